This design comes from an exercise in tuning for small area and a short achievable clock period on the open sky130 flow, not from production work. In this exercise RTL edits were held to simulation tests only and were not proved equivalent to the original. The runs stand in the order in which they began. Some may have run side by side, so a run need not build on the results above it, and the first need not be the original design. Some runs may be left out. An edit can pass the tests and still lose a function that they never use. Power figures rest on the tool's default switching activity, not on a simulated workload.

## design/flow/run.sh

```bash
#!/bin/bash
# synth_recipe.tcl (not shown) runs the flow's synth.tcl, then flattens the netlist and writes it again
# the make line also repeats each setting of config.mk as NAME=value (left out here)
make -C /OpenROAD-flow-scripts/flow DESIGN_CONFIG=/design/flow/config.mk WORK_HOME=/design/flow/orfs CLKGATE_MAP_FILE= SYNTH_SCRIPT=/design/flow/synth_recipe.tcl finish
```

## design/flow/config.mk

```make
export PLATFORM = sky130hd
export DESIGN_NAME = datapath
export DESIGN_NICKNAME = datapath
export VERILOG_FILES = /design/flow/design.v
export SDC_FILE = /design/flow/constraint.sdc
export NUM_CORES = 4
export LEC_CHECK = 0
export CAP_MARGIN = 20
export CORE_MARGIN = 2
export CORE_UTILIZATION = 40
export SLEW_MARGIN = 20
```

## design/flow/constraint.sdc

```tcl
create_clock -name core_clock -period 5.5 [get_ports {clk}]
set_input_delay 1.1000 -clock core_clock [delete_from_list [all_inputs] [get_ports {clk}]]
set_output_delay 1.1000 -clock core_clock [all_outputs]
set_load 0.01 [all_outputs]
```

## design/flow/design.v

```verilog
module vDFFE(clk,en,D,Q);
  parameter n=1;
  input clk, en;
  input [n-1:0] D;
  output [n-1:0] Q;
  reg [n-1:0] Q;
  always @(posedge clk)
    if (en) Q <= D;
endmodule
module regfile(data_in,writenum,write,readnum,clk,data_out);
localparam IV0 = 8'b00000001;
localparam IV1 = 8'b00000010;
localparam IV2 = 8'b00000100;
localparam IV3 = 8'b00001000;
localparam IV4 = 8'b00010000;
localparam IV5 = 8'b00100000;
localparam IV6 = 8'b01000000;
localparam IV7 = 8'b10000000;
reg[15:0] OUT0, OUT1, OUT2, OUT3, OUT4, OUT5, OUT6, OUT7;
input [15:0] data_in;
input [2:0] writenum, readnum;
input write, clk;
output [15:0] data_out;
reg registerOut;
reg regSel[2:0];
always_ff @(posedge clk) begin
if (write) begin
case(writenum)
	0:begin
	   OUT0 <= data_in;
	   OUT1 <= OUT1;
	   OUT2 <= OUT2;
	   OUT3 <= OUT3;
	   OUT4 <= OUT4;
	   OUT5 <= OUT5;
	   OUT6 <= OUT6;
	   OUT7 <= OUT7;
	   end
	1: begin
	   OUT0 <= OUT0;
	   OUT1 <= data_in;
	   OUT2 <= OUT2;
	   OUT3 <= OUT3;
	   OUT4 <= OUT4;
	   OUT5 <= OUT5;
	   OUT6 <= OUT6;
	   OUT7 <= OUT7;
	   end
	2: begin
 	   OUT0 <= OUT0;
	   OUT1 <= OUT1;
	   OUT2 <= data_in;
	   OUT3 <= OUT3;
	   OUT4 <= OUT4;
	   OUT5 <= OUT5;
	   OUT6 <= OUT6;
	   OUT7 <= OUT7;
	   end
	3: begin 
	   OUT0 <= OUT0;
	   OUT1 <= OUT1;
	   OUT2 <= OUT2;
	   OUT3 <= data_in;
	   OUT4 <= OUT4;
	   OUT5 <= OUT5;
	   OUT6 <= OUT6;
	   OUT7 <= OUT7;
	   end
	4: begin
	   OUT0 <= OUT0;
	   OUT1 <= OUT1;
	   OUT2 <= OUT2;
	   OUT3 <= OUT3;
	   OUT4 <= data_in;
	   OUT5 <= OUT5;
	   OUT6 <= OUT6;
	   OUT7 <= OUT7;
	   end
	5: begin
	   OUT0 <= OUT0;
	   OUT1 <= OUT1;
	   OUT2 <= OUT2;
	   OUT3 <= OUT3;
	   OUT4 <= OUT4;
	   OUT5 <= data_in;
	   OUT6 <= OUT6;
	   OUT7 <= OUT7;
	   end
	6: begin 
	   OUT0 <= OUT0;
	   OUT1 <= OUT1;
	   OUT2 <= OUT2;
	   OUT3 <= OUT3;
	   OUT4 <= OUT4;
	   OUT5 <= OUT5;
	   OUT6 <= data_in;
	   OUT7 <= OUT7;
	   end
	7: begin
	   OUT0 <= OUT0;
	   OUT1 <= OUT1;
	   OUT2 <= OUT2;
	   OUT3 <= OUT3;
	   OUT4 <= OUT4;
	   OUT5 <= OUT5;
	   OUT6 <= OUT6;
	   OUT7 <= data_in;
	   end
	default: begin
	   OUT0 <= OUT0;
	   OUT1 <= OUT1;
	   OUT2 <= OUT2;
	   OUT3 <= OUT3;
	   OUT4 <= OUT4;
	   OUT5 <= OUT5;
	   OUT6 <= OUT6;
	   OUT7 <= OUT7;
	   end
endcase
end 
end  
assign data_out = (readnum == 3'b000) ? OUT0 :
              (readnum == 3'b001) ? OUT1 :
              (readnum == 3'b010) ? OUT2 :
              (readnum == 3'b011) ? OUT3 :
              (readnum == 3'b100) ? OUT4 :
              (readnum == 3'b101) ? OUT5 :
              (readnum == 3'b110) ? OUT6 :
              (readnum == 3'b111) ? OUT7 :
              1'b0;  
endmodule
module shifter(in,shift,sout);
input [15:0] in;
input [1:0] shift;
output reg [15:0] sout;
always @(shift or in) begin 
    case(shift)
        2'b00: sout = in;
        2'b01: sout = in << 1;
        2'b10: sout = in >> 1;
        2'b11: sout = $signed(in) >>> 1;
        default: sout = 16'bx;
    endcase
end
endmodule
module ALU(Ain,Bin,ALUop,out,Z);
input [15:0] Ain, Bin;
input [1:0] ALUop;
output reg [15:0] out;
output reg Z;
always @(Ain or Bin or ALUop) begin
	case(ALUop) 
		2'b00: out = Ain + Bin;
		2'b01: out = Ain - Bin;
		2'b10: out = Ain & Bin;
		2'b11: out = ~Bin;
		default: out = 16'bx;
	endcase
	if (out == 16'b0) Z = 1;
	else Z = 0;
end 
endmodule
module datapath(write, vsel, loada, loadb, asel, bsel, loadc, loads, datapath_in,
		 clk, readnum, writenum, shift, ALUop, Z_out, datapath_out);
  input [15:0] datapath_in;
  input clk, write, vsel, loada, loadb, asel, bsel, loadc, loads;
  input [2:0] writenum, readnum;
  input [1:0] shift, ALUop;
  output [15:0] datapath_out;
  output reg Z_out;
  reg [15:0] Ain, Bin,data_out, A_out, B_out, ALU_out, B_shift, data_in, sout;
  reg Z;
  assign data_in = vsel ? datapath_in: datapath_out;
  regfile REGFILE (.data_in(data_in), .writenum(writenum),
			 .write(write), .readnum(readnum), .clk(clk), .data_out(data_out));
  vDFFE #(16) A (.clk(clk), .en(loada), .D(data_out), .Q(A_out));
  vDFFE #(16) B (.clk(clk), .en(loadb), .D(data_out), .Q(B_out));
  vDFFE #(16) C (.clk(clk), .en(loadc), .D(ALU_out), .Q(datapath_out));
  vDFFE status (.clk(clk), .en(loads), .D(Z), .Q(Z_out));
 shifter shifter (.in(B_out), .shift(shift), .sout(sout));
  assign Ain = (asel == 1) ? 16'b0 : A_out;
  assign Bin = (bsel == 1) ? {11'b0, datapath_in[4:0]} : sout;
  ALU calculator (.Ain(Ain), .Bin(Bin), .ALUop(ALUop), .out(ALU_out) , .Z(Z));
endmodule
```

==> flow_summary.ini, run 1 <==
[critical_path]
crit_path_cell_trace = clkdlybuf4s50_1, nor2b_1, a221o_1, ha_1, nand3_1, nor3_1, nor2_1, nor2_1, xor2_1, ha_1, and3_1, a221oi_1, a2bb2oi_1, o211ai_1, xnor2_1, mux2_2, nand4b_1, nor2_1
path_buf_inv = 1
worstSetupEndpointType = register
crit_end = status.Q$_DFFE_PP_
path_depth = 18
crit_top_cell = nor2_1
crit_required_ps = 5680
r2r-end = status.Q$_DFFE_PP_
critPathMaxFanout = 6
startpoint = shift[1]
reg2reg_depth = 18
timing.rr.start = B.Q[1]$_DFFE_PP_
cpMaxStageDelayCell = clkdlybuf4s50_1
cp_slowest_stage_delay_ps = 590
critical_path_class = input pin to register
cp.arrival_ps = 5210
start_kind = input pin
regToRegSetupSlack_ps = 1460
path_delay_family = simple AND/OR/NAND/NOR gates

[logic_synthesis]
netlist_instances = 688
yosysWarningCount = 8
synthDistinctLibCells = 61
synth-edff-count = 177
synthMostInstantiatedCell = edfxtp_1
seq_area_frac_synth_pct = 59.35
yosys-top-cells-count = edfxtp_1 (177), nor2_1 (48), nor2b_1 (47)
synth_top_area_share_pct = 59.35
synth_seq_cells = 177
syn-num-nets = 741
ys.flop_type = edfxtp_1
synth_area_leaders = edfxtp_1 (59%), mux2_2 (5.4%), mux2i_1 (4.1%)
syn_area_per_cell_um2 = 13.02
yosysTopAreaCell = edfxtp_1
syn_area_um2 = 8955
async_flop_share_pct = 0

[sta]
hold_viol = 0
fin_crit_ps = 5031
fin_crit_sh_pct = 91.47
tns_ps = 0
finalSetupViolCount = 0
worstMarginPinSlew_ps = 934.6
fmax_mhz = 198.8
relSlewSlack_pct = 37.50
fin_worst_skew_ps = 8.286
slew_violations = 0
rsz0062_at_grt = false

[power]
irDropWorstVdd_mv = 0.2084
power_mw = 3.496
p_leak_nw = 3.823
p_per_area_nw_per_um2 = 329.7

[global_route]
antenna_found_initial = 0
grt_pass1_vias = 5978
grt_pass1_wl_mm = 33.27
grt_overflow = 0
grt_use_total_pct = 18.38
grt_max_degree = 41

[min_path]
min_path_type = register to register

[detailed_routing]
wl_per_cell_um = 20.05
first_pass_iters = 5
initialDrtViolationCount = 397
drc = 0
vias = 5773
routed_via_density = 5.467
wirelength_mm = 21.17
ant_nets = 0

[cts]
cts_buffers = 17
cts_tree = done
clk_pin_slew_worst_paths_ps = 60
clock_tree.buffer_depth = 2
cts_max_level = 4
cts-resized-gates = 0
hold_buffers = 0
cts.sinks = 177
cts_setup_buffers = 0
clk_latency_ps = 430
cts_root_buffer = clkbuf_16

[floorplanning]
num_rows = 54
start_util_pct = 40.91
io_pins = 52
coreArea_um2 = 21890
die_h_um = 153.6
die-width_um = 153.6
die_area_um2 = 23600

[layout]
area_growth_pct = 18.43
final_area_um2 = 10610
diodes = 0
drive_above_1_share_pct = 16.62
final_nets = 816

[placement]
gp_congestion = 0.8247
place.port_buffers = 51
placed_area_um2 = 9966
dp_hpwl_mm = 14.97

[outcome]
status = timing/DRC/antenna clean

[run]
max_cap_viol_count = 0
-- flip-flops by register name, summed over array words and instances (netlist names) --
| name | flops |
|---|---|
| A.Q | 16 |
| B.Q | 16 |
| C.Q | 16 |
| REGFILE.OUT0 | 16 |
| REGFILE.OUT1 | 16 |
| REGFILE.OUT2 | 16 |
| REGFILE.OUT3 | 16 |
| REGFILE.OUT4 | 16 |
| REGFILE.OUT5 | 16 |
| REGFILE.OUT6 | 16 |
| REGFILE.OUT7 | 16 |
| status.Q | 1 |
-- power breakdown --
part	switching, mW	leakage, nW	internal (mW)
logic	0.331	1.86	0.260
registers	0.0274	1.65	1.58
clock network	0.492	0.310	0.806
total	0.850	3.82	2.65
-- final cells by class --
class                      count  area, um2
sequential                   177       5315
tap                          280      350.3
multi-input combinational    453       3403
clock buffer                  18      429.2
clock inverter                14      210.2
timing repair buffer          89      803.3
fill                        1947      11290
inverter                      25      93.84
-- logic make-up (layout without fill, tap and decap cells) --
| family | after synthesis | in the layout | share of synthesized area (%) |
|---|---|---|---|
| and+or+nand+nor | 186 | 186 | 10.77 |
| DFF | 177 | 177 | 59.35 |
| AOI/OAI and AO/OA | 139 | 139 | 10.97 |
| muxes | 87 | 87 | 11.30 |
| buffers and inverters | 58 | 146 | 2.753 |
| xor gates and xnor gates | 23 | 23 | 2.250 |
| adders and majority gates | 18 | 18 | 2.599 |
-- layout by cell type, fill, tap and decap left out, types with 4 or more instances in the layout --
master	instances
a211oi_1	9
a21o_1	9
a21oi_1	34
a222oi_1	6
a22o_1	8
a22oi_1	7
a31oi_1	4
and3_1	4
buf_4	37
bufinv_16	5
clkbuf_16	17
clkdlybuf4s50_1	50
edfxtp_1	177
ha_1	17
inv_1	24
mux2_2	43
mux2i_1	37
mux4_2	7
nand2_1	32
nand2b_1	11
nand3_1	6
nor2_1	48
nor2b_1	47
nor3_1	8
nor3b_1	6
o211ai_1	5
o21a_1	7
o21ai_0	21
o221ai_1	8
xnor2_1	17
xor2_1	6
-- per-stage QoR --
step	setup slack, ps	instances	utilization, %	hold slack (ps)
2_1_floorplan	819.5	688	-	508.0
3_5_place_dp	82.43	1024	45.52	571.9
5_1_grt	130.8	1056	48.45	634.8
4_1_cts	508.2	1056	48.45	592.5
3_3_place_gp	157.7	1024	45.52	573.5
6_report	469.3	1056	48.45	599.6
-- how the worst min path moves through the flow --
stage | startpoint | cells past startpoint | end | slack, ps
floorplan | REGFILE.OUT0[11]$_DFFE_PP_ | 2 | A.Q[11]$_DFFE_PP_ | 510
global placement | REGFILE.OUT0[8]$_DFFE_PP_ | 2 | A.Q[8]$_DFFE_PP_ | 570
global route | REGFILE.OUT0[11]$_DFFE_PP_ | 2 | B.Q[11]$_DFFE_PP_ | 630
CTS | REGFILE.OUT0[8]$_DFFE_PP_ | 2 | A.Q[8]$_DFFE_PP_ | 590
detailed placement | REGFILE.OUT0[8]$_DFFE_PP_ | 2 | A.Q[8]$_DFFE_PP_ | 570
finish | REGFILE.OUT0[8]$_DFFE_PP_ | 2 | A.Q[8]$_DFFE_PP_ | 600
-- worst reg2reg max path, cell delays in order (launching register included) --
cell and delay [ps]:
edfxtp_1 410, a21o_1 190, o21a_1 220, inv_1 90, ha_1 220, nand3_1 160, nor3_1 180, nor2_1 110
nor2_1 160, xor2_1 170, ha_1 310, and3_1 240, a221oi_1 270, a2bb2oi_1 210, o211ai_1 130, xnor2_1 190
mux2_2 370, nand4b_1 130, nor2_1 70
-- metal layers --
layer	track usage (%)	vias up	wire (um)
met3	3.269	31	618
met1	24.05	2856	9653
met2	31.37	116	10520
met5	0	-	0
met4	5.505	0	374
li1	-	2770	-
==> run 2: changes to the inputs <==
==> design/flow/design.v (replaced) <==
module vDFFE(clk,en,D,Q);
  parameter n=1;
  input clk, en;
  input [n-1:0] D;
  output [n-1:0] Q;
  reg [n-1:0] Q;
  always @(posedge clk)
    if (en) Q <= D;
endmodule
module regfile(data_in,writenum,write,readnum,clk,data_out);
  input [15:0] data_in;
  input [2:0] writenum, readnum;
  input write, clk;
  output [15:0] data_out;
  reg [15:0] R [0:7];
  always_ff @(posedge clk)
    if (write) R[writenum] <= data_in;
  assign data_out = R[readnum];
endmodule
module shifter(in,shift,sout);
  input [15:0] in;
  input [1:0] shift;
  output reg [15:0] sout;
  always @* begin
    case (shift)
      2'b00: sout = in;
      2'b01: sout = {in[14:0], 1'b0};
      2'b10: sout = {1'b0, in[15:1]};
      default: sout = {in[15], in[15:1]};
    endcase
  end
endmodule
module ALU(Ain,Bin,ALUop,out,Z);
  input [15:0] Ain, Bin;
  input [1:0] ALUop;
  output reg [15:0] out;
  output reg Z;
  wire [15:0] x = Ain ^ Bin;
  wire zadd = ~|(x ^ {Ain[14:0] | Bin[14:0], 1'b0});
  wire zsub = ~|x;
  wire zand = ~|(Ain & Bin);
  wire znot = &Bin;
  always @* begin
    case (ALUop)
      2'b00: out = Ain + Bin;
      2'b01: out = Ain - Bin;
      2'b10: out = Ain & Bin;
      default: out = ~Bin;
    endcase
    case (ALUop)
      2'b00: Z = zadd;
      2'b01: Z = zsub;
      2'b10: Z = zand;
      default: Z = znot;
    endcase
  end
endmodule
module datapath(write, vsel, loada, loadb, asel, bsel, loadc, loads, datapath_in,
		 clk, readnum, writenum, shift, ALUop, Z_out, datapath_out);
  input [15:0] datapath_in;
  input clk, write, vsel, loada, loadb, asel, bsel, loadc, loads;
  input [2:0] writenum, readnum;
  input [1:0] shift, ALUop;
  output [15:0] datapath_out;
  output Z_out;
  wire [15:0] data_in, data_out, A_out, B_out, sout, Ain, Bin, ALU_out;
  wire Z;
  assign data_in = vsel ? datapath_in : datapath_out;
  regfile REGFILE (.data_in(data_in), .writenum(writenum), .write(write),
                   .readnum(readnum), .clk(clk), .data_out(data_out));
  vDFFE #(16) A (.clk(clk), .en(loada), .D(data_out), .Q(A_out));
  vDFFE #(16) B (.clk(clk), .en(loadb), .D(data_out), .Q(B_out));
  vDFFE #(16) C (.clk(clk), .en(loadc), .D(ALU_out), .Q(datapath_out));
  vDFFE status (.clk(clk), .en(loads), .D(Z), .Q(Z_out));
  shifter shifter (.in(B_out), .shift(shift), .sout(sout));
  assign Ain = asel ? 16'b0 : A_out;
  assign Bin = bsel ? {11'b0, datapath_in[4:0]} : sout;
  ALU calculator (.Ain(Ain), .Bin(Bin), .ALUop(ALUop), .out(ALU_out), .Z(Z));
endmodule
==> flow_summary.ini, run 2 <==
[global_route]
grt_pass1_vias = 5779
grt_overflow = 0
antenna_found_initial = 1
grt_use_total_pct = 19.14
grt_max_degree = 33
grt_pass1_wl_mm = 34.64

[layout]
fillerInstances = 2058
utilization_pct = 46.86
largest_reg_flops = 128
diodes = 0
layout_commonest_cell = edfxtp_1
ff_latch_area_um2 = 5315
mostFrequentLayoutCells = edfxtp_1 (177), clkdlybuf4s50_1 (50), ha_1 (48)
max_flop_register = REGFILE.R
drive_above_1_share_pct = 20.49
final_nets = 804
area_growth_pct = 15.70
multiInputGateArea_um2 = 3796

[placement]
dp_hpwl_mm = 16.48
place.port_buffers = 51
gp_congestion = 0.9848
pre_cts_slack_ps = 351.7

[logic_synthesis]
synthDistinctLibCells = 76
syn-num-nets = 742
seq_area_frac_synth_pct = 56.41
async_flop_share_pct = 0
netlist_instances = 658
synth_top_area_share_pct = 56.41
synthMostInstantiatedCell = edfxtp_1
yosys-top-cells-count = edfxtp_1 (177), ha_1 (48), inv_1 (37)
synth-edff-count = 177
yosysTopAreaCell = edfxtp_1
syn_area_per_cell_um2 = 14.32
synth_seq_cells = 177
syn_area_um2 = 9422
yosysWarningCount = 5
synth_area_leaders = edfxtp_1 (56%), mux4_2 (7.6%), ha_1 (6.4%)
ys.flop_type = edfxtp_1

[floorplanning]
coreArea_um2 = 23260
die-width_um = 157.5
start_util_pct = 40.50
die_h_um = 157.5
num_rows = 56
io_pins = 52
die_area_um2 = 24800

[critical_path]
crit_required_ps = 5680
cp.arrival_ps = 4890
critical_path_class = input pin to register
crit_top_cell = o21ai_0
worstSetupEndpointType = register
critPathMaxFanout = 24
cpMaxStageDelayCell = clkdlybuf4s50_1
crit_path_cell_trace = clkdlybuf4s50_1, buf_4, nor3b_1, o31ai_4, ha_1, nor2_1, xor2_1, ha_1, nor2b_1, o21ai_0, a21boi_0, o21ai_0, a21oi_1, a311oi_1, xor2_1, o21ai_0
start_kind = input pin
cp_slowest_stage_delay_ps = 510

[cts]
cts-resized-gates = 0
cts.sinks = 177
clk_pin_slew_worst_paths_ps = 80
cts_tree = done
cts_max_level = 4
cts_setup_buffers = 0
hold_buffers = 0
clk_latency_ps = 430
cts_buffers = 17
cts_root_buffer = clkbuf_16
clock_tree.buffer_depth = 2

[power]
p_int_mw = 2.442
p_comb_share_pct = 17.4
seqPwrFrac_pct = 48.0
sw_frac_of_total_pct = 27.68
p_per_area_nw_per_um2 = 309.7
switching_power_mw = 0.9346
p_leak_nw = 3.913
clock_power_share_pct = 34.6
irDropWorstVdd_mv = 0.2483
power_mw = 3.376

[sta]
worstMarginPinSlew_ps = 1057
rsz0062_at_grt = false
fin_crit_sh_pct = 85.58
slew_violations = 0
fin_worst_skew_ps = 22.35
hold_viol = 0
tns_ps = 0
finalSetupViolCount = 0
fin_crit_ps = 4707
fmax_mhz = 212.5
relSlewSlack_pct = 29.29
fin_ws_ps = 793.2
whs_ps = 751.7

[detailed_routing]
vias = 5687
wl_per_cell_um = 21.63
first_pass_iters = 5
ant_nets = 0
routed_via_density = 5.411
wirelength_mm = 22.73
drc = 0
initialDrtViolationCount = 325

[min_path]
min_path_type = register to register

[run]
max_cap_viol_count = 0

[outcome]
status = timing/DRC/antenna clean
[run 2: cell types whose count changed after synthesis, moves of 7 or more]
cell	change
nor2_1	-32
nor2b_1	-32
ha_1	+31
mux2i_1	-29
mux4_2	+25
a21oi_1	-15
nand2b_1	+15
inv_1	+13
xor2_1	+13
mux2_2	-8
o211ai_1	+8
o221ai_1	-8
a22oi_1	-7
[run 2: logic make-up after synthesis]
logic type	count (synthesis)	synth area share, %
compound gates	108	8.579
xor+xnor	39	3.705
fa+ha+maj	49	6.587
buf+inv	70	3.532
flops	177	56.41
mux	78	13.15
simple gates	137	8.034
[run 2: final timing paths]
kind                         start                         to  slack [ps]  depth (start not counted)
hold / removal    C.Q[0]$_DFFE_PP_  REGFILE.R[4][0]$_DFFE_PP_         750                          1
setup reg to reg  B.Q[1]$_DFFE_PP_          C.Q[12]$_DFFE_PP_        1680                         16
setup / recovery          shift[0]          C.Q[12]$_DFFE_PP_         790                         16
hold reg to reg   C.Q[0]$_DFFE_PP_  REGFILE.R[4][0]$_DFFE_PP_         750                          1
[run 2: layer usage]
| metal | vias up | global-route usage, % | wire length, um |
|---|---|---|---|
| met5 | - | 0 | 0 |
| met4 | 0 | 4.329 | 299 |
| li1 | 2648 | - | - |
| met1 | 2899 | 25.55 | 10120 |
| met2 | 117 | 33.29 | 11660 |
| met3 | 23 | 2.588 | 656 |
[run 2: per-stage QoR]
stage,std cells,area [um2]
6_report,1051,10900
5_1_grt,1051,10900
4_1_cts,1051,10900
3_5_place_dp,1020,10330
3_3_place_gp,1020,10330
2_1_floorplan,658,9422
[run 2: layout make-up]
class	instances	share of cell area, %
clock buffer	17	3.903
clock inverter	14	1.309
inverter	40	1.389
multi-input combinational	411	34.83
sequential	177	48.76
tap	319	3.662
timing repair buffer	73	6.152
[run 2: critical path, delay by kind of cell]
kind                       cells  cell delay, ps
AOI/OAI and AO/OA              7            1590
adders and majority gates      2             660
and+or+nand+nor                3             370
xor gates and xnor gates       2             340
buffers and inverters          2             830
[run 2: power groups by stage]
stage | clock, mW | combinational [mW] | sequential, mW
after floorplan | 0 | 0.382 | 1.64
after global placement | 0 | 0.578 | 1.65
after detailed placement | 0 | 0.586 | 1.65
after CTS | 1.19 | 0.588 | 1.62
after global routing | 1.24 | 0.645 | 1.63
final | 1.17 | 0.587 | 1.62
==> run 3: changes to the inputs <==
--- a/design/flow/design.v
+++ b/design/flow/design.v
@@ -34,6 +34,52 @@
   input [15:0] Ain, Bin;
   input [1:0] ALUop;
-  output reg [15:0] out;
+  output [15:0] out;
   output reg Z;
+  wire arith = ~ALUop[1];
+  wire sub   = ~ALUop[1] & ALUop[0];
+  wire [15:0] bb = Bin ^ {16{sub}};
+  wire [15:0] p  = Ain ^ bb;
+  wire [15:0] g  = Ain & bb & {16{arith}};
+  wire [15:0] t  = arith ? p : (ALUop[0] ? ~Bin : (Ain & Bin));
+  wire [15:0] g0 = {g[15:1], g[0] | (p[0] & sub)};
+  wire [15:0] G1, P1, G2, P2, G3, P3, G4;
+  genvar i;
+  generate
+    for (i = 0; i < 16; i = i + 1) begin : l1
+      if (i >= 1) begin
+        assign G1[i] = g0[i] | (p[i] & g0[i-1]);
+        assign P1[i] = p[i] & p[i-1];
+      end else begin
+        assign G1[i] = g0[i];
+        assign P1[i] = p[i];
+      end
+    end
+    for (i = 0; i < 16; i = i + 1) begin : l2
+      if (i >= 2) begin
+        assign G2[i] = G1[i] | (P1[i] & G1[i-2]);
+        assign P2[i] = P1[i] & P1[i-2];
+      end else begin
+        assign G2[i] = G1[i];
+        assign P2[i] = P1[i];
+      end
+    end
+    for (i = 0; i < 16; i = i + 1) begin : l3
+      if (i >= 4) begin
+        assign G3[i] = G2[i] | (P2[i] & G2[i-4]);
+        assign P3[i] = P2[i] & P2[i-4];
+      end else begin
+        assign G3[i] = G2[i];
+        assign P3[i] = P2[i];
+      end
+    end
+    for (i = 0; i < 16; i = i + 1) begin : l4
+      if (i >= 8)
+        assign G4[i] = G3[i] | (P3[i] & G3[i-8]);
+      else
+        assign G4[i] = G3[i];
+    end
+  endgenerate
+  wire [15:0] c = {G4[14:0], sub};
+  assign out = t ^ (c & {16{arith}});
   wire [15:0] x = Ain ^ Bin;
   wire zadd = ~|(x ^ {Ain[14:0] | Bin[14:0], 1'b0});
@@ -42,10 +88,4 @@
   wire znot = &Bin;
   always @* begin
-    case (ALUop)
-      2'b00: out = Ain + Bin;
-      2'b01: out = Ain - Bin;
-      2'b10: out = Ain & Bin;
-      default: out = ~Bin;
-    endcase
     case (ALUop)
       2'b00: Z = zadd;
==> design/flow/flow/run.sh (new file) <==
#!/bin/bash
set -euo pipefail
W=$(pwd)
cat > "$W/own_config.mk" <<EOF
include $W/config.mk
export BUFFER_PORTS_ARGS = -buffer_cell sky130_fd_sc_hd__buf_2
export CTS_ARGS = -sink_clustering_enable -repair_clock_nets -dont_use_dummy_load
EOF
sed "s#DESIGN_CONFIG=[^ ]*#DESIGN_CONFIG=$W/own_config.mk#" standard.sh > own_standard.sh
bash own_standard.sh > "$W/flow_make.log" 2>&1
==> design/flow/standard.sh (new file) <==
#!/bin/bash
# synth_recipe.tcl (not shown) runs the flow's synth.tcl, then flattens the netlist and writes it again
# the make line also repeats each setting of config.mk as NAME=value (left out here)
make -C /OpenROAD-flow-scripts/flow DESIGN_CONFIG=/design/flow/config.mk WORK_HOME=/design/flow/orfs CLKGATE_MAP_FILE= SYNTH_SCRIPT=/design/flow/synth_recipe.tcl "${@:-finish}"
--- a/design/flow/config.mk
+++ b/design/flow/config.mk
@@ -9,3 +9,4 @@
 export CORE_MARGIN = 2
 export CORE_UTILIZATION = 40
+export SETUP_SLACK_MARGIN = 3.2
 export SLEW_MARGIN = 20
removed: design/flow/run.sh
==> flow_summary.ini, run 3 <==
[global_route]
grt_overflow = 0
grt_use_total_pct = 18.67
grt_max_degree = 37
grt_pass1_vias = 5758
antenna_found_initial = 0
grt_pass1_wl_mm = 33.47

[cts]
cts.sinks = 177
hold_buffers = 0
cts_root_buffer = clkbuf_16
cts_tree = done
clock_tree.buffer_depth = 2
cts_max_level = 4
clk_latency_ps = 420
cts_buffers = 17
clk_pin_slew_worst_paths_ps = 60

[logic_synthesis]
netlist_instances = 643
seq_area_frac_synth_pct = 57.89
synth-edff-count = 177
synth_area_leaders = edfxtp_1 (58%), mux4_2 (7.8%), ha_1 (6.3%)
synthDistinctLibCells = 51
syn-num-nets = 724
syn_area_um2 = 9181
yosysWarningCount = 5
async_flop_share_pct = 0
yosys-top-cells-count = edfxtp_1 (177), ha_1 (46), mux2_2 (43)
syn_area_per_cell_um2 = 14.28
ys.flop_type = edfxtp_1
yosysTopAreaCell = edfxtp_1
synth_seq_cells = 177
synthMostInstantiatedCell = edfxtp_1
synth_top_area_share_pct = 57.89

[layout]
final_nets = 805
drive_above_1_share_pct = 35.87
layout_commonest_cell = edfxtp_1
multiInputGateArea_um2 = 3976
area_growth_pct = 19.04
fillerInstances = 1970
largest_reg_flops = 128
diodes = 0
mostFrequentLayoutCells = edfxtp_1 (177), buf_2 (46), ha_1 (41)
ff_latch_area_um2 = 5315
max_flop_register = REGFILE.R

[floorplanning]
die-width_um = 155.5
die_area_um2 = 24180
start_util_pct = 40.68
coreArea_um2 = 22570
num_rows = 55
die_h_um = 155.5
io_pins = 52

[min_path]
min_from = C.Q[6]$_DFFE_PP_
whs_endpoint = REGFILE.R[2][6]$_DFFE_PP_
min_path_type = register to register
whs_path_depth = 1

[detailed_routing]
routed_via_density = 5.496
ant_nets = 0
vias = 5534
wirelength_mm = 22.11
initialDrtViolationCount = 243
drc = 0
first_pass_iters = 4
wl_per_cell_um = 21.95

[sta]
finalSetupViolCount = 0
fin_ws_ps = 2281
rsz0062_at_grt = true
fin_crit_ps = 3219
slew_violations = 0
tns_ps = 0
worstMarginPinSlew_ps = 674.0
whs_ps = 745.7
hold_viol = 0
fin_crit_sh_pct = 58.53
fmax_mhz = 310.6
fin_worst_skew_ps = 23.43
relSlewSlack_pct = 54.96

[critical_path]
reg2reg_depth = 13
cp_slowest_stage_delay_ps = 380
regToRegSetupSlack_ps = 2690
cp.arrival_ps = 3380
critPathMaxFanout = 5
start_kind = input pin
worstSetupEndpointType = register
cpMaxStageDelayCell = ha_2
r2r-end = C.Q[7]$_DFFE_PP_
crit_required_ps = 5660
path_buf_inv = 3
critical_path_class = input pin to register
crit_path_cell_trace = buf_16, mux2i_1, nor2_1, a21oi_2, o21a_1, xor2_1, ha_2, nand3b_1, o211ai_4, a41oi_2, buf_4, buf_4, o22ai_2, a21oi_2
path_delay_family = compound AO/OA/AOI/OAI gates
timing.rr.start = B.Q[1]$_DFFE_PP_

[power]
p_leak_nw = 3.937
irDropWorstVdd_mv = 0.2005
p_per_area_nw_per_um2 = 295.2
power_mw = 3.226

[placement]
pre_cts_slack_ps = 1313
dp_hpwl_mm = 15.33
gp_congestion = 0.9100
place.port_buffers = 51

[outcome]
status = timing/DRC/antenna clean

[run]
max_cap_viol_count = 0
==> run 3: through the flow <==
stage	util [%]	cell area, um2	cells
final	48.42	10930	1007
after global routing	48.42	10930	1007
after CTS	47.64	10750	997
after detailed placement	43.49	9817	957
after global placement	43.49	9817	957
after floorplan	-	9408	643
==> run 3: logic make-up after synthesis <==
kind of cell / Yosys count / share of synthesized area, %
buffers and inverters: 67 / 3.107
and+or+nand+nor: 125 / 6.732
adders and majority gates: 46 / 6.269
xor gates and xnor gates: 48 / 4.579
DFF: 177 / 57.89
AOI/OAI and AO/OA: 92 / 6.882
muxes: 88 / 14.54
==> run 3: layout make-up <==
class	count	share of cell area [%]
inverters	37	1.339
flip-flops and latches	177	48.63
well taps	285	3.263
repair buffers	92	6.491
multi-input cells	399	36.38
clock buffers	17	3.892
==> run 3: repair_timing <==
action	CTS	global route
setup buffers	21	9
endpoints found under the setup margin	70	26
gates cloned	2	1
gates resized for setup	68	17
pin swaps	26	22
==> run 3: worst max-delay path by stage <==
| stage | startpoint | end | slack (ps) | cells past startpoint |
|---|---|---|---|---|
| 2_1_floorplan | shift[0] | C.Q[13]$_DFFE_PP_ | 1970 | 14 |
| 3_3_place_gp | shift[0] | C.Q[5]$_DFFE_PP_ | 1330 | 13 |
| 3_5_place_dp | shift[0] | C.Q[5]$_DFFE_PP_ | 1310 | 13 |
| 4_1_cts | shift[0] | C.Q[13]$_DFFE_PP_ | 2260 | 13 |
| 5_1_grt | shift[0] | C.Q[10]$_DFFE_PP_ | 2150 | 14 |
| 6_report | shift[0] | C.Q[7]$_DFFE_PP_ | 2280 | 14 |
==> run 3: power breakdown <==
part	total (mW)	internal [mW]	switching, mW
Clock	0.973	0.538	0.435
Combinational	0.634	0.282	0.353
Sequential	1.62	1.58	0.0388
Total	3.23	2.40	0.827
==> run 3: per-layer routing <==
layer  GRT usage (%)  share of wire (%)  vias to the layer above
li1                -                  -                     2572
met1           24.62                 45                     2822
met2           32.34                 51                      111
met3           2.451                2.6                       29
met4           5.636                1.9                        0
met5               0                  0                        -
==> run 4: changes to the inputs <==
--- a/design/flow/design.v
+++ b/design/flow/design.v
@@ -35,64 +35,65 @@
   input [1:0] ALUop;
   output [15:0] out;
-  output reg Z;
+  output Z;
   wire arith = ~ALUop[1];
   wire sub   = ~ALUop[1] & ALUop[0];
-  wire [15:0] bb = Bin ^ {16{sub}};
-  wire [15:0] p  = Ain ^ bb;
-  wire [15:0] g  = Ain & bb & {16{arith}};
-  wire [15:0] t  = arith ? p : (ALUop[0] ? ~Bin : (Ain & Bin));
-  wire [15:0] g0 = {g[15:1], g[0] | (p[0] & sub)};
-  wire [15:0] G1, P1, G2, P2, G3, P3, G4;
-  genvar i;
-  generate
-    for (i = 0; i < 16; i = i + 1) begin : l1
-      if (i >= 1) begin
-        assign G1[i] = g0[i] | (p[i] & g0[i-1]);
-        assign P1[i] = p[i] & p[i-1];
-      end else begin
-        assign G1[i] = g0[i];
-        assign P1[i] = p[i];
-      end
-    end
-    for (i = 0; i < 16; i = i + 1) begin : l2
-      if (i >= 2) begin
-        assign G2[i] = G1[i] | (P1[i] & G1[i-2]);
-        assign P2[i] = P1[i] & P1[i-2];
-      end else begin
-        assign G2[i] = G1[i];
-        assign P2[i] = P1[i];
-      end
-    end
-    for (i = 0; i < 16; i = i + 1) begin : l3
-      if (i >= 4) begin
-        assign G3[i] = G2[i] | (P2[i] & G2[i-4]);
-        assign P3[i] = P2[i] & P2[i-4];
-      end else begin
-        assign G3[i] = G2[i];
-        assign P3[i] = P2[i];
-      end
-    end
-    for (i = 0; i < 16; i = i + 1) begin : l4
-      if (i >= 8)
-        assign G4[i] = G3[i] | (P3[i] & G3[i-8]);
-      else
-        assign G4[i] = G3[i];
-    end
-  endgenerate
-  wire [15:0] c = {G4[14:0], sub};
-  assign out = t ^ (c & {16{arith}});
-  wire [15:0] x = Ain ^ Bin;
-  wire zadd = ~|(x ^ {Ain[14:0] | Bin[14:0], 1'b0});
-  wire zsub = ~|x;
-  wire zand = ~|(Ain & Bin);
-  wire znot = &Bin;
-  always @* begin
-    case (ALUop)
-      2'b00: Z = zadd;
-      2'b01: Z = zsub;
-      2'b10: Z = zand;
-      default: Z = znot;
-    endcase
-  end
+  wire add   = ~ALUop[1] & ~ALUop[0];
+  wire [15:0] a = Ain ^ {16{sub}};
+  wire [15:0] p = a ^ Bin;
+  wire [15:0] g = a & Bin & {16{arith}};
+  wire [15:0] t = arith ? (p ^ {16{sub}}) : (ALUop[0] ? ~Bin : (Ain & Bin));
+  wire g1_1 = g[1] | (p[1] & g[0]);
+  wire g1_3 = g[3] | (p[3] & g[2]);
+  wire p1_3 = p[3] & p[2];
+  wire g1_5 = g[5] | (p[5] & g[4]);
+  wire p1_5 = p[5] & p[4];
+  wire g1_7 = g[7] | (p[7] & g[6]);
+  wire p1_7 = p[7] & p[6];
+  wire g1_9 = g[9] | (p[9] & g[8]);
+  wire p1_9 = p[9] & p[8];
+  wire g1_11 = g[11] | (p[11] & g[10]);
+  wire p1_11 = p[11] & p[10];
+  wire g1_13 = g[13] | (p[13] & g[12]);
+  wire p1_13 = p[13] & p[12];
+  wire g1_15 = g[15] | (p[15] & g[14]);
+  wire p1_15 = p[15] & p[14];
+  wire g2_2 = g[2] | (p[2] & g1_1);
+  wire g2_3 = g1_3 | (p1_3 & g1_1);
+  wire g2_6 = g[6] | (p[6] & g1_5);
+  wire p2_6 = p[6] & p1_5;
+  wire g2_7 = g1_7 | (p1_7 & g1_5);
+  wire p2_7 = p1_7 & p1_5;
+  wire g2_10 = g[10] | (p[10] & g1_9);
+  wire p2_10 = p[10] & p1_9;
+  wire g2_11 = g1_11 | (p1_11 & g1_9);
+  wire p2_11 = p1_11 & p1_9;
+  wire g2_14 = g[14] | (p[14] & g1_13);
+  wire p2_14 = p[14] & p1_13;
+  wire g2_15 = g1_15 | (p1_15 & g1_13);
+  wire p2_15 = p1_15 & p1_13;
+  wire g3_4 = g[4] | (p[4] & g2_3);
+  wire g3_5 = g1_5 | (p1_5 & g2_3);
+  wire g3_6 = g2_6 | (p2_6 & g2_3);
+  wire g3_7 = g2_7 | (p2_7 & g2_3);
+  wire g3_12 = g[12] | (p[12] & g2_11);
+  wire p3_12 = p[12] & p2_11;
+  wire g3_13 = g1_13 | (p1_13 & g2_11);
+  wire p3_13 = p1_13 & p2_11;
+  wire g3_14 = g2_14 | (p2_14 & g2_11);
+  wire p3_14 = p2_14 & p2_11;
+  wire g3_15 = g2_15 | (p2_15 & g2_11);
+  wire p3_15 = p2_15 & p2_11;
+  wire g4_8 = g[8] | (p[8] & g3_7);
+  wire g4_9 = g1_9 | (p1_9 & g3_7);
+  wire g4_10 = g2_10 | (p2_10 & g3_7);
+  wire g4_11 = g2_11 | (p2_11 & g3_7);
+  wire g4_12 = g3_12 | (p3_12 & g3_7);
+  wire g4_13 = g3_13 | (p3_13 & g3_7);
+  wire g4_14 = g3_14 | (p3_14 & g3_7);
+  wire g4_15 = g3_15 | (p3_15 & g3_7);
+  wire [15:0] c = {g4_14, g4_13, g4_12, g4_11, g4_10, g4_9, g4_8, g3_7, g3_6, g3_5, g3_4, g2_3, g2_2, g1_1, g[0], 1'b0};
+  assign out = t ^ c;
+  wire [15:0] k = {(a[14:0] | Bin[14:0]) & {15{add}}, 1'b0};
+  assign Z = ~|(t ^ k);
 endmodule
 module datapath(write, vsel, loada, loadb, asel, bsel, loadc, loads, datapath_in,
--- a/design/flow/config.mk
+++ b/design/flow/config.mk
@@ -6,7 +6,8 @@
 export NUM_CORES = 4
 export LEC_CHECK = 0
+export ABC_AREA = 1
 export CAP_MARGIN = 20
 export CORE_MARGIN = 2
 export CORE_UTILIZATION = 40
-export SETUP_SLACK_MARGIN = 3.2
+export SETUP_SLACK_MARGIN = 2.6
 export SLEW_MARGIN = 20
==> flow_summary.ini, run 4 <==
[logic_synthesis]
yosysTopAreaCell = edfxtp_1
seq_area_frac_synth_pct = 57.35
async_flop_share_pct = 0
syn_area_um2 = 9268
syn-num-nets = 1033
syn_area_per_cell_um2 = 9.554
synth_seq_cells = 177
synth_area_leaders = edfxtp_1 (57%), nand2_1 (7.3%), nor2_1 (6.5%)
synth_top_area_share_pct = 57.35
ys.flop_type = edfxtp_1
yosysWarningCount = 4
synth-edff-count = 177
yosys-top-cells-count = nand2_1 (180), edfxtp_1 (177), nor2_1 (161)
synthMostInstantiatedCell = nand2_1
netlist_instances = 970
synthDistinctLibCells = 36

[cts]
cts_tree = done
clk_pin_slew_worst_paths_ps = 60
cts_buffers = 17
cts.sinks = 177
cts_max_level = 4
hold_buffers = 0
cts_root_buffer = clkbuf_16
clk_latency_ps = 420
clock_tree.buffer_depth = 2

[power]
irDropWorstVdd_mv = 0.2022
p_per_area_nw_per_um2 = 294.0
p_leak_nw = 4.281
power_mw = 3.164

[placement]
dp_hpwl_mm = 15.25
gp_congestion = 0.8205
place.port_buffers = 51

[layout]
drive_above_1_share_pct = 18.32
mostFrequentLayoutCells = edfxtp_1 (177), nand2_1 (168), nor2_1 (159)
layout_commonest_cell = edfxtp_1
max_flop_register = REGFILE.R
largest_reg_flops = 128
diodes = 0
fillerInstances = 2113
final_nets = 1091
area_growth_pct = 16.15

[sta]
whs_ps = 692.3
fin_worst_skew_ps = 18.11
worstMarginPinSlew_ps = 948.5
finalSetupViolCount = 0
hold_viol = 0
slew_violations = 0
tns_ps = 0
fmax_mhz = 358.9
rsz0062_at_grt = false
relSlewSlack_pct = 36.77
fin_crit_ps = 2786
fin_crit_sh_pct = 50.66

[global_route]
antenna_found_initial = 0
grt_max_degree = 37
grt_pass1_wl_mm = 35.25
grt_overflow = 0
grt_use_total_pct = 19.04
grt_pass1_vias = 6554

[floorplanning]
die-width_um = 156.2
io_pins = 52
coreArea_um2 = 22710
die_h_um = 156.2
start_util_pct = 40.81
num_rows = 55
die_area_um2 = 24400

[critical_path]
cpMaxStageDelayCell = nor2_4
crit_required_ps = 5660
worstSetupEndpointType = register
critical_path_class = input pin to register
cp.arrival_ps = 2950
crit_path_cell_trace = buf_8, nor2_4, nand2_1, nand3_2, nand2_2, ha_4, a21oi_2, nor2_2, nand3_1, nand3_2, nand3_2, nand3_4, nand2_2, nand3_2, nand2_1, nand2_1
crit_top_cell = nand3_2
critPathMaxFanout = 21
cp_slowest_stage_delay_ps = 230
start_kind = input pin

[run]
max_cap_viol_count = 0

[detailed_routing]
drc = 0
first_pass_iters = 5
wl_per_cell_um = 17.48
wirelength_mm = 22.92
vias = 6868
initialDrtViolationCount = 439
routed_via_density = 5.239
ant_nets = 0

[min_path]
min_path_type = register to register

[outcome]
status = timing/DRC/antenna clean
==> run 4: cell types whose count changed after synthesis, sizes merged, moves of 13 or more <==
cell    delta
nand2    +149
nor2     +135
nand3     +69
o21ai     +64
inv       +49
mux4      -32
mux2      -29
ha        -18
nand2b    -18
mux2i     -13
xnor2     -13
==> run 4: cells by family after synthesis <==
kind of cell | synth area share [%]
XOR/XNOR | 2.268
AO/OA/AOI/OAI | 8.505
flip-flops | 57.35
buffers and inverters | 5.873
AND/OR/NAND/NOR | 20.52
multiplexers | 1.701
adder cells (fa/ha/maj) | 3.780
==> run 4: per-stage QoR <==
stage / worst slack (ps) / instance area (um2) / instances / utilization (%)
global route: 2592 / 10760 / 1311 / 47.40
floorplan: 2577 / 9417 / 970 / -
finish: 2714 / 10760 / 1311 / 47.40
CTS: 2602 / 10460 / 1301 / 46.07
detailed placement: 1469 / 9899 / 1275 / 43.59
global placement: 1527 / 9872 / 1274 / 43.47
==> run 4: metal layers <==
metal | track usage [%] | share of wire [%] | vias to the layer above
li1 | - | - | 3405
met1 | 25.56 | 45 | 3286
met2 | 32.57 | 49 | 152
met3 | 2.991 | 4.5 | 25
met4 | 4.500 | 1.4 | 0
met5 | 0 | 0 | -
==> run 4: repair_timing <==
action / CTS / global route
cloned: 1 / 3
resized for setup: 22 / 45
setup buffers: 8 / 7
setup endpoints to repair: 16 / 11
pin swaps: 3 / 14
==> run 4: worst paths after layout <==
kind | start | endpoint | slack (ps) | cells after the start
setup / recovery | shift[1] | C.Q[12]$_DFFE_PP_ | 2710 | 16
hold / removal | REGFILE.R[1][2]$_DFFE_PP_ | B.Q[2]$_DFFE_PP_ | 690 | 2
setup reg to reg | B.Q[3]$_DFFE_PP_ | C.Q[12]$_DFFE_PP_ | 3230 | 13
hold reg to reg | REGFILE.R[1][2]$_DFFE_PP_ | B.Q[2]$_DFFE_PP_ | 690 | 2
==> run 4: worst max-delay path: cells and delay by family <==
kind | cells | cell delay, ps
AO/OA/AOI/OAI | 1 | 140
buffers and inverters | 1 | 150
adder cells (fa/ha/maj) | 1 | 230
AND/OR/NAND/NOR | 13 | 1310
==> run 4: where the power goes <==
part / switching (mW) / internal (mW)
clock: 0.440 / 0.538
combinational: 0.370 / 0.204
sequential: 0.0293 / 1.58
total: 0.839 / 2.33
==> run 4: final cells by class <==
cell class / instances / area (um2) / area share [%]
repair buffers: 80 / 585.6 / 5.440
clock buffers: 17 / 425.4 / 3.952
repair inverters: 1 / 5.005 / 0.04650
well taps: 285 / 356.6 / 3.313
inverters: 88 / 371.6 / 3.452
flip-flops and latches: 177 / 5315 / 49.38
multi-input cells: 663 / 3705 / 34.42
==> run 5: changes to the inputs <==
--- a/design/flow/design.v
+++ b/design/flow/design.v
@@ -16,5 +16,10 @@
   always_ff @(posedge clk)
     if (write) R[writenum] <= data_in;
-  assign data_out = R[readnum];
+  wire [7:0] rsel = 8'b1 << readnum;
+  wire [15:0] r01 = (R[0] & {16{rsel[0]}}) | (R[1] & {16{rsel[1]}});
+  wire [15:0] r23 = (R[2] & {16{rsel[2]}}) | (R[3] & {16{rsel[3]}});
+  wire [15:0] r45 = (R[4] & {16{rsel[4]}}) | (R[5] & {16{rsel[5]}});
+  wire [15:0] r67 = (R[6] & {16{rsel[6]}}) | (R[7] & {16{rsel[7]}});
+  assign data_out = (r01 | r23) | (r45 | r67);
 endmodule
 module shifter(in,shift,sout);
==> design/flow/flow/run.sh (replaced) <==
#!/bin/bash
# Own layout flow: the standard ORFS flow (standard.sh, unchanged synthesis)
# with these changes layered on top of the standard flow's config.mk:
#  - port buffers are plain buf_2 cells instead of the delay cells
#    buffer_ports picks by default,
#  - CTS builds the clock tree from clkbuf_8 cells and adds no dummy loads,
set -euo pipefail
W=$(pwd)
cat > "$W/own_config.mk" <<EOF
include $W/config.mk
export BUFFER_PORTS_ARGS = -buffer_cell sky130_fd_sc_hd__buf_2
export CTS_ARGS = -sink_clustering_enable -repair_clock_nets -dont_use_dummy_load -buf_list sky130_fd_sc_hd__clkbuf_8
EOF
sed "s#DESIGN_CONFIG=[^ ]*#DESIGN_CONFIG=$W/own_config.mk#" standard.sh > own_standard.sh
bash own_standard.sh > "$W/flow_make.log" 2>&1
==> flow_summary.ini, run 5 <==
[logic_synthesis]
synth-edff-count = 177
yosysWarningCount = 4
synth_seq_cells = 177
synth_area_leaders = edfxtp_1 (59%), nand2_1 (8.5%), ha_1 (3.9%)
async_flop_share_pct = 0
syn_area_um2 = 9071
netlist_instances = 861
yosysTopAreaCell = edfxtp_1
syn_area_per_cell_um2 = 10.54
seq_area_frac_synth_pct = 58.59
synth_top_area_share_pct = 58.59
synthDistinctLibCells = 33
yosys-top-cells-count = nand2_1 (206), edfxtp_1 (177), inv_1 (91)
synthMostInstantiatedCell = nand2_1
ys.flop_type = edfxtp_1
syn-num-nets = 924

[layout]
instances_no_fill = 1215
diodes = 0
final_nets = 995
largest_reg_flops = 128
area_growth_pct = 13.86
max_flop_register = REGFILE.R
layout_commonest_cell = nand2_1
drive_above_1_share_pct = 21.29
mostFrequentLayoutCells = nand2_1 (196), edfxtp_1 (177), inv_1 (88)

[sta]
hold_viol = 0
fin_worst_skew_ps = 40.83
worstMarginPinSlew_ps = 848.0
slew_violations = 0
tns_ps = 0
relSlewSlack_pct = 43.47
fin_crit_ps = 2762
rsz0062_at_grt = true
fin_crit_sh_pct = 50.21
finalSetupViolCount = 0
fmax_mhz = 362.1

[detailed_routing]
ant_nets = 0
wirelength_mm = 23.15
first_pass_iters = 5
initialDrtViolationCount = 512
wl_per_cell_um = 19.06
routed_via_density = 5.267
vias = 6399
drc = 0

[critical_path]
cp.arrival_ps = 2940
critPathMaxFanout = 11
start_kind = input pin
crit_required_ps = 5680
worstSetupEndpointType = register
critical_path_class = input pin to register

[global_route]
grt_pass1_wl_mm = 35.12
grt_pass1_vias = 6064
grt_overflow = 0
grt_max_degree = 36
grt_use_total_pct = 19.62
antenna_found_initial = 0

[cts]
cts_max_level = 4
cts_root_buffer = clkbuf_8
clk_pin_slew_worst_paths_ps = 90
clk_latency_ps = 460
clock_tree.buffer_depth = 2
cts_tree = done
cts_buffers = 17
cts.sinks = 177
hold_buffers = 0

[floorplanning]
coreArea_um2 = 22430
num_rows = 55
start_util_pct = 40.44
die_area_um2 = 23900
die_h_um = 154.6
die-width_um = 154.6
io_pins = 52

[power]
p_per_area_nw_per_um2 = 278.9
irDropWorstVdd_mv = 0.2072
p_leak_nw = 4.116

[placement]
gp_congestion = 0.8612
dp.cells = 1181
place.port_buffers = 51
dp_hpwl_mm = 15.60

[run]
max_cap_viol_count = 0

[outcome]
status = timing/DRC/antenna clean

[min_path]
min_path_type = register to register
run 5: cell type report:
type / instances / area, um2
clock buffers: 17 / 234.0
fillers: 2091 / 12110
inverters: 96 / 391.6
multi-input cells: 558 / 3448
flip-flops and latches: 177 / 5315
well taps: 285 / 356.6
repair buffers: 81 / 578.1
repair inverters: 1 / 5.005
run 5: what timing repair did:
| action | 4_1_cts | 5_1_grt |
|---|---|---|
| pin swaps | 2 | 7 |
| gates cloned | 1 | 1 |
| endpoints found under the setup margin | 15 | 10 |
| gates resized for setup | 21 | 38 |
| buffers inserted | 8 | 7 |
run 5: stage by stage:
stage | util [%] | area [um2] | setup WS [ps] | power, mW | hold slack, ps
2_1_floorplan | - | 9111 | 2357 | 2.004 | 524.1
3_3_place_gp | 43.11 | 9671 | 1492 | 2.178 | 569.6
3_5_place_dp | 43.11 | 9671 | 1443 | 2.185 | 604.0
4_1_cts | 44.83 | 10060 | 2594 | 2.857 | 619.0
5_1_grt | 46.04 | 10330 | 2594 | 3.011 | 640.0
6_report | 46.04 | 10330 | 2738 | 2.881 | 607.4
run 5: kinds of logic after synthesis:
group           synth area share, %
compound gates                7.228
xor+xnor                      2.304
fa+ha+maj                     3.862
buf+inv                       5.917
flops                         58.59
mux                           1.614
simple gates                  20.48
run 5: power by group:
group | internal (mW) | leakage [nW] | switching, mW
combinational | 0.206 | 2.35 | 0.364
sequential | 1.59 | 1.65 | 0.0404
clock | 0.274 | 0.122 | 0.404
run 5: path summary, 6_finish.rpt:
kind	start	endpoint	slack (ps)	depth (start not counted)
hold / removal	REGFILE.R[4][5]$_DFFE_PP_	B.Q[5]$_DFFE_PP_	610	2
setup reg to reg	B.Q[2]$_DFFE_PP_	C.Q[13]$_DFFE_PP_	3170	17
hold reg to reg	REGFILE.R[4][5]$_DFFE_PP_	B.Q[5]$_DFFE_PP_	610	2
setup / recovery	bsel	C.Q[13]$_DFFE_PP_	2740	18
run 5: worst max-delay path, stage by stage:
cell        delay, ps
buf_8             130
clkinvlp_4        120
or2_2             300
nand2_2            80
inv_1              70
ha_4              250
nand3_1            70
nand2_1            50
inv_1              60
nand2_2            70
nand2_1            90
nand3_2            80
nand2_2            90
nand2_4           100
nand2_1           100
nand3_1            70
nand2_1            60
nand2_1            50
run 5: layer usage:
metal	vias up	GRT usage (%)	wire length, um
li1	3125	-	-
met1	3078	26.68	10190
met2	173	33.01	11330
met3	23	3.783	1315
met4	0	3.924	316
met5	-	0	0
==> run 6: changes to the inputs <==
--- a/design/flow/flow/run.sh
+++ b/design/flow/flow/run.sh
@@ -5,4 +5,6 @@
 #    buffer_ports picks by default,
 #  - CTS builds the clock tree from clkbuf_8 cells and adds no dummy loads,
+#  - synthesis maps no half/full adder cells (ha/fa are added to the
+#    don't-use list, so the adders stay plain gates for abc),
 set -euo pipefail
 W=$(pwd)
@@ -10,4 +12,5 @@
 include $W/config.mk
 export BUFFER_PORTS_ARGS = -buffer_cell sky130_fd_sc_hd__buf_2
+export DONT_USE_CELLS = sky130_fd_sc_hd__ha_1 sky130_fd_sc_hd__ha_2 sky130_fd_sc_hd__ha_4 sky130_fd_sc_hd__fa_1 sky130_fd_sc_hd__fa_2 sky130_fd_sc_hd__fa_4
 export CTS_ARGS = -sink_clustering_enable -repair_clock_nets -dont_use_dummy_load -buf_list sky130_fd_sc_hd__clkbuf_8
 EOF
--- a/design/flow/config.mk
+++ b/design/flow/config.mk
@@ -10,4 +10,4 @@
 export CORE_MARGIN = 2
 export CORE_UTILIZATION = 40
-export SETUP_SLACK_MARGIN = 2.6
+export SETUP_SLACK_MARGIN = 2.8
 export SLEW_MARGIN = 20
==> flow_summary.ini, run 6 <==
[critical_path]
critical_path_class = input pin to register
crit_required_ps = 5670
cp.arrival_ps = 2790
worstSetupEndpointType = register
start_kind = input pin
critPathMaxFanout = 16

[layout]
layout_commonest_cell = nand2_1
drive_above_1_share_pct = 15.60
max_flop_register = REGFILE.R
diodes = 0
final_area_um2 = 9527
mostFrequentLayoutCells = nand2_1 (257), edfxtp_1 (177), nand3_1 (65)
largest_reg_flops = 128
fillerInstances = 1970
final_nets = 941
area_growth_pct = 11.27

[floorplanning]
die_h_um = 150.3
die-width_um = 150.3
coreArea_um2 = 21020
num_rows = 53
die_area_um2 = 22590
io_pins = 52
start_util_pct = 40.73

[sta]
fin_worst_skew_ps = 37.66
fin_crit_sh_pct = 47.63
fin_crit_ps = 2620
fmax_mhz = 381.7
slew_violations = 0
relSlewSlack_pct = 46.21
finalSetupViolCount = 0
rsz0062_at_grt = true
worstMarginPinSlew_ps = 806.8
fin_ws_ps = 2880
hold_viol = 0
tns_ps = 0

[detailed_routing]
vias = 6217
drc = 0
wl_per_cell_um = 18.23
ant_nets = 0
initialDrtViolationCount = 507
wirelength_mm = 21.49
first_pass_iters = 5
routed_via_density = 5.273

[logic_synthesis]
syn_area_um2 = 8562
synth_area_leaders = edfxtp_1 (62%), nand2_1 (11%), nand3_1 (3.9%)
netlist_instances = 841
ys.flop_type = edfxtp_1
synthMostInstantiatedCell = nand2_1
yosysWarningCount = 4
synth_seq_cells = 177
synthDistinctLibCells = 34
async_flop_share_pct = 0
synth-edff-count = 177
yosys-top-cells-count = nand2_1 (261), edfxtp_1 (177), inv_1 (66), nand3_1 (66), nor2_1 (55)
syn_area_per_cell_um2 = 10.18
yosysTopAreaCell = edfxtp_1
syn-num-nets = 876
seq_area_frac_synth_pct = 62.08
synth_top_area_share_pct = 62.08

[global_route]
antenna_found_initial = 0
grt_use_total_pct = 19.78
grt_pass1_vias = 5886
grt_max_degree = 24
grt_pass1_wl_mm = 33.00
grt_overflow = 0

[cts]
cts_root_buffer = clkbuf_8
cts_max_level = 4
cts_tree = done
hold_buffers = 0
cts_buffers = 17
clk_pin_slew_worst_paths_ps = 80
clock_tree.buffer_depth = 2
cts.sinks = 177
clk_latency_ps = 440

[outcome]
status = timing/DRC/antenna clean

[run]
max_cap_viol_count = 0

[power]
irDropWorstVdd_mv = 0.1341
power_mw = 2.685
p_leak_nw = 3.722
p_per_area_nw_per_um2 = 281.9

[placement]
place.port_buffers = 51
pre_cts_slack_ps = 2028
gp_congestion = 0.8856
placed_area_um2 = 9126
dp_hpwl_mm = 14.49

[min_path]
min_path_type = register to register
run 6: changes by cell type after synthesis, moves of 8 or more:
cell,change
inv_1,-25
nand2_1,+55
nand2_2,-8
nand3b_1,-8
or2_2,-8
a22oi_1,-11
nand3_2,-14
a21oi_1,+8
buf_2,-10
clkbuf_1,+8
o21ai_0,+12
ha_1,-28
run 6: worst max-delay path, stage by stage:
cell	delay, ps
buf_4	180
nor2_4	220
buf_4	160
nand2_1	40
nand3_1	140
nand2_1	110
nand2_2	110
nand2_1	110
nor2_2	110
nand2_1	150
nor3_2	150
nand2_1	80
nand3_1	70
nand2_1	70
run 6: path summary, 6_finish.rpt:
path                              startpoint           endpoint  slack (ps)  depth (start not counted)
hold reg to reg   REGFILE.R[5][14]$_DFFE_PP_  A.Q[14]$_DFFE_PP_         570                          2
setup / recovery                    shift[0]  C.Q[15]$_DFFE_PP_        2880                         14
setup reg to reg            B.Q[1]$_DFFE_PP_  C.Q[12]$_DFFE_PP_        3510                         14
hold / removal    REGFILE.R[5][14]$_DFFE_PP_  A.Q[14]$_DFFE_PP_         570                          2
run 6: cells by family after synthesis:
group	Yosys count	share of synthesized area (%)
AOI/OAI and AO/OA	105	8.169
buffers and inverters	100	5.027
and+or+nand+nor	430	21.41
DFF	177	62.08
muxes	12	1.578
xor gates and xnor gates	17	1.739
run 6: timing repair:
item | in CTS | in global routing
endpoints found under the setup margin | 14 | 11
pin swaps | 1 | 6
buffers inserted | 1 | 5
gates resized for setup | 9 | 23
gates cloned | 3 | 1
run 6: layer usage:
| metal | up-vias | share of wire, % | GRT usage (%) |
|---|---|---|---|
| li1 | 3043 | - | - |
| met1 | 2981 | 46 | 27.16 |
| met2 | 169 | 48 | 32.77 |
| met3 | 24 | 4.7 | 3.606 |
| met4 | 0 | 1.3 | 4.575 |
| met5 | - | 0 | 0 |
run 6: metrics by stage:
step	instances	hold slack, ps	utilization (%)
after detailed placement	1152	554.9	43.41
final	1179	571.1	45.32
after global placement	1152	549.2	43.41
after floorplan	841	534.4	-
after CTS	1173	575.0	44.77
after global routing	1179	619.8	45.32
run 6: where the power goes:
group / total (mW) / internal, mW / switching (mW) / leakage, nW
registers: 1.61 / 1.58 / 0.0288 / 1.65
logic: 0.425 / 0.134 / 0.291 / 1.95
clock network: 0.655 / 0.274 / 0.381 / 0.122
run 6: final cells by class:
type	instances	area [um2]	area share, %
timing repair buffer	70	421.7	4.426
tap	275	344.1	3.612
clock buffer	17	234.0	2.456
sequential	177	5315	55.79
timing repair inverter	3	22.52	0.2364
inverter	72	290.3	3.047
multi-input combinational	565	2899	30.43
==> run 7: changes to the inputs <==
--- a/design/flow/design.v
+++ b/design/flow/design.v
@@ -26,13 +26,13 @@
   input [15:0] in;
   input [1:0] shift;
-  output reg [15:0] sout;
-  always @* begin
-    case (shift)
-      2'b00: sout = in;
-      2'b01: sout = {in[14:0], 1'b0};
-      2'b10: sout = {1'b0, in[15:1]};
-      default: sout = {in[15], in[15:1]};
-    endcase
-  end
+  output [15:0] sout;
+  wire pass  = ~shift[1] & ~shift[0];
+  wire left  = ~shift[1] &  shift[0];
+  wire right =  shift[1];
+  wire keep  =  shift[1] &  shift[0];
+  assign sout = ({16{pass}} & in)
+              | ({16{left}} & {in[14:0], 1'b0})
+              | ({16{right}} & {1'b0, in[15:1]})
+              | {keep & in[15], 15'b0};
 endmodule
 module ALU(Ain,Bin,ALUop,out,Z);
@@ -121,5 +121,5 @@
   shifter shifter (.in(B_out), .shift(shift), .sout(sout));
   assign Ain = asel ? 16'b0 : A_out;
-  assign Bin = bsel ? {11'b0, datapath_in[4:0]} : sout;
+  assign Bin = ({16{~bsel}} & sout) | ({16{bsel}} & {11'b0, datapath_in[4:0]});
   ALU calculator (.Ain(Ain), .Bin(Bin), .ALUop(ALUop), .out(ALU_out), .Z(Z));
 endmodule
--- a/design/flow/flow/run.sh
+++ b/design/flow/flow/run.sh
@@ -1,4 +1,4 @@
 #!/bin/bash
-# Own layout flow: the standard ORFS flow (standard.sh, unchanged synthesis)
+# Own layout flow: the standard ORFS flow (standard.sh, with its synthesis script)
 # with these changes layered on top of the standard flow's config.mk:
 #  - port buffers are plain buf_2 cells instead of the delay cells
--- a/design/flow/config.mk
+++ b/design/flow/config.mk
@@ -10,4 +10,4 @@
 export CORE_MARGIN = 2
 export CORE_UTILIZATION = 40
-export SETUP_SLACK_MARGIN = 2.8
+export SETUP_SLACK_MARGIN = 2.9
 export SLEW_MARGIN = 20
==> flow_summary.ini, run 7 <==
[outcome]
status = timing/DRC/antenna clean

[logic_synthesis]
synth-edff-count = 177
seq_area_frac_synth_pct = 62.13
yosysTopAreaCell = edfxtp_1
syn_area_per_cell_um2 = 10.14
synthDistinctLibCells = 32
yosys-top-cells-count = nand2_1 (256), edfxtp_1 (177), nand3_1 (79)
synthMostInstantiatedCell = nand2_1
syn_area_um2 = 8554
yosysWarningCount = 3
async_flop_share_pct = 0
ys.flop_type = edfxtp_1
synth_seq_cells = 177
syn-num-nets = 879
synth_area_leaders = edfxtp_1 (62%), nand2_1 (11%), nand3_1 (4.6%)
netlist_instances = 844
synth_top_area_share_pct = 62.13

[layout]
layout_commonest_cell = nand2_1
utilization_pct = 46.13
drive_above_1_share_pct = 18.35
final_area_um2 = 9698
final_nets = 947
diodes = 0
largest_reg_flops = 128
area_growth_pct = 13.37
max_flop_register = REGFILE.R
mostFrequentLayoutCells = nand2_1 (235), edfxtp_1 (177), nand3_1 (71)

[min_path]
min_path_type = register to register
min_from = REGFILE.R[7][4]$_DFFE_PP_

[cts]
clk_latency_ps = 450
clk_pin_slew_worst_paths_ps = 80
cts.sinks = 177
hold_buffers = 0
cts_max_level = 4
cts_tree = done
cts_buffers = 17
cts_root_buffer = clkbuf_8
clock_tree.buffer_depth = 2

[placement]
pre_cts_slack_ps = 1736
gp_congestion = 0.8976
placed_area_um2 = 9146
place.port_buffers = 51
dp_hpwl_mm = 14.04

[detailed_routing]
wl_per_cell_um = 17.36
vias = 6204
initialDrtViolationCount = 434
wirelength_mm = 20.57
first_pass_iters = 5
drc = 0
routed_via_density = 5.235
ant_nets = 0

[power]
irDropWorstVdd_mv = 0.1455
p_per_area_nw_per_um2 = 278.2
p_leak_nw = 3.805

[global_route]
antenna_found_initial = 0
grt_pass1_wl_mm = 31.66
grt_overflow = 0
grt_max_degree = 29
grt_use_total_pct = 18.88
grt_pass1_vias = 5771

[floorplanning]
die_area_um2 = 22570
num_rows = 53
io_pins = 52
die_h_um = 150.2
coreArea_um2 = 21020
die-width_um = 150.2
start_util_pct = 40.69

[sta]
whs_ps = 575.4
relSlewSlack_pct = 49.90
fmax_mhz = 397.9
hold_viol = 0
fin_crit_sh_pct = 45.69
fin_crit_ps = 2513
tns_ps = 0
slew_violations = 0
rsz0062_at_grt = true
finalSetupViolCount = 0
worstMarginPinSlew_ps = 750.7
fin_ws_ps = 2987
fin_worst_skew_ps = 34.74

[critical_path]
cp.arrival_ps = 2690
regToRegSetupSlack_ps = 3580
timing.rr.start = B.Q[3]$_DFFE_PP_
startpoint = ALUop[0]
worstSetupEndpointType = register
critical_path_class = input pin to register
crit_required_ps = 5680
critPathMaxFanout = 11
start_kind = input pin

[run]
max_cap_viol_count = 0
==> run 7: changes by cell type in the layout (fill, tap and decap cells not counted), moves of 7 or more <==
| cell | before | now |
|---|---|---|
| a32o_1 | 0 | 16 |
| nand2_1 | 257 | 235 |
| buf_4 | 19 | 26 |
| nand2_2 | 8 | 22 |
| a22o_1 | 14 | 0 |
==> run 7: logic make-up (layout without fill, tap and decap cells) <==
logic type | Yosys count | in the layout | share of synthesized area, %
flops | 177 | 177 | 62.13
mux | 12 | 12 | 1.580
compound gates | 104 | 104 | 8.381
simple gates | 427 | 428 | 20.94
xor+xnor | 17 | 17 | 1.740
buf+inv | 107 | 172 | 5.221
==> run 7: final cells by class <==
class | count | area, um2
clock buffer | 17 | 234.0
timing repair buffer | 79 | 516.7
fill | 1955 | 11320
tap | 275 | 344.1
sequential | 177 | 5315
inverter | 76 | 309.0
multi-input combinational | 561 | 2979
==> run 7: where the power goes <==
group	internal (mW)	total (mW)	switching [mW]
clock	0.273	0.652	0.379
sequential	1.58	1.61	0.0299
combinational	0.148	0.439	0.291
==> run 7: timing repair <==
item	CTS	global route
hold endpoints to repair	0	0
gates resized for setup	14	50
gates cloned	1	1
pin swaps	3	13
setup buffers	4	8
setup endpoints to repair	19	11
==> run 7: metrics by stage <==
step	cells	total power [mW]
after global routing	1185	2.823
final	1185	2.698
after detailed placement	1154	2.042
after global placement	1154	2.037
after floorplan	844	1.905
after CTS	1176	2.692
==> run 7: layer usage <==
layer	routed length, um	part of all wire (%)	GRT usage [%]	up-vias
li1	-	-	-	3079
met4	366	1.8	5.189	0
met2	10250	50	32.53	151
met5	0	0	0	-
met1	9068	44	24.74	2948
met3	890	4.3	3.152	26
==> run 7: path summary, 6_finish.rpt <==
path / end / cells past startpoint
max: C.Q[8]$_DFFE_PP_ / 13
min: B.Q[4]$_DFFE_PP_ / 2
max reg2reg: C.Q[10]$_DFFE_PP_ / 12
min reg2reg: B.Q[4]$_DFFE_PP_ / 2
==> run 7: critical path: stages <==
cell,delay [ps]
buf_4,190
inv_2,60
nor2_4,120
buf_12,140
nand2_1,50
nand2_1,80
nand3_1,110
nand2_1,120
nor2_2,50
a21oi_1,230
nand2_4,130
buf_4,150
xor2_1,130
==> run 8: changes to the inputs <==
--- a/design/flow/config.mk
+++ b/design/flow/config.mk
@@ -10,4 +10,4 @@
 export CORE_MARGIN = 2
 export CORE_UTILIZATION = 40
-export SETUP_SLACK_MARGIN = 2.9
+export SETUP_SLACK_MARGIN = 3.0
 export SLEW_MARGIN = 20
==> flow_summary.ini, run 8 <==
[critical_path]
timing.rr.start = B.Q[1]$_DFFE_PP_
critPathMaxFanout = 14
crit_required_ps = 5690
cp.arrival_ps = 2640
reg2reg_depth = 12
crit_path_cell_trace = buf_16, clkinv_16, nand2_8, buf_8, xnor2_2, nand2_2, nand2_1, nand2_2, nand2_1, nand2_2, nand2_2, nand2_4, buf_4, xor2_1
start_kind = input pin
cpMaxStageDelayCell = xnor2_2
r2r-end = C.Q[8]$_DFFE_PP_
regToRegSetupSlack_ps = 3590
crit_top_cell = nand2_2
worstSetupEndpointType = register
startpoint = ALUop[1]
cp_slowest_stage_delay_ps = 180
crit_end = C.Q[8]$_DFFE_PP_
critical_path_class = input pin to register

[logic_synthesis]
yosysTopAreaCell = edfxtp_1
synth_area_leaders = edfxtp_1 (62%), nand2_1 (11%), nand3_1 (4.6%)
yosys-top-cells-count = nand2_1 (256), edfxtp_1 (177), nand3_1 (79)
syn-num-nets = 879
async_flop_share_pct = 0
netlist_instances = 844
syn_area_per_cell_um2 = 10.14
ys.flop_type = edfxtp_1
syn_area_um2 = 8554
synthMostInstantiatedCell = nand2_1
synthDistinctLibCells = 32
synth_top_area_share_pct = 62.13
yosysWarningCount = 3
synth_seq_cells = 177
seq_area_frac_synth_pct = 62.13
synth-edff-count = 177

[detailed_routing]
drc = 0
first_pass_iters = 5
ant_nets = 0
initialDrtViolationCount = 401
wirelength_mm = 20.80
wl_per_cell_um = 17.55
routed_via_density = 5.243
vias = 6213

[floorplanning]
num_rows = 53
die_h_um = 150.2
start_util_pct = 40.69
coreArea_um2 = 21020
die-width_um = 150.2
io_pins = 52
die_area_um2 = 22570

[cts]
hold_buffers = 0
cts_root_buffer = clkbuf_8
clock_tree.buffer_depth = 2
cts_tree = done
clk_pin_slew_worst_paths_ps = 70
cts_buffers = 17
cts_max_level = 4
cts.sinks = 177
clk_latency_ps = 460

[sta]
whs_ps = 567.1
worstMarginPinSlew_ps = 719.6
tns_ps = 0
slew_violations = 0
fin_worst_skew_ps = 40.85
relSlewSlack_pct = 51.97
finalSetupViolCount = 0
fmax_mhz = 408.2
hold_viol = 0
rsz0062_at_grt = true
fin_crit_ps = 2450
fin_crit_sh_pct = 44.54

[outcome]
status = timing/DRC/antenna clean

[layout]
largest_reg_flops = 128
layout_commonest_cell = nand2_1
final_area_um2 = 9791
area_growth_pct = 14.45
multiInputGateArea_um2 = 3003
diodes = 0
instances_no_fill = 1185
max_flop_register = REGFILE.R
fillerInstances = 1943
final_nets = 947
mostFrequentLayoutCells = nand2_1 (235), edfxtp_1 (177), nand3_1 (72)
drive_above_1_share_pct = 18.79
ff_latch_area_um2 = 5315

[placement]
place.port_buffers = 51
dp_hpwl_mm = 14.09
dp.cells = 1154
placed_area_um2 = 9159
gp_congestion = 0.8631

[min_path]
min_path_type = register to register

[global_route]
grt_pass1_vias = 5718
grt_overflow = 0
antenna_found_initial = 0
grt_pass1_wl_mm = 30.89
grt_max_degree = 29
grt_use_total_pct = 18.59

[power]
irDropWorstVdd_mv = 0.1407
p_leak_nw = 3.834
p_per_area_nw_per_um2 = 277.1

[run]
max_cap_viol_count = 0
[run 8: how the worst min path moves through the flow]
stage	startpoint	end	slack (ps)	cells past startpoint
after global routing	REGFILE.R[5][0]$_DFFE_PP_	A.Q[0]$_DFFE_PP_	600	2
final	REGFILE.R[4][0]$_DFFE_PP_	B.Q[0]$_DFFE_PP_	570	2
after detailed placement	REGFILE.R[5][8]$_DFFE_PP_	A.Q[8]$_DFFE_PP_	550	2
after floorplan	REGFILE.R[4][0]$_DFFE_PP_	A.Q[0]$_DFFE_PP_	530	2
after global placement	REGFILE.R[4][0]$_DFFE_PP_	A.Q[0]$_DFFE_PP_	550	2
after CTS	REGFILE.R[4][0]$_DFFE_PP_	B.Q[0]$_DFFE_PP_	570	2
[run 8: final cells by class]
class                   instances  share of cell area [%]
clock buffers                  17                   2.390
inverters                      76                   3.374
multi-input cells             562                   30.67
flip-flops and latches        177                   54.29
well taps                     275                   3.514
repair buffers                 78                   5.764
[run 8: through the flow]
stage	util [%]	power, mW	setup slack [ps]
6_report	46.57	2.713	3050
4_1_cts	45.12	2.691	2934
5_1_grt	46.57	2.833	2915
3_5_place_dp	43.57	2.044	2074
3_3_place_gp	43.57	2.040	2146
2_1_floorplan	-	1.907	2859
[run 8: where the power goes]
part           total [mW]  internal, mW  switching (mW)
clock network       0.655         0.273           0.382
logic               0.449         0.152           0.297
registers            1.61          1.58          0.0312
[run 8: worst max-delay path: cells and delay by family]
family        cells  cell delay [ps]
xor+xnor          2              310
buf+inv           4              520
simple gates      8              700
[run 8: what timing repair did]
action | in CTS | in global routing
buffers inserted | 2 | 9
gates cloned | 1 | 2
resized for setup | 17 | 55
endpoints found under the setup margin | 40 | 11
pin swaps | 2 | 11
[run 8: per-layer routing]
layer / track usage, % / part of all wire [%]
met1: 24.28 / 44
met2: 31.42 / 50
met3: 3.212 / 4.0
met4: 6.368 / 2.3
met5: 0 / 0
[run 8: kinds of logic (layout without fill, tap and decap cells)]
| group | Yosys count | count (layout) | synth area share (%) |
|---|---|---|---|
| and+or+nand+nor | 427 | 429 | 20.94 |
| xor gates and xnor gates | 17 | 17 | 1.740 |
| DFF | 177 | 177 | 62.13 |
| muxes | 12 | 12 | 1.580 |
| buffers and inverters | 107 | 171 | 5.221 |
| AOI/OAI and AO/OA | 104 | 104 | 8.381 |
==> run 9: changes to the inputs <==
--- a/design/flow/config.mk
+++ b/design/flow/config.mk
@@ -9,5 +9,6 @@
 export CAP_MARGIN = 20
 export CORE_MARGIN = 2
-export CORE_UTILIZATION = 40
+export CORE_UTILIZATION = 60
+export PLACE_DENSITY = 0.8
 export SETUP_SLACK_MARGIN = 3.0
 export SLEW_MARGIN = 20
==> flow_summary.ini, run 9 <==
[sta]
relSlewSlack_pct = 49.52
fin_crit_ps = 2427
hold_viol = 0
rsz0062_at_grt = false
fin_worst_skew_ps = 28.19
worstMarginPinSlew_ps = 757.3
fmax_mhz = 412.0
slew_violations = 0
finalSetupViolCount = 0
fin_crit_sh_pct = 44.14
tns_ps = 0

[detailed_routing]
wl_per_cell_um = 17.57
drc = 0
wirelength_mm = 19.13
ant_nets = 0
initialDrtViolationCount = 612
routed_via_density = 5.765
first_pass_iters = 6
vias = 6278

[layout]
max_flop_register = REGFILE.R
drive_above_1_share_pct = 19.14
final_nets = 946
ff_latch_area_um2 = 5315
area_growth_pct = 12.42
layout_commonest_cell = nand2_1
multiInputGateArea_um2 = 3009
largest_reg_flops = 128
fillerInstances = 1038
diodes = 0
instances_no_fill = 1089
mostFrequentLayoutCells = nand2_1 (234), edfxtp_1 (177), inv_1 (69), nand3_1 (69), nor2_1 (52)

[floorplanning]
die-width_um = 123.4
io_pins = 52
die_h_um = 123.4
start_util_pct = 61.63
num_rows = 43
coreArea_um2 = 13880
die_area_um2 = 15230

[logic_synthesis]
synth-edff-count = 177
async_flop_share_pct = 0
yosys-top-cells-count = nand2_1 (256), edfxtp_1 (177), nand3_1 (79)
syn_area_um2 = 8554
yosysWarningCount = 3
synth_top_area_share_pct = 62.13
synth_area_leaders = edfxtp_1 (62%), nand2_1 (11%), nand3_1 (4.6%)
synthMostInstantiatedCell = nand2_1
synth_seq_cells = 177
seq_area_frac_synth_pct = 62.13
ys.flop_type = edfxtp_1
syn-num-nets = 879
syn_area_per_cell_um2 = 10.14
synthDistinctLibCells = 32
yosysTopAreaCell = edfxtp_1
netlist_instances = 844

[power]
p_per_area_nw_per_um2 = 280.8
irDropWorstVdd_mv = 0.2389
p_leak_nw = 3.806

[cts]
clk_pin_slew_worst_paths_ps = 80
cts_tree = done
cts_root_buffer = clkbuf_8
clk_latency_ps = 460
clock_tree.buffer_depth = 2
cts_buffers = 17
cts_max_level = 4
cts.sinks = 177

[global_route]
grt_pass1_wl_mm = 28.90
antenna_found_initial = 0
grt_use_total_pct = 25.93
grt_overflow = 0
grt_max_degree = 31
grt_pass1_vias = 5652

[critical_path]
critical_path_class = input pin to register
reg2reg_depth = 12
crit_end = C.Q[8]$_DFFE_PP_
worstSetupEndpointType = register
crit_required_ps = 5700
cp.arrival_ps = 2630
critPathMaxFanout = 26
startpoint = ALUop[1]
regToRegSetupSlack_ps = 3620
timing.rr.start = B.Q[2]$_DFFE_PP_
start_kind = input pin
r2r-end = C.Q[8]$_DFFE_PP_

[placement]
dp.cells = 1059
place.port_buffers = 51
dp_hpwl_mm = 13.07
gp_congestion = 0.8955

[outcome]
status = timing/DRC/antenna clean

[run]
max_cap_viol_count = 0

[min_path]
min_path_type = register to register
-- run 9: cell type report --
cell class,count,share of cell area [%]
timing repair buffer,78,5.477
clock buffer,17,2.433
multi-input combinational,561,31.29
tap,180,2.342
inverter,76,3.188
sequential,177,55.27
-- run 9: repair_timing --
action,CTS,global route
gates cloned,0,1
buffers inserted,3,9
hold buffers,0,0
endpoints found under the hold margin,0,0
gates resized for setup,11,56
pin swaps,1,10
setup endpoints to repair,33,11
-- run 9: through the flow --
stage	instance area (um2)	hold WS (ps)	total power [mW]	worst slack (ps)	util [%]
after CTS	9343	577.2	2.668	2951	67.31
after global placement	9040	546.4	2.024	2157	65.13
final	9617	577.3	2.701	3073	69.28
after floorplan	8622	534.4	1.907	2859	-
after detailed placement	9040	555.3	2.032	2151	65.13
after global routing	9617	600.2	2.805	2978	69.28
-- run 9: worst min-delay path by stage --
stage / from / end / slack [ps] / depth (start not counted)
6_report: REGFILE.R[5][13]$_DFFE_PP_ / B.Q[13]$_DFFE_PP_ / 580 / 2
5_1_grt: REGFILE.R[5][13]$_DFFE_PP_ / B.Q[13]$_DFFE_PP_ / 600 / 2
4_1_cts: REGFILE.R[5][8]$_DFFE_PP_ / A.Q[8]$_DFFE_PP_ / 580 / 2
3_5_place_dp: REGFILE.R[5][3]$_DFFE_PP_ / B.Q[3]$_DFFE_PP_ / 560 / 2
3_3_place_gp: REGFILE.R[5][7]$_DFFE_PP_ / A.Q[7]$_DFFE_PP_ / 550 / 2
2_1_floorplan: REGFILE.R[4][0]$_DFFE_PP_ / A.Q[0]$_DFFE_PP_ / 530 / 2
-- run 9: power breakdown --
part / total, mW / switching (mW) / internal, mW
logic: 0.435 / 0.288 / 0.148
registers: 1.61 / 0.0312 / 1.58
clock network: 0.657 / 0.384 / 0.273
total: 2.70 / 0.703 / 2.00
-- run 9: kinds of logic after synthesis --
| group | count (synthesis) | share of synthesized area [%] |
|---|---|---|
| AO/OA/AOI/OAI | 104 | 8.381 |
| XOR/XNOR | 17 | 1.740 |
| buffers and inverters | 107 | 5.221 |
| flip-flops | 177 | 62.13 |
| multiplexers | 12 | 1.580 |
| AND/OR/NAND/NOR | 427 | 20.94 |
-- run 9: worst max-delay path, cell delays in order --
cell,delay (ps)
buf_12,140
inv_6,140
nand2_8,130
xnor2_1,230
nand2_1,100
nand2_1,80
nand2_2,60
nand2_1,70
nand2_2,100
nand2_2,90
nand2_4,80
buf_4,150
xor2_1,140
-- run 9: per-layer routing --
metal / up-vias / track usage, % / wire, um
li1: 3069 / - / -
met1: 2958 / 34.48 / 7943
met2: 207 / 42.48 / 9583
met3: 44 / 4.705 / 1130
met4: 0 / 10.44 / 476
met5: - / 0 / 0

==> static timing again, ports no longer ideal <==
Ports are ideal in the flow. The routed layouts listed here were re-timed in OpenROAD. Step 1 (the two cells are an assumption about what drives the block):
set clk [get_ports {clk}]
set_driving_cell -lib_cell sky130_fd_sc_hd__clkbuf_16 $clk
set_driving_cell -lib_cell sky130_fd_sc_hd__buf_2 [delete_from_list [all_inputs] $clk]
Step 2 adds t to the input delays and takes it off the output delays; t is the mean of the earliest and latest rising clock arrival at the registers after step 1. Input paths then give back, and output paths get back, about the clock's delay inside the block. a / b / c = no drivers / after step 1 / after step 2; a / b = the first two.
| run | shift t [ns] | slack for setup (ns) | worst register clock-pin slew, ns | worst slew at a driven data input, ns | pins driven straight from the clock port |
|---|---|---|---|---|---|
| run 1 | 0.465 | 0.469 / 0.452 / -0.013 | 0.07 / 0.07 | 0.06 | 1 |
| run 2 | 0.464 | 0.793 / 0.811 / 0.347 | 0.08 / 0.08 | 0.04 | 1 |
| run 3 | 0.455 | 2.281 / 2.144 / 1.689 | 0.07 / 0.07 | 0.21 | 1 |
| run 4 | 0.463 | 2.714 / 2.614 / 2.152 | 0.07 / 0.07 | 0.17 | 1 |
| run 5 | 0.478 | 2.738 / 2.665 / 2.188 | 0.11 / 0.11 | 0.18 | 1 |
| run 6 | 0.463 | 2.880 / 2.869 / 2.406 | 0.10 / 0.10 | 0.06 | 1 |
| run 7 | 0.474 | 2.987 / 2.997 / 2.524 | 0.11 / 0.11 | 0.06 | 1 |
| run 8 | 0.486 | 3.050 / 2.917 / 2.431 | 0.10 / 0.10 | 0.19 | 1 |
| run 9 | 0.481 | 3.073 / 3.058 / 2.577 | 0.09 / 0.09 | 0.08 | 1 |
With both steps, setup timing fails in run 1, where it was met with ideal ports. For run 8, which loses most, drivers alone change the setup slack by -0.133 ns; drivers and shift together by -0.619 ns.
